Context: an optimization exercise on an open-source flow, tuned for small area. The choices shown serve that exercise and are no tape-out recipe.
In this exercise RTL edits were held to simulation tests only and were not proved equivalent to the original.
Runs are listed by start time; runs that overlapped did not see each other's results, and the first one shown may already differ from the original design.
Not every run is shown, and edits may drop behaviour that the tests do not exercise.
Power and IR drop assume default switching activity. The clock port is modelled as an ideal driver; clocking choices that lean on that would not hold on a real chip.

<file path="flow/design.v">
module decoder_5bits(out, sel, en);
	output [31:0] out;
	input [4:0] sel;
	input en;
	wire [4:0]nsel;
not n0 (nsel[0], sel[0]);
not n1 (nsel[1], sel[1]);
not n2 (nsel[2], sel[2]);
not n3 (nsel[3], sel[3]);
not n4 (nsel[4], sel[4]);
and_5bits out0(out[0], nsel[4], nsel[3], nsel[2], nsel[1], nsel[0],en);
and_5bits out1(out[1], nsel[4], nsel[3], nsel[2], nsel[1], sel[0],en);
and_5bits out2(out[2], nsel[4], nsel[3], nsel[2], sel[1], nsel[0],en);
and_5bits out3(out[3], nsel[4], nsel[3], nsel[2], sel[1], sel[0],en);
and_5bits out4(out[4], nsel[4], nsel[3], sel[2], nsel[1], nsel[0],en);
and_5bits out5(out[5], nsel[4], nsel[3], sel[2], nsel[1], sel[0],en);
and_5bits out6(out[6], nsel[4], nsel[3], sel[2], sel[1], nsel[0],en);
and_5bits out7(out[7], nsel[4], nsel[3], sel[2], sel[1], sel[0],en);
and_5bits out8(out[8], nsel[4], sel[3], nsel[2], nsel[1], nsel[0],en);
and_5bits out9(out[9], nsel[4], sel[3], nsel[2], nsel[1], sel[0],en);
and_5bits out10(out[10], nsel[4], sel[3], nsel[2], sel[1], nsel[0],en);
and_5bits out11(out[11], nsel[4], sel[3], nsel[2], sel[1], sel[0],en);
and_5bits out12(out[12], nsel[4], sel[3], sel[2], nsel[1], nsel[0],en);
and_5bits out13(out[13], nsel[4], sel[3], sel[2], nsel[1], sel[0],en);
and_5bits out14(out[14], nsel[4], sel[3], sel[2], sel[1], nsel[0],en);
and_5bits out15(out[15], nsel[4], sel[3], sel[2], sel[1], sel[0],en);
and_5bits out16(out[16], sel[4], nsel[3], nsel[2], nsel[1], nsel[0],en);
and_5bits out17(out[17], sel[4], nsel[3], nsel[2], nsel[1], sel[0],en);
and_5bits out18(out[18], sel[4], nsel[3], nsel[2], sel[1], nsel[0],en);
and_5bits out19(out[19], sel[4], nsel[3], nsel[2], sel[1], sel[0],en);
and_5bits out20(out[20], sel[4], nsel[3], sel[2], nsel[1], nsel[0],en);
and_5bits out21(out[21], sel[4], nsel[3], sel[2], nsel[1], sel[0],en);
and_5bits out22(out[22], sel[4], nsel[3], sel[2], sel[1], nsel[0],en);
and_5bits out23(out[23], sel[4], nsel[3], sel[2], sel[1], sel[0],en);
and_5bits out24(out[24], sel[4], sel[3], nsel[2], nsel[1], nsel[0],en);
and_5bits out25(out[25], sel[4], sel[3], nsel[2], nsel[1], sel[0],en);
and_5bits out26(out[26], sel[4], sel[3], nsel[2], sel[1], nsel[0],en);
and_5bits out27(out[27], sel[4], sel[3], nsel[2], sel[1], sel[0],en);
and_5bits out28(out[28], sel[4], sel[3], sel[2], nsel[1], nsel[0],en);
and_5bits out29(out[29], sel[4], sel[3], sel[2], nsel[1], sel[0],en);
and_5bits out30(out[30], sel[4], sel[3], sel[2], sel[1], nsel[0],en);
and_5bits out31(out[31], sel[4], sel[3], sel[2], sel[1], sel[0],en);
endmodule
module and_5bits(o, a, b, c, d, e, en);
output o;
input a, b, c, d, e, en;
wire w0,w1,w2,w3;
and a0(w0, a, b);
and a1(w1, w0, c);
and a2(w2, w1, d);
and a3(w3, w2, e);
and a4(o, w3, en);
endmodule
module register_32bits(q, d, clk, en, reset);
	input [31:0] d;
	input clk, en, reset;
  	output reg [31:0] q;
	always @(posedge clk or posedge reset) begin
     	     if (reset) begin
                  q <= 32'h00000000;
     	     end
     	     else if (en) begin
                  q <= d;
     	     end
        end
endmodule
module tristate_buffer( 
output [31:0]buffer, 
input [4:0]ctrl_readReg,
input [31:0] writereg_out0, writereg_out1,writereg_out2,writereg_out3,writereg_out4,
writereg_out5,writereg_out6,writereg_out7,writereg_out8,writereg_out9,writereg_out10,
writereg_out11,writereg_out12,writereg_out13,writereg_out14,writereg_out15,writereg_out16,
writereg_out17,writereg_out18,writereg_out19,writereg_out20,writereg_out21,writereg_out22,
writereg_out23,writereg_out24,writereg_out25,writereg_out26,writereg_out27,writereg_out28,
writereg_out29,writereg_out30,writereg_out31 );
wire[31:0] buffer_in[31:0];
wire [31:0] dec_readReg;
	decoder_5bits dec1(dec_readReg, ctrl_readReg, 1'b1);
assign buffer_in[0] = dec_readReg[0] ? writereg_out0 : 32'b0;
assign buffer_in[1] = dec_readReg[1] ? writereg_out1 : 32'b0;
assign buffer_in[2] = dec_readReg[2] ? writereg_out2 : 32'b0;
assign buffer_in[3] = dec_readReg[3] ? writereg_out3 : 32'b0;
assign buffer_in[4] = dec_readReg[4] ? writereg_out4 : 32'b0;
assign buffer_in[5] = dec_readReg[5] ? writereg_out5 : 32'b0;
assign buffer_in[6] = dec_readReg[6] ? writereg_out6 : 32'b0;
assign buffer_in[7] = dec_readReg[7] ? writereg_out7 : 32'b0;
assign buffer_in[8] = dec_readReg[8] ? writereg_out8 : 32'b0;
assign buffer_in[9] = dec_readReg[9] ? writereg_out9 : 32'b0;
assign buffer_in[10] = dec_readReg[10] ? writereg_out10 : 32'b0;
assign buffer_in[11] = dec_readReg[11] ? writereg_out11 : 32'b0;
assign buffer_in[12] = dec_readReg[12] ? writereg_out12 : 32'b0;
assign buffer_in[13] = dec_readReg[13] ? writereg_out13 : 32'b0;
assign buffer_in[14] = dec_readReg[14] ? writereg_out14 : 32'b0;
assign buffer_in[15] = dec_readReg[15] ? writereg_out15 : 32'b0;
assign buffer_in[16] = dec_readReg[16] ? writereg_out16 : 32'b0;
assign buffer_in[17] = dec_readReg[17] ? writereg_out17 : 32'b0;
assign buffer_in[18] = dec_readReg[18] ? writereg_out18 : 32'b0;
assign buffer_in[19] = dec_readReg[19] ? writereg_out19 : 32'b0;
assign buffer_in[20] = dec_readReg[20] ? writereg_out20 : 32'b0;
assign buffer_in[21] = dec_readReg[21] ? writereg_out21 : 32'b0;
assign buffer_in[22] = dec_readReg[22] ? writereg_out22 : 32'b0;
assign buffer_in[23] = dec_readReg[23] ? writereg_out23 : 32'b0;
assign buffer_in[24] = dec_readReg[24] ? writereg_out24 : 32'b0;
assign buffer_in[25] = dec_readReg[25] ? writereg_out25 : 32'b0;
assign buffer_in[26] = dec_readReg[26] ? writereg_out26 : 32'b0;
assign buffer_in[27] = dec_readReg[27] ? writereg_out27 : 32'b0;
assign buffer_in[28] = dec_readReg[28] ? writereg_out28 : 32'b0;
assign buffer_in[29] = dec_readReg[29] ? writereg_out29 : 32'b0;
assign buffer_in[30] = dec_readReg[30] ? writereg_out30 : 32'b0;
assign buffer_in[31] = dec_readReg[31] ? writereg_out31 : 32'b0;
assign buffer = buffer_in[ctrl_readReg];
endmodule
module regfile (
    clock,
    ctrl_writeEnable,
    ctrl_reset, ctrl_writeReg,
    ctrl_readRegA, ctrl_readRegB, data_writeReg,
    data_readRegA, data_readRegB
);
   input clock, ctrl_writeEnable, ctrl_reset;
   input [4:0] ctrl_writeReg, ctrl_readRegA, ctrl_readRegB;
   input [31:0] data_writeReg;
   output [31:0] data_readRegA, data_readRegB;
	wire [31:0] dec_writeReg;
	decoder_5bits dec0(dec_writeReg, ctrl_writeReg, ctrl_writeEnable);
	wire[31:0] writereg_out[31:0];
	genvar i;
   generate
		for (i = 0; i < 32; i = i + 1) 
			begin:register_writing
				register_32bits reg_n(writereg_out[i], data_writeReg, clock, dec_writeReg[i], ctrl_reset);
			end
   endgenerate
	tristate_buffer t0(data_readRegA, ctrl_readRegA, writereg_out[0], writereg_out[1],writereg_out[2],
	writereg_out[3],writereg_out[4],writereg_out[5],writereg_out[6],writereg_out[7],writereg_out[8],writereg_out[9],
	writereg_out[10],writereg_out[11],writereg_out[12],writereg_out[13],writereg_out[14],writereg_out[15],
	writereg_out[16],writereg_out[17],writereg_out[18],writereg_out[19],writereg_out[20],writereg_out[21],
	writereg_out[22],writereg_out[23],writereg_out[24],writereg_out[25],writereg_out[26],writereg_out[27],
	writereg_out[28],writereg_out[29],writereg_out[30],writereg_out[31] );
	tristate_buffer t1(data_readRegB, ctrl_readRegB, writereg_out[0], writereg_out[1],writereg_out[2],
	writereg_out[3],writereg_out[4],writereg_out[5],writereg_out[6],writereg_out[7],writereg_out[8],writereg_out[9],
	writereg_out[10],writereg_out[11],writereg_out[12],writereg_out[13],writereg_out[14],writereg_out[15],
	writereg_out[16],writereg_out[17],writereg_out[18],writereg_out[19],writereg_out[20],writereg_out[21],
	writereg_out[22],writereg_out[23],writereg_out[24],writereg_out[25],writereg_out[26],writereg_out[27],
	writereg_out[28],writereg_out[29],writereg_out[30],writereg_out[31] );
endmodule
</file>
<file path="flow/constraint.sdc">
create_clock -name core_clock -period 10.0 [get_ports {clock}]
set_input_delay 2.0000 -clock core_clock [delete_from_list [all_inputs] [get_ports {clock}]]
set_output_delay 2.0000 -clock core_clock [all_outputs]
set_load 0.01 [all_outputs]
</file>
<file path="flow/run.sh">
#!/bin/bash
# synth_recipe.tcl (not shown) runs the flow's synth.tcl, then flattens the netlist and writes it again
# the make line also repeats each setting of config.mk as NAME=value (left out here)
make -C /OpenROAD-flow-scripts/flow DESIGN_CONFIG=/design/flow/config.mk WORK_HOME=/design/flow/orfs CLKGATE_MAP_FILE= SYNTH_SCRIPT=/design/flow/synth_recipe.tcl finish
</file>
<file path="flow/config.mk">
export PLATFORM = sky130hd
export DESIGN_NAME = regfile
export DESIGN_NICKNAME = regfile
export VERILOG_FILES = /design/flow/design.v
export SDC_FILE = /design/flow/constraint.sdc
export NUM_CORES = 4
export LEC_CHECK = 0
export CAP_MARGIN = 20
export CORE_MARGIN = 2
export CORE_UTILIZATION = 50
export PLACE_DENSITY = 0.6
export SLEW_MARGIN = 20
</file>
==> impl_metrics.json, run 1 <==
{
  "antenna_found_initial": 15,
  "cts-resized-gates": 0,
  "drcViolationCount": 0,
  "synth_area_leaders": "dfrtp_1 51%, mux2_2 23%, a22oi_1 13%",
  "cp-start-kind": "input port",
  "place_congestion": 0.9913,
  "endpoint_kind": "output port",
  "cap_violations": 0,
  "drv_slew": 0,
  "die_area_um2": 104000,
  "ant_nets": 0,
  "drtPass1Iterations": 12,
  "die_w_um": 322.5,
  "wl_per_cell_um": 43.01,
  "grt_max_degree": 152,
  "cp_top_family": "buffers and inverters",
  "top_register": "register_writing.reg_n.q",
  "yosysUniqueCellTypes": 56,
  "synth-edff-count": 0,
  "ys_ff_latch": 1024,
  "synthCells": 4345,
  "timing.hold.ws_ns": 0.5293,
  "initialDrtViolationCount": 9272,
  "grt_pass1_vias": 42270,
  "reg.largest.list": "register_writing.reg_n.q x1024",
  "postSynth.asyncResetShare_pct": 100.0,
  "syn_nets": 4395,
  "dpl_cell_area_um2": 53860,
  "clock_path_buffers": 3,
  "initial_core_util_pct": 50.59,
  "final_nets": 4363,
  "vias": 44590,
  "rows": 116,
  "worstPathArrival_ns": 6.71,
  "post-route-period-util_pct": 87.14,
  "max_clock_freq_mhz": 114.8,
  "synth_ff_type": "dfrtp_1",
  "slowest_stage": "clkdlybuf4s50_1",
  "finalClockSkew_ns": 0,
  "final_area_um2": 57570,
  "post_cts_buffers": 0,
  "ys_seq_area_share_pct": 50.51,
  "largest_register_ffs": 1024,
  "cp_cell_sequence": "clkdlybuf4s50_1 -> nand3_1 -> nor2_4 -> buf_4 -> a22oi_1 -> nand3_1 -> nor3_1 -> a21oi_1 -> clkdlybuf4s50_1",
  "tightest_slew_ns": 1.357,
  "finalPower_w": 0.01165,
  "area_growth_syn_to_layout_pct": 13.47,
  "min_path_type": "flop to flop",
  "fill_cells": 8571,
  "grt_pass1_wl_um": 340500,
  "insertion_delay_ns": 0.72,
  "status": "timing/DRC/antenna clean",
  "leakage_nw": 25.35,
  "syn_area_per_cell_um2": 11.68,
  "final_util_pct": 57.40,
  "dp_hpwl_um": 140900,
  "fin_crit_ns": 8.714,
  "rsz0062_at_grt": "no",
  "synth.largest_area_cell": "dfrtp_1",
  "yosys_warnings": 3,
  "setup_viol": 0,
  "cts_inserted_buffers": 110,
  "cp.buffers_inverters": 3,
  "cts_root_buffer": "clkbuf_16",
  "path_class": "input port to output port",
  "peakVddDrop_uv": 147.6,
  "viasPerCell": 7.726,
  "cts_tree": "built",
  "synth_top_area_share_pct": 50.51,
  "grt_remaining_overflow": 0,
  "cp.required_ns": 8.00,
  "htreeDepth": 3,
  "pin_count": 114,
  "wl_um": 248200,
  "die_h_um": 322.5,
  "crit_path_max_incr_delay_ns": 1.16,
  "port_buffers": 113,
  "cts_hold_buf": 0,
  "drive_gt1_share_pct": 33.88,
  "clkSinkCount": 1024,
  "core-area_um2": 100300,
  "clkTransAtPathRegs_ns": 0.06,
  "powerDensity_nw_per_um2": 202.3,
  "relSlewSlack_pct": 9.293,
  "synth_area_um2": 50730,
  "grt_use_total_pct": 47.20,
  "path_max_fanout": 24,
  "hold_viol": 0
}
[cell usage after synthesis (all sizes together) (13+ instances only)]
| library cell | instances |
|---|---|
| dfrtp | 1024 |
| nand2b | 13 |
| nor2 | 156 |
| buf | 185 |
| a222oi | 16 |
| mux2i | 18 |
| nand4 | 80 |
| mux2 | 1023 |
| a221oi | 16 |
| a22oi | 855 |
| o21ai | 17 |
| a21oi | 91 |
| nor4 | 43 |
| nand2 | 302 |
| nand3 | 41 |
| clkbuf | 237 |
| a22o | 25 |
| nor3 | 64 |
[report_power, final]
part	internal (W)	total (W)	leakage (nW)	switching [W]
registers	0.00496	0.00579	13.1	0.000834
logic	0.000866	0.00164	10.4	0.000773
clock network	0.00239	0.00422	1.82	0.00182
total	0.00822	0.0116	25.4	0.00343
[worst paths after layout]
check / end / start / cells past startpoint / slack (ns)
max: data_readRegA[30] / ctrl_readRegA[4] / 9 / 1.29
min: register_writing[9].reg_n.q[17]$_DFFE_PP0P_ / register_writing[9].reg_n.q[17]$_DFFE_PP0P_ / 1 / 0.53
max reg2reg: register_writing[24].reg_n.q[24]$_DFFE_PP0P_ / register_writing[24].reg_n.q[24]$_DFFE_PP0P_ / 1 / 9.11
min reg2reg: register_writing[9].reg_n.q[17]$_DFFE_PP0P_ / register_writing[9].reg_n.q[17]$_DFFE_PP0P_ / 1 / 0.53
max in group asynchronous: register_writing[18].reg_n.q[4]$_DFFE_PP0P_ / ctrl_reset / 4 / 6.44
min in group asynchronous: register_writing[7].reg_n.q[10]$_DFFE_PP0P_ / ctrl_reset / 2 / 1.57
[layout make-up]
| class | instances | area (um2) | area share, % |
|---|---|---|---|
| flip-flops and latches | 1024 | 25620 | 44.51 |
| clock inverters | 50 | 444.2 | 0.7716 |
| repair buffers | 278 | 2530 | 4.395 |
| well taps | 1357 | 1698 | 2.949 |
| inverters | 11 | 45.04 | 0.07824 |
| diodes | 11 | 27.53 | 0.04782 |
| multi-input cells | 2888 | 23980 | 41.66 |
| clock buffers | 153 | 3218 | 5.590 |
[logic make-up (layout without fill, tap and decap cells)]
| logic type | after synthesis | in the layout | share of synthesized area, % |
|---|---|---|---|
| AO/OA/AOI/OAI | 1079 | 1079 | 15.71 |
| buffers and inverters | 433 | 492 | 3.573 |
| flip-flops | 1024 | 1024 | 50.51 |
| multiplexers | 1041 | 1041 | 23.06 |
| other | 0 | 11 | 0 |
| AND/OR/NAND/NOR | 768 | 768 | 7.149 |
[placed cells by master, fill, tap and decap left out, types with 33 or more instances in the layout]
cell,n
a21oi_1,91
nand4_1,80
clkbuf_16,113
nor3_1,63
mux2_2,1016
nand3_1,37
nor2_1,80
a22oi_1,855
nor4_1,43
dfrtp_1,1024
clkdlybuf4s50_1,98
nand2_1,288
buf_4,147
nor2_4,76
clkinv_2,33
[per-stage QoR]
stage / worst slack [ns] / TNS, ns / instances
2_1_floorplan: -6.114 / -6260.67 / 4345
3_3_place_gp: 1.642 / 0 / 5553
3_5_place_dp: 1.543 / 0 / 5555
4_1_cts: 1.547 / 0 / 5758
5_1_grt: 1.436 / 0 / 5765
6_report: 1.286 / 0 / 5772
[routing by layer]
layer | track usage [%] | vias to the layer above | wire, um
met5 | 0 | - | 86
met4 | 28.80 | 14 | 19750
met3 | 20.07 | 1347 | 39320
met2 | 64.12 | 4369 | 98430
met1 | 62.05 | 22380 | 90660
li1 | - | 16490 | -
==> run 2, diff against run 1 <==
==> flow/design.v (replaced) <==
module regfile (
    clock,
    ctrl_writeEnable,
    ctrl_reset, ctrl_writeReg,
    ctrl_readRegA, ctrl_readRegB, data_writeReg,
    data_readRegA, data_readRegB
);
   input clock, ctrl_writeEnable, ctrl_reset;
   input [4:0] ctrl_writeReg, ctrl_readRegA, ctrl_readRegB;
   input [31:0] data_writeReg;
   output [31:0] data_readRegA, data_readRegB;
   reg [31:0] valid;
   reg [31:0] data [0:31];
   wire [31:0] wsel = ctrl_writeEnable ? (32'd1 << ctrl_writeReg) : 32'd0;
   always @(posedge clock or posedge ctrl_reset) begin
      if (ctrl_reset)
         valid <= 32'd0;
      else
         valid <= valid | wsel;
   end
   genvar i;
   generate
      for (i = 0; i < 32; i = i + 1) begin : regs
         always @(posedge clock) begin
            if (wsel[i])
               data[i] <= data_writeReg;
         end
      end
   endgenerate
   wire [31:0] rselA = (32'd1 << ctrl_readRegA) & valid;
   wire [31:0] rselB = (32'd1 << ctrl_readRegB) & valid;
   read_port rdA (.sel(rselA), .d00(data[0]), .d01(data[1]), .d02(data[2]), .d03(data[3]),
      .d04(data[4]), .d05(data[5]), .d06(data[6]), .d07(data[7]), .d08(data[8]), .d09(data[9]),
      .d10(data[10]), .d11(data[11]), .d12(data[12]), .d13(data[13]), .d14(data[14]), .d15(data[15]),
      .d16(data[16]), .d17(data[17]), .d18(data[18]), .d19(data[19]), .d20(data[20]), .d21(data[21]),
      .d22(data[22]), .d23(data[23]), .d24(data[24]), .d25(data[25]), .d26(data[26]), .d27(data[27]),
      .d28(data[28]), .d29(data[29]), .d30(data[30]), .d31(data[31]), .q(data_readRegA));
   read_port rdB (.sel(rselB), .d00(data[0]), .d01(data[1]), .d02(data[2]), .d03(data[3]),
      .d04(data[4]), .d05(data[5]), .d06(data[6]), .d07(data[7]), .d08(data[8]), .d09(data[9]),
      .d10(data[10]), .d11(data[11]), .d12(data[12]), .d13(data[13]), .d14(data[14]), .d15(data[15]),
      .d16(data[16]), .d17(data[17]), .d18(data[18]), .d19(data[19]), .d20(data[20]), .d21(data[21]),
      .d22(data[22]), .d23(data[23]), .d24(data[24]), .d25(data[25]), .d26(data[26]), .d27(data[27]),
      .d28(data[28]), .d29(data[29]), .d30(data[30]), .d31(data[31]), .q(data_readRegB));
endmodule
module read_port (
   input  [31:0] sel,
   input  [31:0] d00, d01, d02, d03, d04, d05, d06, d07,
   input  [31:0] d08, d09, d10, d11, d12, d13, d14, d15,
   input  [31:0] d16, d17, d18, d19, d20, d21, d22, d23,
   input  [31:0] d24, d25, d26, d27, d28, d29, d30, d31,
   output [31:0] q
);
   wire [31:0] d [0:31];
   assign d[0] = d00;  assign d[1] = d01;  assign d[2] = d02;  assign d[3] = d03;
   assign d[4] = d04;  assign d[5] = d05;  assign d[6] = d06;  assign d[7] = d07;
   assign d[8] = d08;  assign d[9] = d09;  assign d[10] = d10; assign d[11] = d11;
   assign d[12] = d12; assign d[13] = d13; assign d[14] = d14; assign d[15] = d15;
   assign d[16] = d16; assign d[17] = d17; assign d[18] = d18; assign d[19] = d19;
   assign d[20] = d20; assign d[21] = d21; assign d[22] = d22; assign d[23] = d23;
   assign d[24] = d24; assign d[25] = d25; assign d[26] = d26; assign d[27] = d27;
   assign d[28] = d28; assign d[29] = d29; assign d[30] = d30; assign d[31] = d31;
   genvar b, g;
   generate
      for (b = 0; b < 32; b = b + 1) begin : bits
         wire [10:0] n;
         for (g = 0; g < 10; g = g + 1) begin : grp
            aoi222 u (.y(n[g]),
               .a1(sel[3*g]),   .a2(d[3*g][b]),
               .b1(sel[3*g+1]), .b2(d[3*g+1][b]),
               .c1(sel[3*g+2]), .c2(d[3*g+2][b]));
         end
         aoi22 u10 (.y(n[10]), .a1(sel[30]), .a2(d[30][b]), .b1(sel[31]), .b2(d[31][b]));
         assign q[b] = ~&n;
      end
   endgenerate
endmodule
module aoi222 (output y, input a1, a2, b1, b2, c1, c2);
   assign y = ~((a1 & a2) | (b1 & b2) | (c1 & c2));
endmodule
module aoi22 (output y, input a1, a2, b1, b2);
   assign y = ~((a1 & a2) | (b1 & b2));
endmodule
--- a/flow/config.mk
+++ b/flow/config.mk
@@ -11,2 +11,4 @@
 export PLACE_DENSITY = 0.6
 export SLEW_MARGIN = 20
+export SYNTH_HIERARCHICAL = 1
+export SYNTH_MINIMUM_KEEP_SIZE = 0
==> run 2 against run 1 <==
Effect of this change: still clean; first-iteration DRC count fell by 11%; critical path depth is 1 lower; via count down 31%; power is 18% lower; sequential cell count up 32; global-route usage fell by 9.4 points; clock skew did not move; routed wire length down 34%; sequential share of layout area is 21 points higher; sequential power down 14%; highest routed layer unchanged.
==> impl_metrics.json, run 2 <==
{
  "status": "timing/DRC/antenna clean",
  "largest_register_ffs": 1024,
  "grt_pass1_wl_um": 224100,
  "area_growth_syn_to_layout_pct": 16.30,
  "synth_ff_type": "edfxtp_1",
  "wl_met1_um": 55070,
  "antenna_found_initial": 15,
  "ant_nets": 0,
  "crit_end": "data_readRegB[17]",
  "synth.largest_area_cell": "edfxtp_1",
  "port_buffers": 113,
  "ys_seq_area_share_pct": 76.22,
  "mostFrequentLayoutCell": "edfxtp_1",
  "grt_pass1_vias": 29830,
  "initialDrtViolationCount": 8270,
  "r2r_start": "valid[25]$_DFF_PP0_",
  "reg2reg_to": "valid[25]$_DFF_PP0_",
  "wl_um": 164400,
  "min_path_type": "flop to flop",
  "synthCells": 2196,
  "intPower_w": 0.007429,
  "grt_remaining_overflow": 0,
  "wl_met2_um": 69180,
  "path_max_fanout": 18,
  "ys_ff_latch": 1056,
  "clock_path_buffers": 3,
  "cts_tree": "built",
  "leakage_nw": 14.97,
  "dp_hpwl_um": 87660,
  "slowest_stage": "and3_2",
  "synth_area_leaders": "edfxtp_1 74%, a222oi_1 15%, nand4_1 1.9%",
  "final_nets": 2528,
  "synth_area_um2": 41400,
  "drtPass1Iterations": 12,
  "synth_top_area_share_pct": 74.28,
  "finalPower_w": 0.009555,
  "top_layer_used": "met5",
  "core-area_um2": 81980,
  "drive_gt1_share_pct": 15.80,
  "power_frac_seq_pct": 52.3,
  "peakVddDrop_uv": 165.3,
  "pin_count": 114,
  "drcViolationCount": 0,
  "clkTransAtPathRegs_ns": 0.06,
  "rsz0062_at_grt": "no",
  "worst-r2r-cell-count": 1,
  "grt_use_total_pct": 37.85,
  "switching_share_pct": 22.25,
  "met3WireLength_um": 29230,
  "rows": 105,
  "max_clock_freq_mhz": 128.1,
  "htreeDepth": 3,
  "post-route-period-util_pct": 78.06,
  "top_register": "data",
  "fin_ws_ns": 2.194,
  "tightest_slew_ns": 1.391,
  "endpoint_kind": "output port",
  "initial_core_util_pct": 50.50,
  "grt_max_degree": 33,
  "die_area_um2": 85110,
  "cp-start-kind": "input port",
  "syn_nets": 2246,
  "hold_viol": 0,
  "worstPathArrival_ns": 5.81,
  "wl_per_cell_um": 45.10,
  "dpl_worst_slack_ns": 2.452,
  "cp_cell_sequence": "clkdlybuf4s50_1 -> nor2b_1 -> and3_2 -> buf_4 -> a22oi_2 -> nand4_1 -> or3_1 -> clkdlybuf4s50_1",
  "cts-resized-gates": 0,
  "drv_slew": 0,
  "viasPerCell": 8.451,
  "path_class": "input port to output port",
  "cap_violations": 0,
  "cts_hold_buf": 0,
  "cpMostUsedCell": "clkdlybuf4s50_1",
  "crit_start": "ctrl_readRegB[1]",
  "post_cts_buffers": 0,
  "synth_commonest_cells": "1024 x edfxtp_1, 640 x a222oi_1, 129 x nand4_1",
  "clkSinkCount": 1056,
  "synth-edff-count": 1024,
  "cp.required_ns": 8.00,
  "relSlewSlack_pct": 7.281,
  "post-synth-top-count-cell": "edfxtp_1",
  "fin_tns_setup_ns": 0,
  "p_sw_w": 0.002126,
  "yosys_warnings": 10,
  "syn_area_per_cell_um2": 18.85,
  "crit_path_max_incr_delay_ns": 0.95,
  "final_cell_mix": "1024 x edfxtp_1, 640 x a222oi_1, 129 x nand4_1",
  "comb_power_share_pct": 6.2,
  "place_congestion": 0.9293,
  "fin_crit_ns": 7.806,
  "cts_root_buffer": "clkbuf_16",
  "die_h_um": 291.7,
  "powerDensity_nw_per_um2": 198.5,
  "finalClockSkew_ns": 0,
  "yosysUniqueCellTypes": 27,
  "cts_inserted_buffers": 109,
  "insertion_delay_ns": 0.66,
  "die_w_um": 291.7,
  "clkPwrFrac_pct": 41.5,
  "setup_viol": 0,
  "postSynth.asyncResetShare_pct": 3.030,
  "worst-r2r-setup-slack_ns": 9.22,
  "vias": 30810,
  "reg.largest.list": "data x1024, valid x32"
}
[run 2: layout make-up]
cell class	instances	area, um2
fill	6115	33840
sequential	1056	31550
multi-input combinational	1124	10110
clock buffer	125	2830
timing repair buffer	186	1639
tap	1070	1339
clock inverter	77	653.1
antenna	7	17.52
inverter	1	3.754
[run 2: critical path: cells and delay by family]
kind | cells | cell delay [ns]
AO/OA/AOI/OAI | 1 | 0.16
buffers and inverters | 3 | 1.71
AND/OR/NAND/NOR | 4 | 1.93
[run 2: metal layers]
layer	up-vias	track usage (%)
met3	685	14.89
met4	12	21.16
met5	-	0.1702
met2	3267	54.30
li1	11530	-
met1	15320	49.34
[run 2: cell families after synthesis]
logic type      after synthesis  synth area share (%)
flops                      1056                 76.22
buf+inv                      16                0.1874
simple gates                388                 5.570
compound gates              736                 18.03
[run 2: how the worst min path moves through the flow]
stage / from / endpoint / slack, ns / cells after the start
after floorplan: valid[0]$_DFF_PP0_ / valid[0]$_DFF_PP0_ / 0.45 / 1
after global placement: valid[22]$_DFF_PP0_ / valid[22]$_DFF_PP0_ / 0.47 / 1
after detailed placement: valid[23]$_DFF_PP0_ / valid[23]$_DFF_PP0_ / 0.48 / 1
after CTS: valid[23]$_DFF_PP0_ / valid[23]$_DFF_PP0_ / 0.49 / 1
after global routing: valid[15]$_DFF_PP0_ / valid[15]$_DFF_PP0_ / 0.54 / 1
final: valid[23]$_DFF_PP0_ / valid[23]$_DFF_PP0_ / 0.50 / 1
[run 2: stage by stage]
step                      hold slack [ns]  std cells  util (%)  cell area, um2
after floorplan                    0.4484       2196         -           41400
after global placement             0.4737       3434     54.45           44640
after detailed placement           0.4770       3435     54.47           44660
after CTS                          0.4936       3637     58.72           48140
after global routing               0.5358       3644     58.72           48140
final                              0.4974       3646     58.73           48140
[run 2: power groups by stage]
| stage | Combinational [W] | Sequential [W] | Clock (W) |
|---|---|---|---|
| 2_1_floorplan | 0.000223 | 0.00506 | 0 |
| 6_report | 0.000591 | 0.00500 | 0.00397 |
| 3_5_place_dp | 0.000572 | 0.00508 | 0 |
| 3_3_place_gp | 0.000564 | 0.00508 | 0 |
| 4_1_cts | 0.000574 | 0.00499 | 0.00398 |
| 5_1_grt | 0.000604 | 0.00500 | 0.00416 |
[run 2: per-module statistics from Yosys, one instance, submodules excluded]
module,flip-flops and latches,area (um2),copies in the design,cells
aoi22,0,12.51,64,1
aoi222,0,10.01,640,1
read_port,0,760.7,2,128
regfile,1056,32670,1,1236
==> run 3, diff against run 2 <==
==> flow/flow/run.sh (new file) <==
#!/bin/bash
# The standard layout (bash standard.sh, with the standard synthesis), with
# two changes: the port buffers are buf_2 cells instead of the tool's default
# delay buffer, and clock tree synthesis uses smaller clock buffers and adds
# no dummy loads.
set -euo pipefail
export BUFFER_PORTS_ARGS="-buffer_cell sky130_fd_sc_hd__buf_2"
export CTS_ARGS="-sink_clustering_enable -repair_clock_nets -dont_use_dummy_load -buf_list {sky130_fd_sc_hd__clkbuf_4 sky130_fd_sc_hd__clkbuf_8 sky130_fd_sc_hd__clkbuf_16}"
bash standard.sh > standard_make.log 2>&1
==> flow/standard.sh (new file) <==
#!/bin/bash
# synth_recipe.tcl (not shown) runs the flow's synth.tcl, then flattens the netlist and writes it again
# the make line also repeats each setting of config.mk as NAME=value (left out here)
make -C /OpenROAD-flow-scripts/flow DESIGN_CONFIG=/design/flow/config.mk WORK_HOME=/design/flow/orfs CLKGATE_MAP_FILE= SYNTH_SCRIPT=/design/flow/synth_recipe.tcl "${@:-finish}"
--- a/flow/config.mk
+++ b/flow/config.mk
@@ -6,9 +6,9 @@
 export NUM_CORES = 4
 export LEC_CHECK = 0
-export CAP_MARGIN = 20
+export CAP_MARGIN = 0
 export CORE_MARGIN = 2
 export CORE_UTILIZATION = 50
 export PLACE_DENSITY = 0.6
-export SLEW_MARGIN = 20
+export SLEW_MARGIN = 0
 export SYNTH_HIERARCHICAL = 1
 export SYNTH_MINIMUM_KEEP_SIZE = 0
removed: flow/run.sh
==> run 3 against run 2 <==
Effect of this change: area after synthesis stayed put; largest power group unchanged; sequential power hardly changed; critical path type unchanged; sequential share of layout area is 2.0 points higher; still clean; first-iteration DRC count is 6.4% lower.
==> impl_metrics.json, run 3 <==
{
  "gr-usage-met1_pct": 46.85,
  "ant_nets": 0,
  "cts_root_buffer": "clkbuf_16",
  "fin_crit_ns": 7.015,
  "syn_nets": 2246,
  "ys_ff_latch": 1056,
  "wl_um": 160600,
  "synthCells": 2196,
  "fin_tns_setup_ns": 0,
  "synth.largest_area_cell": "edfxtp_1",
  "min_path_type": "flop to flop",
  "viasPerCell": 8.572,
  "seq_area_um2": 31550,
  "cp_cell_sequence": "buf_2 -> nor3_1 -> and3_2 -> a222oi_1 -> nand4_1 -> or3_1 -> buf_2",
  "synth_ff_type": "edfxtp_1",
  "powerDensity_nw_per_um2": 189.8,
  "cts_hold_buf": 0,
  "final_cell_mix": "1024 x edfxtp_1, 640 x a222oi_1, 129 x nand4_1",
  "largest_register_ffs": 1024,
  "rows": 105,
  "slowest_stage": "and3_2",
  "peakVddDrop_uv": 144.6,
  "grt_remaining_overflow": 0,
  "path_max_fanout": 32,
  "hold_depth": 1,
  "place_congestion": 0.8999,
  "leakage_nw": 14.64,
  "clkSinkCount": 1056,
  "endpoint_kind": "output port",
  "holdPathEnd": "valid[5]$_DFF_PP0_",
  "post_cts_buffers": 0,
  "reg2reg_to": "valid[0]$_DFF_PP0_",
  "die_w_um": 291.7,
  "insertion_delay_ns": 0.65,
  "rsz0062_at_grt": "no",
  "cts_inserted_buffers": 107,
  "grt_max_degree": 33,
  "r2r_start": "valid[0]$_DFF_PP0_",
  "grt_use_total_pct": 36.83,
  "clkTransAtPathRegs_ns": 0.04,
  "yosys_warnings": 10,
  "synth_top_area_share_pct": 74.28,
  "hp-start": "valid[5]$_DFF_PP0_",
  "final_util_pct": 56.99,
  "finalPower_w": 0.008869,
  "grt_util_met2_pct": 54.28,
  "yosysUniqueCellTypes": 27,
  "final_nets": 2518,
  "post-route-period-util_pct": 70.15,
  "antenna_found_initial": 14,
  "multi_input_area_um2": 10090,
  "reg.largest.list": "data x1024, valid x32",
  "ys_seq_area_share_pct": 76.22,
  "crit_start": "ctrl_readRegB[4]",
  "pin_count": 114,
  "port_buffers": 113,
  "initialDrtViolationCount": 7737,
  "fill_cells": 6241,
  "vias": 30340,
  "clock_path_buffers": 3,
  "cp.required_ns": 8.00,
  "die_h_um": 291.7,
  "postSynth.asyncResetShare_pct": 3.030,
  "worst-r2r-setup-slack_ns": 9.23,
  "grt_pass1_wl_um": 218700,
  "die_area_um2": 85110,
  "drive_gt1_share_pct": 18.25,
  "setup_viol": 0,
  "tightest_slew_ns": 1.412,
  "worst-r2r-cell-count": 1,
  "core-area_um2": 81980,
  "synth_area_um2": 41400,
  "top_register": "data",
  "mostFrequentLayoutCell": "edfxtp_1",
  "path_class": "input port to output port",
  "grt_pass1_vias": 30470,
  "wl_per_cell_um": 45.39,
  "crit_path_max_incr_delay_ns": 1.21,
  "max_clock_freq_mhz": 142.6,
  "relSlewSlack_pct": 5.859,
  "cpMostUsedCell": "buf_2",
  "syn_area_per_cell_um2": 18.85,
  "drcViolationCount": 0,
  "hold_viol": 0,
  "cts_tree": "built",
  "status": "timing/DRC/antenna clean",
  "cts-resized-gates": 0,
  "htreeDepth": 3,
  "grt_use_met3_pct": 14.40,
  "finalClockSkew_ns": 0,
  "drtPass1Iterations": 15,
  "dp_hpwl_um": 82210,
  "synth_commonest_cells": "1024 x edfxtp_1, 640 x a222oi_1, 129 x nand4_1",
  "post-synth-top-count-cell": "edfxtp_1",
  "area_growth_syn_to_layout_pct": 12.86,
  "cp-start-kind": "input port",
  "synth_area_leaders": "edfxtp_1 74%, a222oi_1 15%, nand4_1 1.9%",
  "drv_slew": 0,
  "worstPathArrival_ns": 5.01,
  "cap_violations": 0,
  "top_usage_layer": "met2",
  "synth-edff-count": 1024,
  "initial_core_util_pct": 50.50
}
## run 3: Yosys stat by module (local to each module, per instance)
module / flops+latches / cells inside / area, um2 / times used
regfile: 1056 / 1236 / 32670 / 1
read_port: 0 / 128 / 760.7 / 2
aoi22: 0 / 1 / 12.51 / 64
aoi222: 0 / 1 / 10.01 / 640
## run 3: report_power, final
group          total [W]  internal, W  switching [W]
registers        0.00500      0.00494      0.0000571
logic           0.000522     0.000157       0.000365
clock network    0.00335      0.00186        0.00149
total            0.00887      0.00696        0.00191
## run 3: logic make-up (layout without fill, tap and decap cells)
logic type / Yosys count / in the layout / synth area share, %
flops: 1056 / 1056 / 76.22
other cells: 0 / 3 / 0
simple gates: 388 / 388 / 5.570
compound gates: 736 / 736 / 18.03
buf+inv: 16 / 286 / 0.1874
## run 3: worst max-delay path: cells and delay by family
family / cells / cell delay (ns)
buf+inv: 2 / 0.34
simple gates: 4 / 2.28
compound gates: 1 / 0.36
## run 3: area by class of cell
type                       instances  share of cell area, %
multi-input combinational       1124                  21.59
sequential                      1056                  67.53
inverter                           1               0.008034
timing repair buffer             178                  2.255
antenna                            3                0.01607
clock buffer                     107                  5.731
tap                             1070                  2.866
## run 3: metrics by stage
stage / area (um2) / setup WS (ns) / instances / hold WS (ns)
2_1_floorplan: 41400 / 4.155 / 2196 / 0.4484
3_3_place_gp: 44030 / 3.443 / 3429 / 0.4850
3_5_place_dp: 44030 / 3.360 / 3429 / 0.4927
4_1_cts: 46710 / 3.348 / 3536 / 0.5089
5_1_grt: 46710 / 3.155 / 3537 / 0.5266
6_report: 46720 / 2.985 / 3539 / 0.5156
## run 3: worst max-delay path by stage
stage / to / slack [ns] / cells past startpoint
after global placement: data_readRegB[26] / 3.44 / 7
final: data_readRegB[25] / 2.99 / 7
after CTS: data_readRegB[11] / 3.35 / 7
after global routing: data_readRegB[11] / 3.16 / 7
after detailed placement: data_readRegB[11] / 3.36 / 7
after floorplan: data_readRegB[10] / 4.16 / 5
## run 3: metal layers
metal,vias up,share of wire (%)
met1,15010,33
met4,14,6.5
met2,3205,43
met3,711,17
met5,-,0.065
li1,11400,-
==> run 4, diff against run 3 <==
--- a/flow/design.v
+++ b/flow/design.v
@@ -63,5 +63,6 @@
    generate
       for (b = 0; b < 32; b = b + 1) begin : bits
-         wire [10:0] n;
+         wire [9:0] n;
+         wire t;
          for (g = 0; g < 10; g = g + 1) begin : grp
             aoi222 u (.y(n[g]),
@@ -70,6 +71,7 @@
                .c1(sel[3*g+2]), .c2(d[3*g+2][b]));
          end
-         aoi22 u10 (.y(n[10]), .a1(sel[30]), .a2(d[30][b]), .b1(sel[31]), .b2(d[31][b]));
-         assign q[b] = ~&n;
+         rd_tail u10 (.y(t), .n8(n[8]), .n9(n[9]),
+            .a1(sel[30]), .a2(d[30][b]), .b1(sel[31]), .b2(d[31][b]));
+         assign q[b] = ~&n[7:0] | t;
       end
    endgenerate
@@ -78,5 +80,5 @@
    assign y = ~((a1 & a2) | (b1 & b2) | (c1 & c2));
 endmodule
-module aoi22 (output y, input a1, a2, b1, b2);
-   assign y = ~((a1 & a2) | (b1 & b2));
+module rd_tail (output y, input n8, n9, a1, a2, b1, b2);
+   assign y = ~(n8 & n9 & ~((a1 & a2) | (b1 & b2)));
 endmodule
==> flow/flow/run.sh (replaced) <==
#!/bin/bash
# The standard layout (bash standard.sh, with the standard synthesis), with
# two changes: the port buffers are buf_1 cells instead of the tool's default
# delay buffer (repair may still resize them), and clock tree synthesis
# clusters more flip-flops per leaf buffer and adds no dummy loads.
set -euo pipefail
export BUFFER_PORTS_ARGS="-buffer_cell sky130_fd_sc_hd__buf_1"
export CTS_ARGS="-sink_clustering_enable -repair_clock_nets -dont_use_dummy_load -buf_list {sky130_fd_sc_hd__clkbuf_8 sky130_fd_sc_hd__clkbuf_16} -sink_clustering_size 30 -sink_clustering_max_diameter 100"
bash standard.sh > standard_make.log 2>&1
--- a/flow/config.mk
+++ b/flow/config.mk
@@ -8,6 +8,6 @@
 export CAP_MARGIN = 0
 export CORE_MARGIN = 2
-export CORE_UTILIZATION = 50
-export PLACE_DENSITY = 0.6
+export CORE_UTILIZATION = 60
+export PLACE_DENSITY = 0.7
 export SLEW_MARGIN = 0
 export SYNTH_HIERARCHICAL = 1
==> run 4 against run 3 <==
Effect of this change: the layout now fails its checks (max-capacitance violations, max-slew violations); die area decreased by 17%; hold slack got worse by 0.0064 ns; fmax increased by 0.77%; synthesized cell count unchanged; power decreased by 16%; critical endpoint is now data_readRegA[6]; largest cell class unchanged.
==> impl_metrics.json, run 4 <==
{
  "status": "complete, but fails checks",
  "so_faults": "max-capacitance violations, max-slew violations",
  "cp_cell_sequence": "buf_1 -> and3b_1 -> and3_2 -> a222oi_1 -> nand3_1 -> or4b_1 -> buf_1",
  "cp.required_ns": 8.00,
  "synth_top_area_share_pct": 74.56,
  "viasPerCell": 9.157,
  "dpl.cell_count": 3221,
  "power_frac_seq_pct": 66.6,
  "top_register": "data",
  "mostFrequentLayoutCell": "edfxtp_1",
  "grt_pass1_vias": 29270,
  "place_congestion": 0.9098,
  "crit_path_max_incr_delay_ns": 0.69,
  "path_class": "input port to output port",
  "drive_gt1_share_pct": 8.015,
  "max_clock_freq_mhz": 143.7,
  "comb_power_share_pct": 6.6,
  "die_w_um": 266.2,
  "setup_viol": 0,
  "fin_crit_ns": 6.961,
  "drtPass1Iterations": 11,
  "synth_commonest_cells": "1024 x edfxtp_1, 640 x a222oi_1, 124 x nand3_1",
  "multi_input_area_um2": 9933,
  "cts_root_buffer": "clkbuf_16",
  "clkTransAtPathRegs_ns": 0.11,
  "cp-start-kind": "input port",
  "post-synth-top-count-cell": "edfxtp_1",
  "slowest_stage": "a222oi_1",
  "intPower_w": 0.005814,
  "core-area_um2": 68350,
  "finalClockSkew_ns": 0,
  "synth-edff-count": 1024,
  "finalPower_w": 0.007471,
  "insertion_delay_ns": 0.62,
  "timing.hold.ws_ns": 0.5091,
  "die_area_um2": 70850,
  "cts_inserted_buffers": 41,
  "reg.largest.list": "data x1024, valid x32",
  "synth_area_leaders": "edfxtp_1 75%, a222oi_1 16%, dfrtp_1 1.9%",
  "seq_area_um2": 31550,
  "port_buffers": 113,
  "initial_core_util_pct": 60.34,
  "switching_share_pct": 22.19,
  "endpoint_kind": "output port",
  "cpMostUsedCell": "buf_1",
  "synth_ff_type": "edfxtp_1",
  "syn_area_per_cell_um2": 18.78,
  "pin_count": 114,
  "cts-resized-gates": 0,
  "rsz0062_at_grt": "no",
  "relSlewSlack_pct": -0.9032,
  "clkSinkCount": 1056,
  "area_growth_syn_to_layout_pct": 7.764,
  "wl_per_cell_um": 45.18,
  "path_max_fanout": 32,
  "die_h_um": 266.2,
  "antenna_found_initial": 15,
  "largest_register_ffs": 1024,
  "synth.largest_area_cell": "edfxtp_1",
  "drv_slew": 33,
  "leakage_nw": 13.52,
  "ys_seq_area_share_pct": 76.50,
  "synth_area_um2": 41240,
  "peakVddDrop_uv": 196.0,
  "cts_tree": "built",
  "cap_violations": 1,
  "cts_hold_buf": 0,
  "ys_ff_latch": 1056,
  "vias": 29960,
  "post-route-period-util_pct": 69.61,
  "grt_max_degree": 33,
  "wl_um": 147800,
  "fill_cells": 4689,
  "grt_remaining_overflow": 0,
  "post_cts_buffers": 0,
  "synthCells": 2196,
  "yosys_warnings": 10,
  "yosysUniqueCellTypes": 27,
  "clock_path_buffers": 3,
  "dp_hpwl_um": 77710,
  "powerDensity_nw_per_um2": 168.1,
  "rows": 96,
  "p_sw_w": 0.001658,
  "drcViolationCount": 0,
  "htreeDepth": 2,
  "ant_nets": 0,
  "final_nets": 2435,
  "worstPathArrival_ns": 4.96,
  "fin_tns_setup_ns": 0,
  "final_cells": 3272,
  "final_cell_mix": "1024 x edfxtp_1, 640 x a222oi_1, 124 x nand3_1",
  "hold_viol": 0,
  "postSynth.asyncResetShare_pct": 3.030,
  "grt_use_total_pct": 40.98,
  "grt_pass1_wl_um": 203500,
  "syn_nets": 2246,
  "min_path_type": "flop to flop",
  "clkPwrFrac_pct": 26.8,
  "tightest_slew_ns": 1.514,
  "initialDrtViolationCount": 8849
}
[run 4: cell types whose count changed after synthesis, sizes merged]
cell   delta
nand4    -64
or3      -64
nand3    +60
or4b     +60
and3      +4
and4b     +4
[run 4: power groups by stage]
| stage | logic [W] | registers, W | clock network, W |
|---|---|---|---|
| final | 0.000493 | 0.00498 | 0.00200 |
| after CTS | 0.000469 | 0.00497 | 0.00199 |
| after global placement | 0.000457 | 0.00507 | 0 |
| after floorplan | 0.000220 | 0.00506 | 0 |
| after detailed placement | 0.000468 | 0.00507 | 0 |
| after global routing | 0.000504 | 0.00499 | 0.00212 |
[run 4: final timing paths]
kind / from / endpoint / slack (ns) / cells after the start
min in group asynchronous: ctrl_reset / valid[29]$_DFF_PP0_ / 1.42 / 3
max reg2reg: valid[1]$_DFF_PP0_ / valid[1]$_DFF_PP0_ / 9.20 / 1
min reg2reg: valid[31]$_DFF_PP0_ / valid[31]$_DFF_PP0_ / 0.51 / 1
max: ctrl_readRegA[1] / data_readRegA[6] / 3.04 / 7
min: valid[31]$_DFF_PP0_ / valid[31]$_DFF_PP0_ / 0.51 / 1
max in group asynchronous: ctrl_reset / valid[10]$_DFF_PP0_ / 8.25 / 3
[run 4: modules after synthesis, one instance, submodules excluded]
module | flip-flops and latches | cells inside
regfile | 1056 | 1236
aoi222 | 0 | 1
read_port | 0 | 96
rd_tail | 0 | 2
[run 4: logic make-up (layout without fill, tap and decap cells)]
| group | count (synthesis) | count (layout) | synth area share, % |
|---|---|---|---|
| AO/OA/AOI/OAI | 736 | 736 | 17.32 |
| buffers and inverters | 16 | 203 | 0.1881 |
| flip-flops | 1056 | 1056 | 76.50 |
| other | 0 | 7 | 0 |
| AND/OR/NAND/NOR | 388 | 388 | 5.992 |
[run 4: area by class of cell]
cell class / instances / area share (%)
Antenna cell: 7 / 0.03941
Timing Repair Buffer: 161 / 1.819
Clock buffer: 41 / 2.309
Tap cell: 882 / 2.483
Inverter: 1 / 0.008446
Sequential cell: 1056 / 70.99
Multi-Input combinational cell: 1124 / 22.35
[run 4: per-layer routing]
metal	track usage [%]	up-vias	wire [um]
met5	0	-	84
met4	24.63	10	10170
met3	15.01	663	28470
met2	58.63	3542	63260
met1	54.02	14520	45840
li1	-	11230	-
[run 4: per-stage QoR]
step,cell area [um2],util (%),worst slack [ns]
floorplan,41240,-,4.299
global placement,43350,63.43,3.352
detailed placement,43350,63.43,3.315
CTS,44380,64.93,3.294
global route,44440,65.02,3.113
finish,44440,65.03,3.039
[run 4: worst max-delay path: cells and delay by family]
family / cells / cell delay [ns]
AO/OA/AOI/OAI: 1 / 0.69
AND/OR/NAND/NOR: 4 / 1.72
buffers and inverters: 2 / 0.52
==> run 5, diff against run 4 <==
--- a/flow/flow/run.sh
+++ b/flow/flow/run.sh
@@ -6,4 +6,4 @@
 set -euo pipefail
 export BUFFER_PORTS_ARGS="-buffer_cell sky130_fd_sc_hd__buf_1"
-export CTS_ARGS="-sink_clustering_enable -repair_clock_nets -dont_use_dummy_load -buf_list {sky130_fd_sc_hd__clkbuf_8 sky130_fd_sc_hd__clkbuf_16} -sink_clustering_size 30 -sink_clustering_max_diameter 100"
+export CTS_ARGS="-sink_clustering_enable -repair_clock_nets -dont_use_dummy_load -buf_list {sky130_fd_sc_hd__clkbuf_8 sky130_fd_sc_hd__clkbuf_16} -sink_clustering_size 26 -sink_clustering_max_diameter 80"
 bash standard.sh > standard_make.log 2>&1
--- a/flow/config.mk
+++ b/flow/config.mk
@@ -6,9 +6,9 @@
 export NUM_CORES = 4
 export LEC_CHECK = 0
-export CAP_MARGIN = 0
+export CAP_MARGIN = 10
 export CORE_MARGIN = 2
 export CORE_UTILIZATION = 60
 export PLACE_DENSITY = 0.7
-export SLEW_MARGIN = 0
+export SLEW_MARGIN = 10
 export SYNTH_HIERARCHICAL = 1
 export SYNTH_MINIMUM_KEEP_SIZE = 0
==> run 5 against run 4 <==
Effect of this change: the run now finishes clean; via count grew 0.39%; synthesized cell count is the same; routed wire length grew 0.24%; critical path depth is the same; clock skew is the same; sequential share of layout area shrank 0.21 points; combinational power is essentially flat; register-to-register slack is essentially flat; largest cell class unchanged; largest power group unchanged.
==> impl_metrics.json, run 5 <==
{
  "status": "timing/DRC/antenna clean",
  "rsz0062_at_grt": "no",
  "cts_tree": "built",
  "viasPerCell": 9.188,
  "die_h_um": 266.2,
  "syn_nets": 2246,
  "initialDrtViolationCount": 8994,
  "synth_top_family_by_area": "compound AO/OA/AOI/OAI gates",
  "leakage_nw": 13.62,
  "synth_compound_area_share_pct": 17.32,
  "worstPathArrival_ns": 4.96,
  "fin_crit_ns": 6.957,
  "cp.required_ns": 8.00,
  "ant_nets": 0,
  "hold_viol": 0,
  "path_class": "input port to output port",
  "largest_register_ffs": 1024,
  "cp-start-kind": "input port",
  "die_w_um": 266.2,
  "intPower_w": 0.005912,
  "post-synth-top-count-cell": "edfxtp_1",
  "slowest_stage": "and3_2",
  "synth.largest_area_cell": "edfxtp_1",
  "post-route-period-util_pct": 69.57,
  "dp_hpwl_um": 77710,
  "die_area_um2": 70850,
  "rows": 96,
  "cts_inserted_buffers": 47,
  "postSynth.asyncResetShare_pct": 3.030,
  "clkSinkCount": 1056,
  "grt_pass1_vias": 29290,
  "vias": 30080,
  "fin_tns_setup_ns": 0,
  "final_nets": 2439,
  "peakVddDrop_uv": 173.5,
  "place_congestion": 0.9098,
  "synth-adder-area-share_pct": 0,
  "switching_share_pct": 22.10,
  "p_sw_w": 0.001677,
  "pin_count": 114,
  "wl_per_cell_um": 45.26,
  "synth_area_um2": 41240,
  "mostFrequentLayoutCell": "edfxtp_1",
  "yosys_warnings": 10,
  "drv_slew": 0,
  "grt_use_total_pct": 41.03,
  "crit_path_max_incr_delay_ns": 1.22,
  "timing.hold.ws_ns": 0.5058,
  "clkPwrFrac_pct": 27.9,
  "min_path_type": "flop to flop",
  "wl_um": 148200,
  "finalClockSkew_ns": 0,
  "synth_area_leaders": "edfxtp_1 75%, a222oi_1 16%, dfrtp_1 1.9%",
  "drcViolationCount": 0,
  "cts_hold_buf": 0,
  "clock_path_buffers": 3,
  "ys_seq_area_share_pct": 76.50,
  "drive_gt1_share_pct": 8.798,
  "cpMostUsedCell": "buf_1",
  "yosys.area_share.simple_pct": 5.992,
  "synth_xor_area_share_pct": 0,
  "comb_power_share_pct": 6.5,
  "grt_remaining_overflow": 0,
  "path_max_fanout": 32,
  "insertion_delay_ns": 0.62,
  "muxShareOfSynthArea_pct": 0,
  "power_frac_seq_pct": 65.6,
  "synth_commonest_cells": "1024 x edfxtp_1, 640 x a222oi_1, 124 x nand3_1",
  "cp_cell_sequence": "buf_1 -> nor3b_1 -> and3_2 -> a222oi_1 -> nand3_1 -> or4b_1 -> buf_1",
  "area_growth_syn_to_layout_pct": 8.088,
  "ys_ff_latch": 1056,
  "port_buffers": 113,
  "core-area_um2": 68350,
  "top_register": "data",
  "cap_violations": 0,
  "syn_area_per_cell_um2": 18.78,
  "yosysUniqueCellTypes": 27,
  "grt_max_degree": 33,
  "antenna_found_initial": 13,
  "grt_pass1_wl_um": 203900,
  "final_cell_mix": "1024 x edfxtp_1, 640 x a222oi_1, 124 x nand3_1",
  "post_cts_buffers": 0,
  "cts_root_buffer": "clkbuf_16",
  "powerDensity_nw_per_um2": 170.2,
  "tightest_slew_ns": 1.433,
  "synthCells": 2196,
  "relSlewSlack_pct": 4.450,
  "initial_core_util_pct": 60.34,
  "endpoint_kind": "output port",
  "drtPass1Iterations": 13,
  "setup_viol": 0,
  "max_clock_freq_mhz": 143.7,
  "clkTransAtPathRegs_ns": 0.10,
  "synth_top_area_share_pct": 74.56,
  "reg.largest.list": "data x1024, valid x32",
  "htreeDepth": 2,
  "synth_ff_type": "edfxtp_1",
  "synth-edff-count": 1024,
  "cts-resized-gates": 0
}
## run 5: cell counts after synthesis
No cell type changed its count.
## run 5: per-layer routing
layer	wire length [um]	GRT usage, %	vias to the layer above	share of wire (%)
met2	63750	59.12	3503	43
met4	9725	23.61	12	6.6
li1	-	-	11240	-
met5	70	0	-	0.047
met3	28760	15.39	682	19
met1	45870	53.91	14650	31
## run 5: Yosys stat by module, one instance, submodules excluded
module | cells | area [um2] | flops+latches
aoi222 | 1 | 10.01 | 0
read_port | 96 | 683.2 | 0
rd_tail | 2 | 12.51 | 0
regfile | 1236 | 32670 | 1056
## run 5: logic make-up after synthesis
kind of cell | count (synthesis)
flip-flops | 1056
AO/OA/AOI/OAI | 736
AND/OR/NAND/NOR | 388
buffers and inverters | 16
## run 5: area by class of cell
cell class | count | area (um2)
Timing Repair Buffer | 159 | 797.0
Antenna cell | 5 | 12.51
Tap cell | 882 | 1104
Fill cell | 4679 | 23770
Multi-Input combinational cell | 1124 | 9933
Clock buffer | 47 | 1176
Inverter | 1 | 3.754
Sequential cell | 1056 | 31550
## run 5: metrics by stage
stage / utilization [%] / instances / power [W] / setup WS, ns / instance area, um2
2_1_floorplan: - / 2196 / 0.005276 / 4.299 / 41240
3_3_place_gp: 63.43 / 3221 / 0.005527 / 3.352 / 43350
3_5_place_dp: 63.43 / 3221 / 0.005542 / 3.315 / 43350
4_1_cts: 65.15 / 3268 / 0.007554 / 3.296 / 44530
5_1_grt: 65.22 / 3273 / 0.007735 / 3.119 / 44570
6_report: 65.22 / 3274 / 0.007589 / 3.043 / 44580
## run 5: worst paths after layout
check	start	to	slack, ns	cells after the start
max	ctrl_readRegB[2]	data_readRegB[18]	3.04	7
min	valid[31]$_DFF_PP0_	valid[31]$_DFF_PP0_	0.51	1
max reg2reg	valid[1]$_DFF_PP0_	valid[1]$_DFF_PP0_	9.20	1
min reg2reg	valid[31]$_DFF_PP0_	valid[31]$_DFF_PP0_	0.51	1
max in group asynchronous	ctrl_reset	valid[6]$_DFF_PP0_	8.26	3
min in group asynchronous	ctrl_reset	valid[10]$_DFF_PP0_	1.43	3
## run 5: critical path, delay by kind of cell
| family | cells | cell delay [ns] |
|---|---|---|
| buffers and inverters | 2 | 0.45 |
| AO/OA/AOI/OAI | 1 | 0.35 |
| AND/OR/NAND/NOR | 4 | 2.15 |
## run 5: power by group through the flow
stage / Combinational, W / Clock, W / Sequential, W
global placement: 0.000457 / 0 / 0.00507
CTS: 0.000469 / 0.00211 / 0.00497
floorplan: 0.000220 / 0 / 0.00506
finish: 0.000493 / 0.00212 / 0.00498
detailed placement: 0.000468 / 0 / 0.00507
global route: 0.000504 / 0.00225 / 0.00498
==> run 6, diff against run 5 <==
--- a/flow/design.v
+++ b/flow/design.v
@@ -73,5 +73,8 @@
          rd_tail u10 (.y(t), .n8(n[8]), .n9(n[9]),
             .a1(sel[30]), .a2(d[30][b]), .b1(sel[31]), .b2(d[31][b]));
-         assign q[b] = ~&n[7:0] | t;
+         wire p0, p1;
+         nand4 c0 (.y(p0), .a(n[0]), .b(n[1]), .c(n[2]), .d(n[3]));
+         nand4 c1 (.y(p1), .a(n[4]), .b(n[5]), .c(n[6]), .d(n[7]));
+         or3 c2 (.y(q[b]), .a(p0), .b(p1), .c(t));
       end
    endgenerate
@@ -83,2 +86,8 @@
    assign y = ~(n8 & n9 & ~((a1 & a2) | (b1 & b2)));
 endmodule
+module nand4 (output y, input a, b, c, d);
+   assign y = ~(a & b & c & d);
+endmodule
+module or3 (output y, input a, b, c);
+   assign y = a | b | c;
+endmodule
--- a/flow/config.mk
+++ b/flow/config.mk
@@ -8,6 +8,6 @@
 export CAP_MARGIN = 10
 export CORE_MARGIN = 2
-export CORE_UTILIZATION = 60
-export PLACE_DENSITY = 0.7
+export CORE_UTILIZATION = 50
+export PLACE_DENSITY = 0.6
 export SLEW_MARGIN = 10
 export SYNTH_HIERARCHICAL = 1
==> run 6 against run 5 <==
Effect of this change: non-clock buffer count is 25 higher; combinational power increased by 3%; hold slack better by 0.012 ns; largest cell class unchanged.
==> impl_metrics.json, run 6 <==
{
  "top_register": "data",
  "synth_area_um2": 41080,
  "fin_tns_setup_ns": 0,
  "setup_viol": 0,
  "rsz0062_at_grt": "no",
  "grt_use_total_pct": 36.49,
  "reg2reg_to": "valid[3]$_DFF_PP0_",
  "hold_depth": 1,
  "area_growth_syn_to_layout_pct": 9.294,
  "ant_nets": 0,
  "path_class": "input port to output port",
  "dp_hpwl_um": 85850,
  "reg.largest.list": "data x1024, valid x32",
  "top_usage_layer": "met2",
  "synthCells": 2196,
  "fin_ws_ns": 2.946,
  "htreeDepth": 2,
  "cap_violations": 0,
  "synth.largest_area_cell": "edfxtp_1",
  "post-synth-top-count-cell": "edfxtp_1",
  "pin_count": 114,
  "finalPower_w": 0.007668,
  "die_h_um": 290.6,
  "final_cells": 3494,
  "fill_cells": 6390,
  "insertion_delay_ns": 0.63,
  "syn_nets": 2246,
  "wl_um": 158300,
  "worst-r2r-setup-slack_ns": 9.21,
  "grt_max_degree": 33,
  "clkTransAtPathRegs_ns": 0.10,
  "core-area_um2": 81720,
  "initial_core_util_pct": 50.27,
  "cp.required_ns": 8.00,
  "synth_commonest_cells": "1024 x edfxtp_1, 640 x a222oi_1, 129 x nand4_1",
  "hold_viol": 0,
  "cts_tree": "built",
  "grt_util_met2_pct": 54.87,
  "cp-start-kind": "input port",
  "tightest_slew_ns": 1.428,
  "holdPathEnd": "valid[22]$_DFF_PP0_",
  "worst-r2r-cell-count": 1,
  "status": "timing/DRC/antenna clean",
  "cts_root_buffer": "clkbuf_16",
  "initialDrtViolationCount": 7901,
  "grt_use_met3_pct": 11.98,
  "largest_register_ffs": 1024,
  "cts_inserted_buffers": 49,
  "ys_seq_area_share_pct": 76.81,
  "max_clock_freq_mhz": 141.8,
  "syn_area_per_cell_um2": 18.70,
  "yosys_warnings": 10,
  "path_max_fanout": 32,
  "drive_gt1_share_pct": 9.693,
  "relSlewSlack_pct": 4.811,
  "synth_area_leaders": "edfxtp_1 75%, a222oi_1 16%, nand4_1 2.0%",
  "synth_ff_type": "edfxtp_1",
  "grt_pass1_vias": 29450,
  "port_buffers": 113,
  "gr-usage-met1_pct": 47.14,
  "powerDensity_nw_per_um2": 170.8,
  "die_w_um": 290.6,
  "yosysUniqueCellTypes": 27,
  "dpl_worst_slack_ns": 3.198,
  "cts_hold_buf": 0,
  "wl_per_cell_um": 45.31,
  "hp-start": "valid[22]$_DFF_PP0_",
  "viasPerCell": 8.588,
  "place_congestion": 0.9581,
  "grt_pass1_wl_um": 216000,
  "final_nets": 2466,
  "synth-edff-count": 1024,
  "ys_ff_latch": 1056,
  "dpl.cell_count": 3433,
  "post_cts_buffers": 0,
  "drv_slew": 0,
  "mostFrequentLayoutCell": "edfxtp_1",
  "min_path_type": "flop to flop",
  "endpoint_kind": "output port",
  "peakVddDrop_uv": 193.4,
  "finalClockSkew_ns": 0,
  "clkSinkCount": 1056,
  "grt_remaining_overflow": 0,
  "drcViolationCount": 0,
  "fin_crit_ns": 7.054,
  "dpl_cell_area_um2": 43600,
  "final_cell_mix": "1024 x edfxtp_1, 640 x a222oi_1, 129 x nand4_1",
  "drtPass1Iterations": 14,
  "leakage_nw": 13.60,
  "antenna_found_initial": 11,
  "cts-resized-gates": 0,
  "final_area_um2": 44890,
  "clock_path_buffers": 3,
  "die_area_um2": 84460,
  "r2r_start": "valid[3]$_DFF_PP0_",
  "synth_top_area_share_pct": 74.86,
  "vias": 30010,
  "rows": 105,
  "post-route-period-util_pct": 70.54,
  "postSynth.asyncResetShare_pct": 3.030,
  "worstPathArrival_ns": 5.05
}
run 6: cells by family after synthesis:
family                 after synthesis  share of synthesized area (%)
AO/OA/AOI/OAI                      736                          17.39
flip-flops                        1056                          76.81
buffers and inverters               16                         0.1888
AND/OR/NAND/NOR                    388                          5.614
run 6: worst max-delay path, stage by stage:
cell,delay [ns]
buf_1,0.20
nor2b_1,0.60
and3_2,1.28
a222oi_1,0.21
nand4_1,0.21
or3_1,0.33
buf_1,0.19
run 6: routing by layer:
metal | routed length (um) | part of all wire, %
met5 | 52 | 0.033
met4 | 9459 | 6.0
met3 | 25300 | 16
met2 | 69850 | 44
met1 | 53650 | 34
run 6: area by class of cell:
type                       instances  area [um2]  share of cell area [%]
antenna                           10       25.02                 0.05574
clock buffer                      49        1226                   2.731
inverter                           1       3.754                0.008361
multi-input combinational       1124        9768                   21.76
sequential                      1056       31550                   70.28
tap                             1070        1339                   2.982
timing repair buffer             184       980.9                   2.185
run 6: Yosys stat by module, one instance, submodules excluded, excerpt:
module,cell area (um2),cells inside,copies in the design
aoi222,10.01,1,640
regfile,32670,1236,1
or3,6.256,1,64
nand4,6.256,1,128
rd_tail,12.51,2,64
run 6: report_power, final:
| group | internal [W] | leakage [nW] | switching [W] |
|---|---|---|---|
| registers | 0.00493 | 9.59 | 0.0000563 |
| logic | 0.000143 | 3.40 | 0.000366 |
| clock network | 0.000876 | 0.604 | 0.00130 |
run 6: worst max-delay path by stage:
| stage | startpoint | to | slack, ns |
|---|---|---|---|
| finish | ctrl_readRegB[1] | data_readRegB[30] | 2.95 |
| global route | ctrl_readRegA[1] | data_readRegA[30] | 2.95 |
| CTS | ctrl_readRegA[0] | data_readRegA[30] | 3.17 |
| detailed placement | ctrl_readRegA[1] | data_readRegA[30] | 3.20 |
| global placement | ctrl_readRegB[0] | data_readRegB[30] | 3.19 |
| floorplan | ctrl_readRegB[1] | data_readRegB[0] | 4.46 |
run 6: per-stage QoR:
stage               hold slack [ns]  utilization, %
floorplan                    0.4484               -
global placement             0.4775           53.36
detailed placement           0.4849           53.36
CTS                          0.5107           54.86
global route                 0.5217           54.92
finish                       0.5183           54.94
==> run 7, diff against run 6 <==
--- a/flow/design.v
+++ b/flow/design.v
@@ -11,23 +11,28 @@
    output [31:0] data_readRegA, data_readRegB;
    reg [31:0] valid;
+   reg phase;
    reg [31:0] data [0:31];
-   wire [31:0] wsel = ctrl_writeEnable ? (32'd1 << ctrl_writeReg) : 32'd0;
+   wire [31:0] we, web;
+   write_decoder wdec (.en(ctrl_writeEnable), .addr(ctrl_writeReg), .we(we), .web(web));
    always @(posedge clock or posedge ctrl_reset) begin
-      if (ctrl_reset)
+      if (ctrl_reset) begin
          valid <= 32'd0;
-      else
-         valid <= valid | wsel;
+         phase <= 1'b0;
+      end else begin
+         valid <= valid | we;
+         phase <= ~phase;
+      end
    end
+   wire [31:0] x = data_writeReg ^ {32{phase}};
    genvar i;
    generate
       for (i = 0; i < 32; i = i + 1) begin : regs
-         always @(posedge clock) begin
-            if (wsel[i])
-               data[i] <= data_writeReg;
-         end
+         always @(posedge clock)
+            data[i] <= ~((data[i] | {32{we[i]}}) & (x | {32{web[i]}}));
       end
    endgenerate
    wire [31:0] rselA = (32'd1 << ctrl_readRegA) & valid;
    wire [31:0] rselB = (32'd1 << ctrl_readRegB) & valid;
+   wire [31:0] rawA, rawB;
    read_port rdA (.sel(rselA), .d00(data[0]), .d01(data[1]), .d02(data[2]), .d03(data[3]),
       .d04(data[4]), .d05(data[5]), .d06(data[6]), .d07(data[7]), .d08(data[8]), .d09(data[9]),
@@ -35,5 +40,5 @@
       .d16(data[16]), .d17(data[17]), .d18(data[18]), .d19(data[19]), .d20(data[20]), .d21(data[21]),
       .d22(data[22]), .d23(data[23]), .d24(data[24]), .d25(data[25]), .d26(data[26]), .d27(data[27]),
-      .d28(data[28]), .d29(data[29]), .d30(data[30]), .d31(data[31]), .q(data_readRegA));
+      .d28(data[28]), .d29(data[29]), .d30(data[30]), .d31(data[31]), .q(rawA));
    read_port rdB (.sel(rselB), .d00(data[0]), .d01(data[1]), .d02(data[2]), .d03(data[3]),
       .d04(data[4]), .d05(data[5]), .d06(data[6]), .d07(data[7]), .d08(data[8]), .d09(data[9]),
@@ -41,5 +46,18 @@
       .d16(data[16]), .d17(data[17]), .d18(data[18]), .d19(data[19]), .d20(data[20]), .d21(data[21]),
       .d22(data[22]), .d23(data[23]), .d24(data[24]), .d25(data[25]), .d26(data[26]), .d27(data[27]),
-      .d28(data[28]), .d29(data[29]), .d30(data[30]), .d31(data[31]), .q(data_readRegB));
+      .d28(data[28]), .d29(data[29]), .d30(data[30]), .d31(data[31]), .q(rawB));
+   wire flipA = phase & |rselA;
+   wire flipB = phase & |rselB;
+   assign data_readRegA = rawA ^ {32{flipA}};
+   assign data_readRegB = rawB ^ {32{flipB}};
+endmodule
+module write_decoder (
+   input         en,
+   input  [4:0]  addr,
+   output [31:0] we,
+   output [31:0] web
+);
+   assign we = en ? (32'd1 << addr) : 32'd0;
+   assign web = ~we;
 endmodule
 module read_port (
==> run 7 against run 6 <==
Effect of this change: register-to-register slack lost 2.1 ns; hold slack lost 0.047 ns; fmax shrank 8.1%; global-route usage grew 6.6 points; sequential cell count grew 1; synthesized cell count grew 71%; clock skew grew 0.047 ns; routed wire length grew 18%; via count grew 36%; area after synthesis shrank 2.6%; largest power group unchanged.
==> impl_metrics.json, run 7 <==
{
  "wl_per_cell_um": 39.19,
  "grt_remaining_overflow": 0,
  "drcViolationCount": 0,
  "syn_area_per_cell_um2": 10.66,
  "synth_area_um2": 39990,
  "max_clock_freq_mhz": 130.3,
  "cp.required_ns": 8.00,
  "synth_commonest_cells": "1025 x o22ai_1, 1024 x dfxtp_1, 640 x a222oi_1",
  "syn_nets": 3800,
  "antenna_found_initial": 12,
  "wl_um": 186300,
  "grt_max_degree": 34,
  "pin_count": 114,
  "post_cts_buffers": 0,
  "yosysUniqueCellTypes": 49,
  "synth_xor_area_share_pct": 2.102,
  "die_h_um": 286.8,
  "endpoint_kind": "output port",
  "grt_use_total_pct": 43.12,
  "viasPerCell": 8.556,
  "cp-start-kind": "input port",
  "synth_top_family_by_area": "compound AO/OA/AOI/OAI gates",
  "insertion_delay_ns": 0.68,
  "path_class": "input port to output port",
  "synth_area_leaders": "dfxtp_1 51%, o22ai_1 16%, a222oi_1 16%",
  "leakage_nw": 14.87,
  "cts_tree": "built",
  "relSlewSlack_pct": 4.843,
  "drive_gt1_share_pct": 8.090,
  "path_max_fanout": 33,
  "setup_viol": 0,
  "vias": 40670,
  "port_buffers": 113,
  "core-area_um2": 79130,
  "ys_seq_area_share_pct": 53.32,
  "cts-resized-gates": 0,
  "dp_hpwl_um": 105500,
  "place_congestion": 1.055,
  "grt_pass1_vias": 38360,
  "hold_viol": 0,
  "synth_ff_type": "dfxtp_1",
  "min_path_type": "flop to flop",
  "mostFrequentLayoutCell": "o22ai_1",
  "top_register": "data",
  "cap_violations": 0,
  "cts_root_buffer": "clkbuf_16",
  "finalPower_w": 0.009924,
  "yosys.area_share.simple_pct": 7.280,
  "die_w_um": 286.8,
  "largest_register_ffs": 1024,
  "final_nets": 3748,
  "synth-edff-count": 0,
  "seq_area_um2": 21330,
  "initial_core_util_pct": 50.54,
  "grt_pass1_wl_um": 264400,
  "cts_inserted_buffers": 51,
  "worstPathArrival_ns": 5.67,
  "dpl_cell_area_um2": 41920,
  "status": "timing/DRC/antenna clean",
  "synth_top_area_share_pct": 51.26,
  "area_growth_syn_to_layout_pct": 8.050,
  "postSynth.asyncResetShare_pct": 3.122,
  "post-synth-top-count-cell": "o22ai_1",
  "synth.largest_area_cell": "dfxtp_1",
  "peakVddDrop_uv": 135.6,
  "drtPass1Iterations": 11,
  "rows": 103,
  "tightest_slew_ns": 1.424,
  "fill_cells": 6954,
  "muxShareOfSynthArea_pct": 0.3567,
  "multi_input_area_um2": 17860,
  "die_area_um2": 82260,
  "clkTransAtPathRegs_ns": 0.06,
  "cts_hold_buf": 0,
  "fin_crit_ns": 7.673,
  "gr-usage-met1_pct": 55.28,
  "reg.largest.list": "data x1024, valid x32, phase x1",
  "clkSinkCount": 1057,
  "final_area_um2": 43210,
  "synth_compound_area_share_pct": 33.55,
  "finalClockSkew_ns": 0.04685,
  "drv_slew": 0,
  "ys_ff_latch": 1057,
  "top_usage_layer": "met2",
  "fin_tns_setup_ns": 0,
  "rsz0062_at_grt": "no",
  "grt_use_met3_pct": 14.98,
  "powerDensity_nw_per_um2": 229.7,
  "initialDrtViolationCount": 9029,
  "synthCells": 3750,
  "yosys_warnings": 10,
  "timing.hold.ws_ns": 0.4715,
  "clock_path_buffers": 3,
  "htreeDepth": 2,
  "synth-adder-area-share_pct": 0,
  "ant_nets": 0,
  "grt_util_met2_pct": 60.80,
  "post-route-period-util_pct": 76.73,
  "final_cell_mix": "1025 x o22ai_1, 1024 x dfxtp_1, 640 x a222oi_1"
}
-- run 7: logic make-up (layout without fill, tap and decap cells) --
group	Yosys count	after routing
other	0	7
and+or+nand+nor	492	492
AOI/OAI and AO/OA	1743	1743
buffers and inverters	351	297
DFF	1057	1057
muxes	11	11
xor gates and xnor gates	96	96
-- run 7: per-stage QoR --
| stage | setup slack [ns] | utilization [%] | instances |
|---|---|---|---|
| 2_1_floorplan | 3.219 | - | 3750 |
| 3_3_place_gp | 2.571 | 52.97 | 4695 |
| 3_5_place_dp | 2.456 | 52.97 | 4695 |
| 4_1_cts | 2.446 | 54.59 | 4746 |
| 5_1_grt | 2.306 | 54.60 | 4749 |
| 6_report | 2.327 | 54.61 | 4753 |
-- run 7: layer usage --
metal | vias up | routed length (um)
met5 | - | 11
met3 | 805 | 29830
li1 | 16290 | -
met1 | 19650 | 66010
met2 | 3919 | 75390
met4 | 2 | 15040
-- run 7: layout make-up --
| class | count | area share [%] |
|---|---|---|
| flip-flops and latches | 1057 | 49.36 |
| multi-input cells | 2342 | 41.33 |
| repair buffers | 244 | 3.257 |
| well taps | 1050 | 3.040 |
| clock buffers | 51 | 2.953 |
| diodes | 7 | 0.04054 |
| inverters | 2 | 0.01737 |
-- run 7: worst paths after layout --
check                      slack, ns                 from  cells after the start                   end
max                             2.33     ctrl_readRegB[4]                     10     data_readRegB[10]
min                             0.47  data[24][6]$_DFF_P_                      1   data[24][6]$_DFF_P_
max reg2reg                     7.16      phase$_DFF_PP0_                      3  data[29][24]$_DFF_P_
min reg2reg                     0.47  data[24][6]$_DFF_P_                      1   data[24][6]$_DFF_P_
max in group asynchronous       8.15           ctrl_reset                      3       phase$_DFF_PP0_
min in group asynchronous       1.47           ctrl_reset                      3       phase$_DFF_PP0_
-- run 7: critical path, stage by stage --
cell,delay [ns]
buf_1,0.47
and3b_1,0.29
and3_1,0.19
buf_4,0.30
or4_1,0.58
or4b_1,0.54
o41ai_4,0.34
buf_4,0.51
xnor2_1,0.19
buf_1,0.21
-- run 7: report_power, final --
part / total [W] / switching [W] / internal [W]
clock network: 0.00227 / 0.00135 / 0.000911
registers: 0.00603 / 0.000797 / 0.00524
logic: 0.00163 / 0.000886 / 0.000740
total: 0.00992 / 0.00304 / 0.00689
-- run 7: Yosys stat by module (local to each module, per instance), a selection --
module / area, um2 / cells inside
rd_tail: 12.51 / 2
nand4: 6.256 / 1
or3: 6.256 / 1
regfile: 31080 / 2692
aoi222: 10.01 / 1
write_decoder: 500.5 / 98
==> run 8, diff against run 7 <==
--- a/flow/config.mk
+++ b/flow/config.mk
@@ -8,6 +8,6 @@
 export CAP_MARGIN = 10
 export CORE_MARGIN = 2
-export CORE_UTILIZATION = 50
-export PLACE_DENSITY = 0.6
+export CORE_UTILIZATION = 60
+export PLACE_DENSITY = 0.7
 export SLEW_MARGIN = 10
 export SYNTH_HIERARCHICAL = 1
==> run 8 against run 7 <==
Effect of this change: first-iteration DRC count rose by 20%; count of clock-buffer cells in the layout decreased by 3; critical path depth shrank 1; critical endpoint is now data_readRegA[0].
==> impl_metrics.json, run 8 <==
{
  "setup_viol": 0,
  "clkTransAtPathRegs_ns": 0.10,
  "final_nets": 3757,
  "cts_root_buffer": "clkbuf_16",
  "syn_area_per_cell_um2": 10.66,
  "area_growth_syn_to_layout_pct": 7.246,
  "final_cell_mix": "1025 x o22ai_1, 1024 x dfxtp_1, 640 x a222oi_1",
  "fill_cells": 5182,
  "initialDrtViolationCount": 10820,
  "min_path_type": "flop to flop",
  "seq_area_um2": 21330,
  "wl_um": 179900,
  "cts_tree": "built",
  "vias": 41610,
  "powerDensity_nw_per_um2": 229.7,
  "status": "timing/DRC/antenna clean",
  "dpl_cell_area_um2": 41670,
  "grt_remaining_overflow": 0,
  "worst-r2r-cell-count": 4,
  "post_cts_buffers": 0,
  "synth_area_um2": 39990,
  "grt_pass1_wl_um": 255900,
  "peakVddDrop_uv": 174.9,
  "path_max_fanout": 32,
  "final_util_pct": 65.12,
  "htreeDepth": 2,
  "antenna_found_initial": 8,
  "largest_register_ffs": 1024,
  "post-route-period-util_pct": 80.60,
  "endpoint_kind": "output port",
  "cp-start-kind": "input port",
  "r2r_start": "phase$_DFF_PP0_",
  "max_clock_freq_mhz": 124.1,
  "relSlewSlack_pct": 6.310,
  "cap_violations": 0,
  "reg2reg_to": "data[23][9]$_DFF_P_",
  "synth-edff-count": 0,
  "timing.hold.ws_ns": 0.4734,
  "worst-r2r-setup-slack_ns": 7.12,
  "yosysUniqueCellTypes": 49,
  "synth_commonest_cells": "1025 x o22ai_1, 1024 x dfxtp_1, 640 x a222oi_1",
  "multi_input_area_um2": 17760,
  "top_register": "data",
  "syn_nets": 3800,
  "worstPathArrival_ns": 6.06,
  "grt_use_total_pct": 49.98,
  "grt_max_degree": 34,
  "synthCells": 3750,
  "cp.required_ns": 8.00,
  "ys_seq_area_share_pct": 53.32,
  "die_area_um2": 68740,
  "mostFrequentLayoutCell": "o22ai_1",
  "die_h_um": 262.2,
  "rsz0062_at_grt": "no",
  "drtPass1Iterations": 13,
  "post-synth-top-count-cell": "o22ai_1",
  "clkSinkCount": 1057,
  "place_congestion": 0.9927,
  "cts_inserted_buffers": 48,
  "port_buffers": 113,
  "synth_top_area_share_pct": 51.26,
  "synth_area_leaders": "dfxtp_1 51%, o22ai_1 16%, a222oi_1 16%",
  "cts_hold_buf": 0,
  "initial_core_util_pct": 60.72,
  "pin_count": 114,
  "grt_pass1_vias": 38370,
  "cts-resized-gates": 0,
  "synth.largest_area_cell": "dfxtp_1",
  "synth_ff_type": "dfxtp_1",
  "reg.largest.list": "data x1024, valid x32, phase x1",
  "postSynth.asyncResetShare_pct": 3.122,
  "insertion_delay_ns": 0.67,
  "viasPerCell": 9.094,
  "die_w_um": 262.2,
  "ant_nets": 0,
  "fin_tns_setup_ns": 0,
  "wl_per_cell_um": 39.32,
  "dp_hpwl_um": 102700,
  "hp-start": "data[4][23]$_DFF_P_",
  "rows": 94,
  "path_class": "input port to output port",
  "yosys_warnings": 10,
  "core-area_um2": 65860,
  "leakage_nw": 14.89,
  "tightest_slew_ns": 1.402,
  "hold_depth": 1,
  "fin_crit_ns": 8.060,
  "final_area_um2": 42890,
  "drcViolationCount": 0,
  "finalClockSkew_ns": 0.03581,
  "ys_ff_latch": 1057,
  "clock_path_buffers": 3,
  "hold_viol": 0,
  "drive_gt1_share_pct": 8.205,
  "drv_slew": 0,
  "holdPathEnd": "data[4][23]$_DFF_P_"
}
run 8: cell count changes in the layout (fill, tap and decap cells not counted), sizes merged:
cell | previous run | this run
buf | 244 | 256
clkbuf | 51 | 48
diode | 7 | 6
run 8: kinds of logic after synthesis:
group,count (synthesis),synth area share [%]
AOI/OAI and AO/OA,1743,33.55
xor gates and xnor gates,96,2.102
buffers and inverters,351,3.391
DFF,1057,53.32
muxes,11,0.3566
and+or+nand+nor,492,7.280
run 8: worst max-delay path, cell delays in order:
cell	delay (ns)
buf_1	0.55
nor2b_1	0.37
and3_1	0.29
buf_4	0.29
a222oi_1	0.53
nand4_1	0.55
or3_1	0.56
xnor2_1	0.66
buf_1	0.23
run 8: routing by layer:
metal	vias to the layer above	part of all wire, %	routed length (um)	global-route usage (%)
met5	-	0.070	126	1.597
met4	8	9.1	16330	35.22
met2	4456	40	71120	69.07
li1	16300	-	-	-
met1	19760	33	59850	63.35
met3	1085	18	32450	19.80
run 8: metrics by stage:
stage	worst slack, ns	power [W]	cells
6_report	1.940	0.009850	4575
3_5_place_dp	2.433	0.007655	4521
3_3_place_gp	2.481	0.007475	4521
5_1_grt	2.090	0.01016	4570
2_1_floorplan	3.219	0.006973	3750
4_1_cts	2.415	0.009711	4569
run 8: per-module statistics from Yosys (local to each module, per instance), excerpt:
module	copies in the design	cells inside	flops+latches	cell area (um2)
aoi222	640	1	0	10.01
nand4	128	1	0	6.256
write_decoder	1	98	0	500.5
or3	64	1	0	6.256
regfile	1	2692	1057	31080
rd_tail	64	2	0	12.51
run 8: power by group:
| group | switching (W) | internal, W |
|---|---|---|
| registers | 0.000811 | 0.00524 |
| clock network | 0.00131 | 0.000861 |
| logic | 0.000893 | 0.000740 |
| total | 0.00301 | 0.00684 |
run 8: cell type report:
type	count	share of cell area, %
Inverter	2	0.01750
Clock buffer	48	2.801
Antenna cell	6	0.03501
Tap cell	864	2.521
Sequential cell	1057	49.73
Multi-Input combinational cell	2342	41.40
Timing Repair Buffer	256	3.492
run 8: how the worst max path moves through the flow:
stage	start	end	slack (ns)	cells after the start
after global routing	ctrl_readRegA[0]	data_readRegA[0]	2.09	9
after global placement	ctrl_readRegB[4]	data_readRegB[16]	2.48	10
after floorplan	ctrl_readRegB[0]	data_readRegB[10]	3.22	9
final	ctrl_readRegA[0]	data_readRegA[0]	1.94	9
after CTS	ctrl_readRegB[4]	data_readRegB[18]	2.41	10
after detailed placement	ctrl_readRegB[4]	data_readRegB[2]	2.43	10
==> run 9, diff against run 8 <==
--- a/flow/config.mk
+++ b/flow/config.mk
@@ -8,6 +8,6 @@
 export CAP_MARGIN = 10
 export CORE_MARGIN = 2
-export CORE_UTILIZATION = 60
-export PLACE_DENSITY = 0.7
+export CORE_UTILIZATION = 55
+export PLACE_DENSITY = 0.65
 export SLEW_MARGIN = 10
 export SYNTH_HIERARCHICAL = 1
==> run 9 against run 8 <==
Effect of this change: clock power grew 2%; clock skew increased by 0.0073 ns; largest cell class unchanged; via count down 1.2%; largest power group unchanged; sequential share of layout area fell by 0.27 points; hold slack worse by 0.00090 ns; fmax rose by 3.0%.
==> impl_metrics.json, run 9 <==
{
  "cp.buffers_inverters": 3,
  "clkSinkCount": 1057,
  "grt_use_total_pct": 46.95,
  "cp.required_ns": 8.00,
  "cp-start-kind": "input port",
  "die_w_um": 273.7,
  "syn_nets": 3800,
  "htreeDepth": 2,
  "synth_commonest_cells": "1025 x o22ai_1, 1024 x dfxtp_1, 640 x a222oi_1",
  "port_buffers": 113,
  "vias": 41100,
  "pin_count": 114,
  "rsz0062_at_grt": "no",
  "largest_register_ffs": 1024,
  "dpl.cell_count": 4600,
  "drv_slew": 0,
  "antenna_found_initial": 9,
  "final_cell_mix": "1025 x o22ai_1, 1024 x dfxtp_1, 640 x a222oi_1",
  "hold_viol": 0,
  "ys_ff_latch": 1057,
  "drcViolationCount": 0,
  "powerDensity_nw_per_um2": 229.1,
  "peakVddDrop_uv": 207.7,
  "drive_gt1_share_pct": 8.212,
  "synth_area_leaders": "dfxtp_1 51%, o22ai_1 16%, a222oi_1 16%",
  "max_clock_freq_mhz": 127.8,
  "wl_per_cell_um": 39.35,
  "ant_nets": 0,
  "mostFrequentLayoutCell": "o22ai_1",
  "path_max_fanout": 18,
  "area_growth_syn_to_layout_pct": 7.837,
  "cp_top_family": "simple AND/OR/NAND/NOR gates",
  "cts_root_buffer": "clkbuf_16",
  "drtPass1Iterations": 12,
  "post-synth-top-count-cell": "o22ai_1",
  "endpoint_kind": "output port",
  "cts-resized-gates": 0,
  "path_class": "input port to output port",
  "post-route-period-util_pct": 78.24,
  "synth-edff-count": 0,
  "ys_seq_area_share_pct": 53.32,
  "postSynth.asyncResetShare_pct": 3.122,
  "core-area_um2": 71730,
  "grt_pass1_vias": 38090,
  "place_congestion": 1.005,
  "yosysUniqueCellTypes": 49,
  "crit_path_max_incr_delay_ns": 1.11,
  "top_register": "data",
  "synth.largest_area_cell": "dfxtp_1",
  "clkTransAtPathRegs_ns": 0.10,
  "rows": 98,
  "dp_hpwl_um": 104900,
  "leakage_nw": 14.90,
  "fin_tns_setup_ns": 0,
  "fill_cells": 6009,
  "cts_inserted_buffers": 49,
  "clock_path_buffers": 3,
  "cts_tree": "built",
  "grt_pass1_wl_um": 261600,
  "slowest_stage": "and4_1",
  "fin_crit_ns": 7.824,
  "cpMostUsedCell": "buf_1",
  "cp_cell_sequence": "buf_1 -> nor2b_1 -> and4_1 -> buf_4 -> a222oi_1 -> nand4_1 -> or3_1 -> xnor2_1 -> buf_1",
  "die_area_um2": 74890,
  "setup_viol": 0,
  "final_cells": 4661,
  "reg.largest.list": "data x1024, valid x32, phase x1",
  "initial_core_util_pct": 55.75,
  "wl_um": 183400,
  "cap_violations": 0,
  "min_path_type": "flop to flop",
  "viasPerCell": 8.819,
  "grt_remaining_overflow": 0,
  "relSlewSlack_pct": 4.302,
  "synth_area_um2": 39990,
  "finalPower_w": 0.009881,
  "finalClockSkew_ns": 0.04312,
  "post_cts_buffers": 0,
  "initialDrtViolationCount": 9812,
  "synthCells": 3750,
  "tightest_slew_ns": 1.432,
  "die_h_um": 273.7,
  "worstPathArrival_ns": 5.82,
  "synth_ff_type": "dfxtp_1",
  "synth_top_area_share_pct": 51.26,
  "final_nets": 3754,
  "yosys_warnings": 10,
  "syn_area_per_cell_um2": 10.66,
  "cts_hold_buf": 0,
  "grt_max_degree": 34,
  "status": "timing/DRC/antenna clean",
  "insertion_delay_ns": 0.68
}
==> run 9: cell counts after synthesis <==
No cell type changed its count.
==> run 9: worst paths after layout <==
kind                       slack, ns                   end  depth (start not counted)                 from
min in group asynchronous       1.44   valid[19]$_DFF_PP0_                          3           ctrl_reset
max reg2reg                     6.94  data[30][16]$_DFF_P_                          4      phase$_DFF_PP0_
min reg2reg                     0.47   data[1][28]$_DFF_P_                          1  data[1][28]$_DFF_P_
min                             0.47   data[1][28]$_DFF_P_                          1  data[1][28]$_DFF_P_
max in group asynchronous       8.19   valid[14]$_DFF_PP0_                          3           ctrl_reset
max                             2.18      data_readRegB[3]                          9     ctrl_readRegB[0]
==> run 9: layer usage <==
metal	track usage, %	vias up	wire [um]
met5	0.7060	-	24
met4	32.84	4	15860
met3	18.07	858	31450
met2	65.20	4260	73090
met1	59.59	19670	63000
li1	-	16310	-
==> run 9: worst register-to-register path, stage by stage, from the launching register on <==
cell     delay, ns
dfrtp_4       1.03
buf_4         0.56
xor2_2        0.75
buf_4         0.42
o22ai_1       0.14
==> run 9: final cells by class <==
class | instances | area (um2) | share of cell area (%)
diodes | 9 | 22.52 | 0.05222
clock buffers | 49 | 1226 | 2.843
inverters | 2 | 7.507 | 0.01741
multi-input cells | 2342 | 17840 | 41.37
flip-flops and latches | 1057 | 21330 | 49.46
well taps | 950 | 1189 | 2.756
repair buffers | 252 | 1513 | 3.508
==> run 9: modules after synthesis, one instance, submodules excluded, a selection <==
module	cells inside	times used	flops+latches
aoi222	1	640	0
nand4	1	128	0
or3	1	64	0
rd_tail	2	64	0
regfile	2692	1	1057
write_decoder	98	1	0
==> run 9: report_power, final <==
part | internal [W] | switching, W
registers | 0.00524 | 0.000802
logic | 0.000740 | 0.000882
clock network | 0.000877 | 0.00134
total | 0.00685 | 0.00303
==> run 9: through the flow <==
stage | cell area [um2] | util (%) | hold WS (ns) | worst slack (ns)
4_1_cts | 43040 | 60.00 | 0.4733 | 2.395
3_5_place_dp | 41810 | 58.29 | 0.4599 | 2.397
5_1_grt | 43110 | 60.10 | 0.4870 | 2.172
3_3_place_gp | 41810 | 58.29 | 0.4493 | 2.478
6_report | 43130 | 60.12 | 0.4725 | 2.176
2_1_floorplan | 39990 | - | 0.4415 | 3.219
==> run 9: cell families (layout without fill, tap and decap cells) <==
kind of cell / Yosys count / count (layout) / share of synthesized area (%)
AO/OA/AOI/OAI: 1743 / 1743 / 33.55
AND/OR/NAND/NOR: 492 / 492 / 7.280
flip-flops: 1057 / 1057 / 53.32
multiplexers: 11 / 11 / 0.3566
other: 0 / 9 / 0
XOR/XNOR: 96 / 96 / 2.102
buffers and inverters: 351 / 303 / 3.391
==> run 10, diff against run 9 <==
==> flow/flow/run.sh (replaced) <==
#!/bin/bash
# The standard layout (bash standard.sh, with the standard synthesis), with
# two changes: the port buffers are buf_1 cells instead of the tool's default
# delay buffer (repair may still resize them), and clock tree synthesis
# builds the tree from buf_12 cells, clusters more flip-flops per leaf
# buffer and adds no dummy loads.
set -euo pipefail
export BUFFER_PORTS_ARGS="-buffer_cell sky130_fd_sc_hd__buf_1"
export CTS_ARGS="-sink_clustering_enable -repair_clock_nets -dont_use_dummy_load -buf_list {sky130_fd_sc_hd__buf_12} -sink_clustering_size 26 -sink_clustering_max_diameter 80"
bash standard.sh > standard_make.log 2>&1
--- a/flow/config.mk
+++ b/flow/config.mk
@@ -6,8 +6,8 @@
 export NUM_CORES = 4
 export LEC_CHECK = 0
-export CAP_MARGIN = 10
+export CAP_MARGIN = 20
 export CORE_MARGIN = 2
-export CORE_UTILIZATION = 55
-export PLACE_DENSITY = 0.65
+export CORE_UTILIZATION = 50
+export PLACE_DENSITY = 0.6
 export SLEW_MARGIN = 10
 export SYNTH_HIERARCHICAL = 1
==> run 10 against run 9 <==
Effect of this change: count of clock-buffer cells in the layout is 1 higher; hold slack worse by 0.0068 ns; clock skew is 0.0020 ns lower; non-clock buffer count is 9 higher; worst setup slack better by 0.18 ns; design area is 0.49% higher; global-route usage is 3.8 points lower; sequential share of layout area is 0.24 points lower; highest routed layer unchanged.
==> impl_metrics.json, run 10 <==
{
  "status": "timing/DRC/antenna clean",
  "path_class": "input port to output port",
  "drcViolationCount": 0,
  "drv_slew": 0,
  "reg.largest.list": "data x1024, valid x32, phase x1",
  "die_w_um": 286.8,
  "hp-start": "data[22][13]$_DFF_P_",
  "hold_depth": 1,
  "post-synth-top-count-cell": "o22ai_1",
  "holdPathEnd": "data[22][13]$_DFF_P_",
  "worstPathArrival_ns": 5.64,
  "grt_max_degree": 34,
  "wl_per_cell_um": 39.13,
  "cts-resized-gates": 0,
  "clkSinkCount": 1057,
  "min_path_type": "flop to flop",
  "top_usage_layer": "met2",
  "synth.largest_area_cell": "dfxtp_1",
  "finalClockSkew_ns": 0.04108,
  "post-route-period-util_pct": 76.41,
  "synth-edff-count": 0,
  "insertion_delay_ns": 0.60,
  "fin_crit_ns": 7.641,
  "max_clock_freq_mhz": 130.9,
  "timing.hold.ws_ns": 0.4656,
  "vias": 41010,
  "postSynth.asyncResetShare_pct": 3.122,
  "area_growth_syn_to_layout_pct": 8.363,
  "cts_root_buffer": "buf_12",
  "setup_viol": 0,
  "cp.required_ns": 8.00,
  "port_buffers": 113,
  "wl_um": 186700,
  "cp_cell_sequence": "buf_1 -> and3b_1 -> and3_1 -> buf_4 -> or4_1 -> or4b_1 -> o41ai_4 -> buf_4 -> xnor2_1 -> buf_1",
  "synthCells": 3750,
  "top_register": "data",
  "final_cell_mix": "1025 x o22ai_1, 1024 x dfxtp_1, 640 x a222oi_1",
  "htreeDepth": 2,
  "synth_area_um2": 39990,
  "ant_nets": 0,
  "die_area_um2": 82260,
  "yosysUniqueCellTypes": 49,
  "mostFrequentLayoutCell": "o22ai_1",
  "cp.buffers_inverters": 4,
  "r2r_start": "phase$_DFF_PP0_",
  "ys_ff_latch": 1057,
  "viasPerCell": 8.595,
  "grt_use_total_pct": 43.17,
  "worst-r2r-setup-slack_ns": 7.07,
  "grt_use_met3_pct": 13.79,
  "powerDensity_nw_per_um2": 226.4,
  "relSlewSlack_pct": 13.60,
  "drtPass1Iterations": 14,
  "largest_register_ffs": 1024,
  "leakage_nw": 14.88,
  "post_cts_buffers": 0,
  "core-area_um2": 79130,
  "cp-start-kind": "input port",
  "pin_count": 114,
  "dp_hpwl_um": 106500,
  "endpoint_kind": "output port",
  "gr-usage-met1_pct": 56.36,
  "die_h_um": 286.8,
  "synth_area_leaders": "dfxtp_1 51%, o22ai_1 16%, a222oi_1 16%",
  "initialDrtViolationCount": 9266,
  "grt_util_met2_pct": 61.09,
  "syn_nets": 3800,
  "cts_hold_buf": 0,
  "syn_area_per_cell_um2": 10.66,
  "synth_commonest_cells": "1025 x o22ai_1, 1024 x dfxtp_1, 640 x a222oi_1",
  "yosys_warnings": 10,
  "cts_inserted_buffers": 50,
  "place_congestion": 1.055,
  "fin_tns_setup_ns": 0,
  "hold_viol": 0,
  "antenna_found_initial": 10,
  "tightest_slew_ns": 1.293,
  "cp_top_family": "simple AND/OR/NAND/NOR gates",
  "synth_ff_type": "dfxtp_1",
  "dpl_cell_area_um2": 42070,
  "initial_core_util_pct": 50.54,
  "final_area_um2": 43340,
  "worst-r2r-cell-count": 3,
  "path_max_fanout": 33,
  "finalPower_w": 0.009811,
  "drive_gt1_share_pct": 8.486,
  "grt_pass1_vias": 38060,
  "ys_seq_area_share_pct": 53.32,
  "peakVddDrop_uv": 148.0,
  "clock_path_buffers": 3,
  "crit_path_max_incr_delay_ns": 0.57,
  "cap_violations": 0,
  "grt_remaining_overflow": 0,
  "cts_tree": "built",
  "clkTransAtPathRegs_ns": 0.04,
  "final_nets": 3764,
  "rsz0062_at_grt": "no",
  "grt_pass1_wl_um": 264400,
  "reg2reg_to": "data[2][6]$_DFF_P_",
  "rows": 103,
  "synth_top_area_share_pct": 51.26,
  "slowest_stage": "or4_1"
}
-- run 10: cell counts after synthesis --
No cell type changed its count.
-- run 10: area by class of cell --
cell class | instances | area, um2
Sequential cell | 1057 | 21330
Antenna cell | 9 | 22.52
Clock buffer | 50 | 1001
Tap cell | 1050 | 1314
Timing Repair Buffer | 261 | 1803
Inverter | 2 | 7.507
Fill cell | 6883 | 35790
Multi-Input combinational cell | 2342 | 17860
-- run 10: cells by family after synthesis --
group,Yosys count,share of synthesized area (%)
flops,1057,53.32
xor+xnor,96,2.102
buf+inv,351,3.391
compound gates,1743,33.55
simple gates,492,7.280
mux,11,0.3566
-- run 10: metal layers --
| layer | up-vias | wire (um) |
|---|---|---|
| met4 | 4 | 14380 |
| met5 | - | 22 |
| met1 | 19920 | 66760 |
| li1 | 16320 | - |
| met3 | 787 | 29490 |
| met2 | 3973 | 76020 |
-- run 10: how the worst max path moves through the flow --
stage          cells past startpoint              from                 to
2_1_floorplan                      9  ctrl_readRegB[0]  data_readRegB[10]
3_3_place_gp                      10  ctrl_readRegB[4]  data_readRegB[13]
3_5_place_dp                      10  ctrl_readRegB[4]  data_readRegB[10]
4_1_cts                           10  ctrl_readRegB[4]  data_readRegB[10]
5_1_grt                           10  ctrl_readRegB[4]  data_readRegB[19]
6_report                          10  ctrl_readRegB[4]  data_readRegB[11]
-- run 10: metrics by stage --
step | instances | utilization, % | worst slack (ns)
5_1_grt | 4765 | 54.75 | 2.271
6_report | 4771 | 54.77 | 2.359
3_3_place_gp | 4695 | 52.97 | 2.571
4_1_cts | 4752 | 54.44 | 2.447
2_1_floorplan | 3750 | - | 3.219
3_5_place_dp | 4702 | 53.17 | 2.464
-- run 10: power by group --
part | switching, W | leakage, nW | internal, W
Clock | 0.00137 | 0.470 | 0.000776
Combinational | 0.000885 | 5.24 | 0.000744
Sequential | 0.000798 | 9.17 | 0.00524
Total | 0.00305 | 14.9 | 0.00676
-- run 10: per-module statistics from Yosys (local to each module, per instance), excerpt --
module	flip-flops and latches	copies in the design	cells inside
aoi222	0	640	1
nand4	0	128	1
or3	0	64	1
rd_tail	0	64	2
regfile	1057	1	2692
write_decoder	0	1	98

[re-timing with driven ports]
Ports are ideal in the flow. The routed layouts listed here were re-timed in OpenROAD. Step 1 sets driving cells, clkbuf_16 on the clock port and buf_2 on the other inputs (assumed; they add their load-dependent delay and slew). Step 2 also shifts input and output timing later by t, the mid clock arrival at the registers, as if the neighbouring blocks saw the same clock. a / b / c = ideal / step 1 / step 2; a / b = the first two.
| run | shift t [ns] | setup WS [ns] | hold WS [ns] | worst setup path at the end | latest minus earliest clock arrival (ns) |
|---|---|---|---|---|---|
| run 1 | 0.790 | 1.286 / 1.212 / 1.212 | 0.529 / 0.529 / 0.529 | input to output | 0.045 / 0.045 |
| run 2 | 0.739 | 2.194 / 2.167 / 2.167 | 0.497 / 0.497 / 0.497 | input to output | 0.028 / 0.028 |
| run 3 | 0.718 | 2.985 / 2.955 / 2.955 | 0.516 / 0.516 / 0.516 | input to output | 0.051 / 0.051 |
| run 4 | 0.683 | 3.039 / 3.003 / 3.003 | 0.509 / 0.509 / 0.509 | input to output | 0.033 / 0.033 |
| run 5 | 0.690 | 3.043 / 3.010 / 3.010 | 0.506 / 0.506 / 0.506 | input to output | 0.047 / 0.047 |
| run 6 | 0.701 | 2.946 / 2.912 / 2.912 | 0.518 / 0.518 / 0.518 | input to output | 0.064 / 0.064 |
| run 7 | 0.718 | 2.327 / 2.303 / 2.303 | 0.471 / 0.471 / 0.471 | input to output | 0.060 / 0.059 |
| run 8 | 0.709 | 1.940 / 1.902 / 1.902 | 0.473 / 0.473 / 0.473 | input to output | 0.061 / 0.061 |
| run 9 | 0.715 | 2.176 / 2.140 / 2.140 | 0.472 / 0.472 / 0.472 | input to output | 0.064 / 0.063 |
| run 10 | 0.656 | 2.359 / 2.331 / 2.331 | 0.466 / 0.466 / 0.466 | input to output | 0.064 / 0.064 |
For run 1, which loses most, drivers alone change the setup slack by -0.074 ns; drivers and shift together by -0.074 ns.
